Background: an optimization exercise with open tools, aiming at small area. Do not read the settings as production practice.
At most, simulation tests tie the RTL to the original design; equivalence was not proved.
Runs are listed by start time; runs that overlapped did not see each other's results, and the first one shown may already differ from the original design.
The series may have gaps, and a smaller design here may also do less where the tests do not look.
For run 2, only the layout was checked, not whether the RTL still works.
The clock cells of runs 4 to 12 come from the design's own scripts or RTL, not from TritonCTS.
The clock port is modelled as an ideal driver, which makes a skipped or thinned clock tree look cheaper than it is; a real chip needs a root buffer or a tree.

## flow/design.v

```verilog
module key_debounce (
    input  wire clk,
    input  wire rst,
    input  wire key_in,
    output reg  key_pulse
);
    localparam [9:0] DB_END = 10'b1010110010;
    reg [1:0] key_state_sync;
    reg [9:0] counter;
    reg       key_state_q;
    reg       key_state_q_prev;
    always @(posedge clk or posedge rst) begin
        if (rst) begin
            key_state_sync   <= 2'b11;
            counter          <= 10'd0;
            key_state_q      <= 1'b1;
            key_state_q_prev <= 1'b1;
            key_pulse        <= 1'b0;
        end else begin
            key_state_sync <= {key_state_sync[0], key_in};
            if (key_state_sync[1] == key_state_q)
                counter <= 10'd0;
            else if (counter != DB_END)
                counter <= {counter[8:0], ~(counter[9] ^ counter[6])};
            else
                key_state_q <= key_state_sync[1];
            key_state_q_prev <= key_state_q;
            key_pulse <= key_state_q_prev & ~key_state_q;
        end
    end
endmodule
module clock_controller (
    input  wire       clk,
    input  wire       rst,
    input  wire       key_mode_pulse,
    input  wire       key_inc_pulse,
    input  wire       key_alarm_off_pulse,
    input  wire [3:0] sec0,
    input  wire [2:0] sec1,
    input  wire [3:0] min0,
    input  wire [2:0] min1,
    input  wire [3:0] hour0,
    input  wire [1:0] hour1,
    input  wire       sec_is_0,
    input  wire       sec_is_59,
    input  wire       min_is_0,
    output wire       time_count_en,
    output reg        load_h,
    output reg        load_m,
    output reg        sec_was_59,
    output wire       blank_h,
    output wire       blank_m,
    output wire       alarm_on_flag
);
    reg [2:0] state;          
    reg [2:0] display_mode;   
    reg [3:0] alarm_hour0;
    reg [1:0] alarm_hour1;
    reg [3:0] alarm_min0;
    reg [2:0] alarm_min1;
    reg       is_alarming;
    wire st_h = state[2], st_m = state[1], st_a = state[0];
    wire adj_h   = st_h & ~st_a;
    wire adj_m   = st_m & ~st_a;
    wire alarm_h = st_h &  st_a;
    wire alarm_m = st_m &  st_a;
    wire [2:0] next_state = {~st_h & ~st_a, st_h, (st_m & ~st_a) | (st_h & st_a)};
    wire match = (hour0 == alarm_hour0) && (hour1 == alarm_hour1) &&
                 (min0 == alarm_min0) && (min1 == alarm_min1) && sec_is_0;
    always @(posedge clk or posedge rst) begin
        if (rst) begin
            state        <= 3'b000;
            display_mode <= 3'b000;
            load_h       <= 1'b0;
            load_m       <= 1'b0;
            sec_was_59   <= 1'b0;
            alarm_hour0  <= 4'd6;
            alarm_hour1  <= 2'd0;
            alarm_min0   <= 4'd0;
            alarm_min1   <= 3'd0;
            is_alarming  <= 1'b0;
        end else begin
            if (key_mode_pulse) state <= next_state;
            display_mode <= state;
            load_h       <= key_inc_pulse & adj_h;
            load_m       <= key_inc_pulse & adj_m;
            sec_was_59   <= sec_is_59;
            if (key_inc_pulse & alarm_h) begin
                if (alarm_hour1 == 2'd2 && alarm_hour0 == 4'd3) begin
                    alarm_hour0 <= 4'd0; alarm_hour1 <= 2'd0;
                end else if (alarm_hour0 == 4'd9) begin
                    alarm_hour0 <= 4'd0; alarm_hour1 <= alarm_hour1 + 1'b1;
                end else
                    alarm_hour0 <= alarm_hour0 + 1'b1;
            end
            if (key_inc_pulse & alarm_m) begin
                if (alarm_min0 == 4'd9) begin
                    alarm_min0 <= 4'd0;
                    alarm_min1 <= (alarm_min1 == 3'd5) ? 3'd0 : alarm_min1 + 1'b1;
                end else
                    alarm_min0 <= alarm_min0 + 1'b1;
            end
            is_alarming <= ~key_alarm_off_pulse & ~key_mode_pulse & (is_alarming | match);
        end
    end
    assign blank_h = display_mode[2];
    assign blank_m = display_mode[1];
    assign time_count_en = display_mode[0] | ~(display_mode[2] | display_mode[1]);
    wire hourly_chime = time_count_en & min_is_0 & sec_is_0 & sec_was_59;
    assign alarm_on_flag = is_alarming | hourly_chime;
endmodule
module buzzer_controller (
    input  wire clk,
    input  wire rst,
    input  wire alarm_on,
    output reg  beep
);
    localparam [14:0] BZ_START = 15'b101001100000000;
    reg [14:0] counter;
    always @(posedge clk or posedge rst) begin
        if (rst) begin
            counter <= 15'd0;
            beep    <= 1'b0;
        end else if (!alarm_on) begin
            counter <= 15'd0;
            beep    <= 1'b0;
        end else if (counter == 15'd0) begin
            counter <= BZ_START;
            beep    <= ~beep;
        end else begin
            counter <= {counter[13:0], ~(counter[14] ^ counter[13])};
        end
    end
endmodule
module clk_divider (
    input  wire clk_in,
    input  wire rst,
    output wire clk_1hz_en,
    output wire scan_en,
    output wire blink
);
    reg [23:0] cyc;
    reg [4:0]  mod25;
    reg [6:0]  div25;
    wire wrap25 = mod25[4] & mod25[3];
    always @(posedge clk_in or posedge rst) begin
        if (rst) begin
            cyc   <= 24'd0;
            mod25 <= 5'd25;
            div25 <= 7'd124;
        end else begin
            cyc   <= cyc + 1'b1;
            mod25 <= wrap25 ? 5'd0 : mod25 + 1'b1;
            if (wrap25)
                div25 <= (&div25[6:2]) ? 7'd0 : div25 + 1'b1;
        end
    end
    assign clk_1hz_en = ~cyc[0] & (mod25 == 5'd24);
    assign scan_en    = (&cyc[3:0]) & (mod25 == 5'd23) & (div25 == 7'd124);
    assign blink      = cyc[23];
endmodule
module time_counter (
    input  wire       clk,
    input  wire       rst,
    input  wire       clk_1hz_en,
    input  wire       time_count_en,
    input  wire       load_h,
    input  wire       load_m,
    input  wire       sec_was_59,
    output reg  [3:0] sec0,
    output reg  [2:0] sec1,
    output reg  [3:0] min0,
    output reg  [2:0] min1,
    output reg  [3:0] hour0,
    output reg  [1:0] hour1,
    output wire       sec_is_0,
    output wire       sec_is_59,
    output wire       min_is_0
);
    assign sec_is_0  = (sec0 == 4'd0) & (sec1 == 3'd0);
    assign sec_is_59 = (sec0 == 4'd9) & (sec1 == 3'd5);
    assign min_is_0  = (min0 == 4'd0) & (min1 == 3'd0);
    wire   min_is_59 = (min0 == 4'd9) & (min1 == 3'd5);
    wire   wrapped   = sec_was_59 & sec_is_0;
    wire count   = time_count_en & clk_1hz_en;
    wire load    = load_h | load_m;
    wire sec_inc = ~load & count;
    wire min_inc = load_m | (sec_inc & sec_is_59);
    wire min_dec = load_h & wrapped;
    wire hour_inc = (load_h & ~(wrapped & min_is_0)) |
                    (sec_inc & sec_is_59 & min_is_59);
    always @(posedge clk or posedge rst) begin
        if (rst) begin
            sec0 <= 4'd0; sec1 <= 3'd0;
            min0 <= 4'd0; min1 <= 3'd0;
            hour0 <= 4'd0; hour1 <= 2'd0;
        end else begin
            if (load) begin
                sec0 <= 4'd0; sec1 <= 3'd0;
            end else if (sec_inc) begin
                if (sec0 == 4'd9) begin
                    sec0 <= 4'd0;
                    sec1 <= (sec1 == 3'd5) ? 3'd0 : sec1 + 1'b1;
                end else
                    sec0 <= sec0 + 1'b1;
            end
            if (min_inc) begin
                if (min0 == 4'd9) begin
                    min0 <= 4'd0;
                    min1 <= (min1 == 3'd5) ? 3'd0 : min1 + 1'b1;
                end else
                    min0 <= min0 + 1'b1;
            end else if (min_dec) begin
                if (min0 == 4'd0) begin
                    min0 <= 4'd9;
                    min1 <= (min1 == 3'd0) ? 3'd5 : min1 - 1'b1;
                end else
                    min0 <= min0 - 1'b1;
            end
            if (hour_inc) begin
                if (hour1 == 2'd2 && hour0 == 4'd3) begin
                    hour0 <= 4'd0; hour1 <= 2'd0;
                end else if (hour0 == 4'd9) begin
                    hour0 <= 4'd0; hour1 <= hour1 + 1'b1;
                end else
                    hour0 <= hour0 + 1'b1;
            end
        end
    end
endmodule
module display_scanner (
    input  wire       clk,
    input  wire       rst,
    input  wire       scan_en,
    input  wire       blink,
    input  wire       blank_h,
    input  wire       blank_m,
    input  wire [3:0] sec0,
    input  wire [2:0] sec1,
    input  wire [3:0] min0,
    input  wire [2:0] min1,
    input  wire [3:0] hour0,
    input  wire [1:0] hour1,
    output reg  [3:0] num_to_decode,
    output wire [5:0] digit_sel
);
    reg [2:0] pos;
    always @(posedge clk or posedge rst) begin
        if (rst)          pos <= 3'b000;
        else if (scan_en) pos <= {pos[1:0], ~pos[2]};
    end
    wire p0 = ~pos[2] & ~pos[0];
    wire p1 = ~pos[1] &  pos[0];
    wire p2 = ~pos[2] &  pos[1];
    wire p3 =  pos[2] &  pos[0];
    wire p4 =  pos[1] & ~pos[0];
    wire p5 =  pos[2] & ~pos[1];
    wire off_h = blink & blank_h;
    wire off_m = blink & blank_m;
    assign digit_sel = ~{p5 & ~off_h, p4 & ~off_h, p3 & ~off_m, p2 & ~off_m, p1, p0};
    always @(*) begin
        num_to_decode = ({4{p0}} & sec0) | ({4{p1}} & {1'b0, sec1}) |
                        ({4{p2}} & min0) | ({4{p3}} & {1'b0, min1}) |
                        ({4{p4}} & hour0) | ({4{p5}} & {2'b00, hour1});
    end
endmodule
module display_decoder (
    input  wire [3:0] num_in,
    output reg  [6:0] seg_out
);
    always @(*) begin
        case (num_in)
            4'd0: seg_out = 7'b0111111;
            4'd1: seg_out = 7'b0000110;
            4'd2: seg_out = 7'b1011011;
            4'd3: seg_out = 7'b1001111;
            4'd4: seg_out = 7'b1100110;
            4'd5: seg_out = 7'b1101101;
            4'd6: seg_out = 7'b1111101;
            4'd7: seg_out = 7'b0000111;
            4'd8: seg_out = 7'b1111111;
            4'd9: seg_out = 7'b1101111;
            default: seg_out = 7'b0000000;
        endcase
    end
endmodule
module DigitalClock (
    input   wire        clk,
    input   wire        rst,
    input   wire        key_mode,
    input   wire        key_inc,
    input   wire        key_alarm_off,
    output  wire        beep,
    output  wire [6:0]  seg_out,
    output  wire [5:0]  digit_sel
);
    wire key_mode_pulse, key_inc_pulse, key_alarm_off_pulse;
    wire clk_1hz_en, scan_en, blink;
    wire time_count_en, load_h, load_m, sec_was_59, blank_h, blank_m, alarm_on_flag;
    wire sec_is_0, sec_is_59, min_is_0;
    wire [3:0] sec0, min0, hour0;
    wire [2:0] sec1, min1;
    wire [1:0] hour1;
    wire [3:0] num_to_decode;
    key_debounce debounce_mode      (.clk(clk), .rst(rst), .key_in(key_mode),      .key_pulse(key_mode_pulse));
    key_debounce debounce_inc       (.clk(clk), .rst(rst), .key_in(key_inc),       .key_pulse(key_inc_pulse));
    key_debounce debounce_alarm_off (.clk(clk), .rst(rst), .key_in(key_alarm_off), .key_pulse(key_alarm_off_pulse));
    clk_divider u_clk_divider (
        .clk_in(clk), .rst(rst),
        .clk_1hz_en(clk_1hz_en), .scan_en(scan_en), .blink(blink)
    );
    clock_controller u_controller (
        .clk(clk), .rst(rst),
        .key_mode_pulse(key_mode_pulse), .key_inc_pulse(key_inc_pulse),
        .key_alarm_off_pulse(key_alarm_off_pulse),
        .sec0(sec0), .sec1(sec1), .min0(min0), .min1(min1), .hour0(hour0), .hour1(hour1),
        .sec_is_0(sec_is_0), .sec_is_59(sec_is_59), .min_is_0(min_is_0),
        .time_count_en(time_count_en), .load_h(load_h), .load_m(load_m),
        .sec_was_59(sec_was_59), .blank_h(blank_h), .blank_m(blank_m),
        .alarm_on_flag(alarm_on_flag)
    );
    buzzer_controller u_buzzer (.clk(clk), .rst(rst), .alarm_on(alarm_on_flag), .beep(beep));
    time_counter u_time_counter (
        .clk(clk), .rst(rst),
        .clk_1hz_en(clk_1hz_en), .time_count_en(time_count_en),
        .load_h(load_h), .load_m(load_m), .sec_was_59(sec_was_59),
        .sec0(sec0), .sec1(sec1), .min0(min0), .min1(min1), .hour0(hour0), .hour1(hour1),
        .sec_is_0(sec_is_0), .sec_is_59(sec_is_59), .min_is_0(min_is_0)
    );
    display_scanner u_display_scanner (
        .clk(clk), .rst(rst), .scan_en(scan_en), .blink(blink),
        .blank_h(blank_h), .blank_m(blank_m),
        .sec0(sec0), .sec1(sec1), .min0(min0), .min1(min1), .hour0(hour0), .hour1(hour1),
        .num_to_decode(num_to_decode), .digit_sel(digit_sel)
    );
    display_decoder u_display_decoder (.num_in(num_to_decode), .seg_out(seg_out));
endmodule
```

## flow/run.sh

```bash
#!/bin/bash
# synth_recipe.tcl (not shown) runs the flow's synth.tcl, then flattens the netlist and writes it again
# the make line also repeats each setting of config.mk as NAME=value (left out here)
make -C /OpenROAD-flow-scripts/flow DESIGN_CONFIG=/design/flow/config.mk WORK_HOME=/design/flow/orfs CLKGATE_MAP_FILE= SYNTH_SCRIPT=/design/flow/synth_recipe.tcl finish
```

## flow/config.mk

```make
export PLATFORM = sky130hd
export DESIGN_NAME = DigitalClock
export DESIGN_NICKNAME = DigitalClock
export VERILOG_FILES = /design/flow/design.v
export SDC_FILE = /design/flow/constraint.sdc
export NUM_CORES = 4
export LEC_CHECK = 0
export ABC_AREA = 1
export CAP_MARGIN = 20
export CORE_MARGIN = 2
export CORE_UTILIZATION = 40
export SLEW_MARGIN = 20
```

## flow/constraint.sdc

```tcl
create_clock -name core_clock -period 10.0 [get_ports {clk}]
set_input_delay 2.0000 -clock core_clock [delete_from_list [all_inputs] [get_ports {clk}]]
set_output_delay 2.0000 -clock core_clock [all_outputs]
set_load 0.01 [all_outputs]
```

==> qor.yml, run 1 <==
dp_cells: 1053
via_per_inst: 4.65
num_rows: 48
worst_setup_path_end_kind: "primary output"
path_delay_family: "buffers and inverters"
cts-hold-fix-buffers: 0
pre_cts_ws_ns: 5.85
wirelength_um: 12700
slowest_delay_ns: 0.52
crit_path_top_delay_cell: "clkdlybuf4s50_1"
post_cts_buffers: 0
drcViolationCount: 0
maxCapViolCount: 0
holdCritStartpoint: "debounce_alarm_off.key_state_sync[0]"
yosys_most_used_dff: "dfrtp_1"
cts_tree: "done"
grt_max_degree: 78
grt_pass1_wl_um: 22800
min_period_ns: 4.59
vias: 5050
antenna_cells: 0
wl_per_cell_um: 11.7
dieArea_mm2: 0.0188
hold_end: "debounce_alarm_off.key_state_sync[1]"
tightest_slew_ns: 0.826
track_usage_pct: 15.2
place.port_buffers: 18
clk_latency_ns: 0.42
setup_viol: 0
htree_levels: 4
synth_most_common_cell: "nand2_1"
cts-root-buf: "clkbuf_16"
crit_top_cell: "nand2_1"
fin_setup_tns_ns: 0
fin_ws_ns: 5.41
period_share_pct: 45.9
clock_sinks: 143
ys_seq_area_share_pct: 50.8
overflow: 0
min_path_type: "flip-flop to flip-flop"
status: "timing/DRC/antenna clean"
die_h_um: 137
hold_depth: 0
syn_area_mm2: 0.00710
grt_pass1_vias: 4966
cp.buffers_inverters: 3
slew_violations: 0
drive_gt1_share_pct: 13.7
crit_chain: "nor2_2 -> nand2_1 -> o21ai_0 -> nor2_1 -> nand4_1 -> inv_1 -> ha_1 -> inv_1 -> nand2_1 -> o21ai_0 -> nand2_1 -> nand2_1 -> clkdlybuf4s50_1"
synth_top_area_share_pct: 42.7
yosysUniqueCellTypes: 37
criticalPathCategory: "flip-flop to primary output"
rsz0062_at_grt: "false"
cts_max_path_buffers: 2
syn_to_final_growth_pct: 14.6
fp.dieW_um: 137
drt_iter0_markers: 236
required_ns: 8.00
cts.clk_slew.worst_paths_ns: 0.06
finalNonFillerCells: 1085
synthArstFlopShare_pct: 100
antenna_found_initial: 0
worstPathMaxFanout: 6
max_freq_ghz: 0.218
initial_utilization_pct: 41.0
regToRegSetupSlack_ns: 8.15
cts_resized: 0
finalHoldViolations: 0
place_hpwl_um: 9240
firstDrtPassIters: 5
ff2ff_path_depth: 10
regToRegEndpoint: "u_buzzer.counter[8]"
synth_area_leader_cell: "dfrtp_1"
ys_warn_count: 7
drtAntennaViolNets: 0
synthTopCellsByCount: "nand2_1 (146), inv_1 (122), dfrtp_1 (121), nor2_1 (80), nand3_1 (64)"
place.gp.congestion: 0.812
synth_area_per_cell_um2: 8.71
synthCells: 815
synth_seq_cells: 143
synth_area_leaders: "dfrtp_1 (43%), dfstp_2 (8.1%), nand2_1 (7.7%), inv_1 (6.5%), nand3_1 (4.5%)"
synthesis.nets: 838
r2r_start: "u_time_counter.sec0[0]"
relSlewSlack_pct: 44.9
core_area_mm2: 0.0173
ios: 19
place_area_mm2: 0.00753
finClkSkew_ns: 0.00836
cts_buffers: 17
final_area_mm2: 0.00813
worst_setup_path_start_kind: "flip-flop"
synth_edf_count: 0
cp.arrival_ns: 2.59
nets: 870
-- cell usage in the layout, fill, tap and decap left out, drive strengths merged, types with 19 or more instances in the layout --
master and count:
nand2 160, inv 135, dfrtp 121, nor2 103, nand3 69, o21ai 55, xnor2 22, dfstp 22
xor2 21, nor3 21, clkbuf 20, a21oi 19
-- logic make-up after synthesis --
family,share of synthesized area [%]
muxes,0.141
adders and majority gates,3.17
DFF,50.8
and+or+nand+nor,26.5
buffers and inverters,7.79
xor gates and xnor gates,5.31
AOI/OAI and AO/OA,6.31
-- metal layers --
layer	vias up	GRT usage (%)	part of all wire, %
met3	20	3.24	2.8
met4	0	6.13	2.0
li1	2645	-	-
met2	62	23.6	45
met1	2323	20.9	51
met5	-	0	0
-- state kept, by name, indices dropped and copies added, names as in the netlist, 4 cells and up --
| name | cells |
|---|---|
| u_clk_divider.cyc | 24 |
| u_buzzer.counter | 15 |
| debounce_alarm_off.counter | 10 |
| debounce_inc.counter | 10 |
| debounce_mode.counter | 10 |
| u_clk_divider.div25 | 7 |
| u_clk_divider.mod25 | 5 |
| u_controller.alarm_hour0 | 4 |
| u_controller.alarm_min0 | 4 |
| u_time_counter.hour0 | 4 |
| u_time_counter.min0 | 4 |
| u_time_counter.sec0 | 4 |
-- metrics by stage --
stage	util, %	hold WS [ns]
floorplan	-	0.345
global placement	43.5	0.346
detailed placement	43.5	0.347
CTS	47.0	0.356
global route	47.0	0.358
finish	47.0	0.355
-- area by class of cell --
type / count / area [µm²]
clock buffer: 20 / 447
clock inverter: 12 / 159
fill: 1676 / 9160
inverter: 135 / 513
multi-input combinational: 531 / 2940
sequential: 143 / 3610
tap: 225 / 282
timing repair buffer: 19 / 188
-- worst max-delay path by stage --
stage,from,endpoint,slack (ns),depth (start not counted)
detailed placement,u_display_scanner.pos[2],seg_out[0],5.85,13
CTS,u_display_scanner.pos[0],seg_out[0],5.39,13
finish,u_display_scanner.pos[2],seg_out[0],5.41,13
global route,u_display_scanner.pos[0],seg_out[0],5.10,13
floorplan,rst,debounce_alarm_off.counter[0],4.20,1
global placement,u_display_scanner.pos[0],seg_out[0],5.85,13
Power of run 1 is not shown: the default activity estimate is doubtful for this run.
==> inputs of run 2 (changes only) <==
--- a/flow/design.v
+++ b/flow/design.v
@@ -6,3 +6,3 @@
 );
-    localparam [9:0] DB_END = 10'b1010110010;
+    localparam [9:0] DB_START = 10'b0000011001;
     reg [1:0] key_state_sync;
@@ -11,18 +11,19 @@
     reg       key_state_q_prev;
+    wire differ  = key_state_sync[1] ^ key_state_q;
+    wire low_nz  = |counter[8:0];
+    wire at_end  = ~low_nz & ~counter[9];
     always @(posedge clk or posedge rst) begin
         if (rst) begin
-            key_state_sync   <= 2'b11;
-            counter          <= 10'd0;
-            key_state_q      <= 1'b1;
-            key_state_q_prev <= 1'b1;
-            key_pulse        <= 1'b0;
+            key_state_sync <= 2'b11;
+            counter        <= DB_START;
+            key_state_q    <= 1'b1;
+            key_pulse      <= 1'b0;
         end else begin
             key_state_sync <= {key_state_sync[0], key_in};
-            if (key_state_sync[1] == key_state_q)
-                counter <= 10'd0;
-            else if (counter != DB_END)
-                counter <= {counter[8:0], ~(counter[9] ^ counter[6])};
+            if (!differ)
+                counter <= DB_START;
             else
-                key_state_q <= key_state_sync[1];
-            key_state_q_prev <= key_state_q;
+                counter <= {counter[8:0], (counter[9] ^ counter[6]) & low_nz};
+            if (differ & at_end)
+                key_state_q <= ~key_state_q;
             key_pulse <= key_state_q_prev & ~key_state_q;
@@ -30,2 +31,4 @@
     end
+    always @(posedge clk)
+        key_state_q_prev <= key_state_q;
 endmodule
@@ -139,23 +142,27 @@
     output wire scan_en,
-    output wire blink
+    output reg  blink
 );
-    reg [23:0] cyc;
-    reg [4:0]  mod25;
-    reg [6:0]  div25;
-    wire wrap25 = mod25[4] & mod25[3];
+    reg [5:0]  mod50;
+    reg [9:0]  div50;
+    reg [22:0] lfsr;
+    wire wrap50  = mod50[5] & mod50[4] & mod50[0];
+    wire wrap1k  = (&div50[9:5]) & (&div50[2:0]);
+    wire low_zero = ~|lfsr[21:0];
     always @(posedge clk_in or posedge rst) begin
         if (rst) begin
-            cyc   <= 24'd0;
-            mod25 <= 5'd25;
-            div25 <= 7'd124;
+            mod50 <= 6'd51;
+            div50 <= 10'd999;
+            lfsr  <= 23'd0;
+            blink <= 1'b0;
         end else begin
-            cyc   <= cyc + 1'b1;
-            mod25 <= wrap25 ? 5'd0 : mod25 + 1'b1;
-            if (wrap25)
-                div25 <= (&div25[6:2]) ? 7'd0 : div25 + 1'b1;
+            mod50 <= wrap50 ? 6'd0 : mod50 + 1'b1;
+            if (wrap50)
+                div50 <= wrap1k ? 10'd0 : div50 + 1'b1;
+            lfsr <= {lfsr[21:0], lfsr[22] ^ lfsr[17] ^ low_zero};
+            if (low_zero & lfsr[22])
+                blink <= ~blink;
         end
     end
-    assign clk_1hz_en = ~cyc[0] & (mod25 == 5'd24);
-    assign scan_en    = (&cyc[3:0]) & (mod25 == 5'd23) & (div25 == 7'd124);
-    assign blink      = cyc[23];
+    assign clk_1hz_en = wrap50 & ~mod50[1];
+    assign scan_en    = wrap1k & (mod50 == 6'd48);
 endmodule
==> flow/flow/run.sh (new file) <==
#!/bin/bash
# Layout flow: the standard ORFS flow (standard.sh), with
#  - an area-oriented ABC script for the combinational logic (amap),
#  - no CTS dummy loads and small clock buffers,
#  - port buffers of the smallest buffer cell.
# Registers and the rest of the synthesis are as in the standard flow.
set -uo pipefail
W=$(pwd)
rm -rf "$W/scripts_local"
cp -r "$FLOW_HOME/scripts" "$W/scripts_local"
cp "$W/flow/abc_area.script" "$W/scripts_local/abc_area.script"
export SCRIPTS_DIR="$W/scripts_local"
export CTS_ARGS="-sink_clustering_enable -repair_clock_nets -dont_use_dummy_load -buf_list sky130_fd_sc_hd__clkbuf_4 -root_buf sky130_fd_sc_hd__clkbuf_8"
export BUFFER_PORTS_ARGS="-inputs -outputs -buffer_cell sky130_fd_sc_hd__buf_1"
bash standard.sh > standard.log 2>&1
==> flow/flow/abc_area.script (new file) <==
strash
dch -f
amap
topo
stime -c
==> flow/standard.sh (new file) <==
#!/bin/bash
# synth_recipe.tcl (not shown) runs the flow's synth.tcl, then flattens the netlist and writes it again
# the make line also repeats each setting of config.mk as NAME=value (left out here)
make -C /OpenROAD-flow-scripts/flow DESIGN_CONFIG=/design/flow/config.mk WORK_HOME=/design/flow/orfs CLKGATE_MAP_FILE= SYNTH_SCRIPT=/design/flow/synth_recipe.tcl "${@:-finish}"
removed: flow/run.sh
==> run 2 against run 1 <==
Against the previous run:
- critical path depth decreased by 3
- final area decreased by 19%
- area after synthesis decreased by 13%
- critical path type unchanged
- critical endpoint is now seg_out[3]
- highest routed layer unchanged
==> qor.yml, run 2 <==
synth_top_area_share_pct: 45.6  # +3.0 points
use_met2_pct: 22.1  # -1.5 points
reg.largest.list: "u_clk_divider.lfsr (23), u_buzzer.counter (15)"
ys_seq_area_share_pct: 60.3  # +9.5 points
cts-hold-fix-buffers: 0  # unchanged
max_freq_ghz: 0.215  # -1.2%
overflow: 0  # unchanged
initial_utilization_pct: 40.7  # -0.34 points
htree_levels: 4  # unchanged
drcViolationCount: 0  # unchanged
drt_iter0_markers: 292  # +24%
holdCritStartpoint: "u_clk_divider.lfsr[16]"
wl_per_cell_um: 13.5  # +15%
top_register: "u_clk_divider.lfsr"
setup_viol: 0  # unchanged
nets: 656  # -25%
syn_to_final_growth_pct: 7.25
finalHoldViolations: 0  # unchanged
finClkSkew_ns: 0.0391  # +0.0307 ns
grt_max_degree: 74  # -5.1%
whs_ns: 0.358  # +0.00314 ns
slew_violations: 0  # unchanged
grt_pass1_vias: 4230  # -15%
synth_seq_cells: 147  # +2.8%
cts_tree: "done"
worst_setup_path_start_kind: "flip-flop"
startpoint: "u_display_scanner.pos[2]"
grtUsageMet1_pct: 19.9  # -0.97 points
fin_setup_tns_ns: 0  # unchanged
track_usage_pct: 14.7  # -0.57 points
worstPathMaxFanout: 5  # -1
tightest_slew_ns: 0.873  # +0.0475 ns
largest_reg_flops: 23  # -4.2%
criticalPathCategory: "flip-flop to primary output"
vias: 4365  # -14%
via_per_inst: 5.32  # +14%
drtAntennaViolNets: 0  # unchanged
use_met3_pct: 4.26  # +1.0 points
rsz0062_at_grt: "false"
cts_max_path_buffers: 2  # unchanged
layout_commonest_cell: "dfrtp_1"
multi_input_area_mm2: 0.00212  # -28%
syn_area_mm2: 0.00614  # -13%
crit_end: "seg_out[3]"
die_h_um: 128  # -6.8%
antenna_found_initial: 0  # unchanged
core_area_mm2: 0.0151  # -13%
seq_area_mm2: 0.00370  # +2.7%
maxCapViolCount: 0  # unchanged
synth_edf_count: 0  # unchanged
cts_buffers: 17  # unchanged
yosysUniqueCellTypes: 39  # +5.4%
regToRegSetupSlack_ns: 6.32  # -1.83 ns
place_hpwl_um: 7850  # -15%
synth_area_leaders: "dfrtp_1 (46%), dfstp_2 (14%), clkinv_1 (5.1%), nor2_1 (4.8%), ha_1 (3.5%)"
synthCells: 597  # -27%
post_cts_buffers: 0  # unchanged
ys_warn_count: 7  # unchanged
cts-root-buf: "clkbuf_8"
grt_pass1_wl_um: 19200  # -15%
nFillCells: 1441  # -14%
wirelength_um: 11100  # -13%
place.port_buffers: 18  # unchanged
num_rows: 45  # -6.3%
place.gp.congestion: 0.876  # +7.9%
ios: 19  # unchanged
clk_latency_ns: 0.41  # about the same
relSlewSlack_pct: 41.8  # -3.2 points
synthTopCellsByCount: "dfrtp_1 (112), clkinv_1 (84), nor2_1 (79), nor2b_1 (34), dfstp_2 (32)"
yosys_most_used_dff: "dfrtp_1"
antenna_cells: 0  # unchanged
min_path_type: "flip-flop to flip-flop"
min_period_ns: 4.65  # +0.0562 ns
ff2ff_path_depth: 10  # unchanged
dieArea_mm2: 0.0164  # -13%
synthArstFlopShare_pct: 98.0  # -2.0 points
final_cell_mix: "dfrtp_1 (112), clkinv_1 (83), nor2_1 (79), nor2b_1 (34), dfstp_2 (32)"
r2r_start: "u_clk_divider.mod50[0]"
fp.dieW_um: 128  # -6.8%
cts_resized: 0  # unchanged
drive_gt1_share_pct: 8.07  # -5.7 points
status: "timing/DRC/antenna clean"
worst_setup_path_end_kind: "primary output"
top_usage_layer: "met2"
synthesis.nets: 619  # -26%
regToRegEndpoint: "u_time_counter.hour1[0]"
synth_area_per_cell_um2: 10.3  # +18%
synth_area_leader_cell: "dfrtp_1"
cp.arrival_ns: 2.65  # +0.06 ns
clock_sinks: 147  # +2.8%
synth_most_common_cell: "dfrtp_1"
cts.clk_slew.worst_paths_ns: 0.11  # +0.05 ns
period_share_pct: 46.5  # +0.56 points
firstDrtPassIters: 4  # -1
required_ns: 8.00  # about the same
[run 2: cell types whose count changed after synthesis, moves of 16 or more]
| cell | before | now |
|---|---|---|
| nor2b_1 | 0 | 34 |
| o22ai_1 | 6 | 30 |
| xnor2_1 | 22 | 0 |
| nand3_1 | 64 | 10 |
| xor2_1 | 21 | 0 |
| nand2_1 | 146 | 30 |
| nor4_1 | 3 | 19 |
| inv_1 | 122 | 0 |
| o21ai_0 | 49 | 31 |
| clkinv_1 | 1 | 84 |
[run 2: area by class of cell]
class	instances	share of cell area, %
Inverter	84	4.86
Timing Repair Buffer	19	1.14
Tap cell	188	3.57
Clock buffer	17	2.03
Sequential cell	147	56.2
Multi-Input combinational cell	365	32.2
[run 2: kinds of logic (layout without fill, tap and decap cells)]
family / Yosys count / in the layout / share of synthesized area [%]
buf+inv: 85 / 120 / 5.20
fa+ha+maj: 17 / 17 / 3.46
flops: 147 / 147 / 60.3
simple gates: 214 / 214 / 16.9
compound gates: 134 / 134 / 14.1
[run 2: metrics by stage]
| stage | setup WS [ns] | cell area (µm²) | std cells | util [%] |
|---|---|---|---|---|
| 2_1_floorplan | 5.49 | 6140 | 597 | - |
| 3_3_place_gp | 5.94 | 6450 | 803 | 42.8 |
| 3_5_place_dp | 5.80 | 6450 | 803 | 42.8 |
| 4_1_cts | 5.35 | 6590 | 820 | 43.6 |
| 5_1_grt | 5.03 | 6590 | 820 | 43.6 |
| 6_report | 5.35 | 6590 | 820 | 43.6 |
[run 2: worst min-delay path by stage]
stage | cells past startpoint | slack (ns) | end
3_3_place_gp | 0 | 0.35 | debounce_alarm_off.key_state_sync[1]
2_1_floorplan | 0 | 0.35 | debounce_alarm_off.key_state_sync[1]
3_5_place_dp | 0 | 0.35 | debounce_inc.key_state_sync[1]
6_report | 0 | 0.36 | u_clk_divider.lfsr[17]
5_1_grt | 0 | 0.37 | u_clk_divider.lfsr[17]
4_1_cts | 0 | 0.35 | u_clk_divider.lfsr[17]
[run 2: critical path: stages, from the launching register on]
cell and delay (ns):
dfrtp_1 0.38, clkinv_1 0.13, nand2_1 0.16, o22ai_1 0.11
a221oi_1 0.26, o221ai_1 0.30, ha_1 0.35, nor2b_1 0.17
nor2_1 0.06, o21ai_0 0.15, buf_1 0.18
[run 2: routing by layer]
metal	wire length [µm]	part of all wire, %
met5	0	0
met4	208	1.9
met3	472	4.3
met2	4900	44
met1	5480	50
Power of run 2 is not shown: the default activity estimate is doubtful for this run.
==> inputs of run 3 (changes only) <==
--- a/flow/design.v
+++ b/flow/design.v
@@ -17,3 +17,2 @@
             key_state_sync <= 2'b11;
-            counter        <= DB_START;
             key_state_q    <= 1'b1;
@@ -22,6 +21,2 @@
             key_state_sync <= {key_state_sync[0], key_in};
-            if (!differ)
-                counter <= DB_START;
-            else
-                counter <= {counter[8:0], (counter[9] ^ counter[6]) & low_nz};
             if (differ & at_end)
@@ -31,4 +26,9 @@
     end
-    always @(posedge clk)
+    always @(posedge clk) begin
+        if (!differ)
+            counter <= DB_START;
+        else
+            counter <= {counter[8:0], (counter[9] ^ counter[6]) & low_nz};
         key_state_q_prev <= key_state_q;
+    end
 endmodule
@@ -47,8 +47,7 @@
     input  wire       sec_is_0,
-    input  wire       sec_is_59,
     input  wire       min_is_0,
+    input  wire       sec_wrapped,
     output wire       time_count_en,
-    output reg        load_h,
-    output reg        load_m,
-    output reg        sec_was_59,
+    output wire       load_h,
+    output wire       load_m,
     output wire       blank_h,
@@ -64,2 +63,3 @@
     reg       is_alarming;
+    reg       load_adj;       
     wire st_h = state[2], st_m = state[1], st_a = state[0];
@@ -76,5 +76,3 @@
             display_mode <= 3'b000;
-            load_h       <= 1'b0;
-            load_m       <= 1'b0;
-            sec_was_59   <= 1'b0;
+            load_adj     <= 1'b0;
             alarm_hour0  <= 4'd6;
@@ -87,5 +85,3 @@
             display_mode <= state;
-            load_h       <= key_inc_pulse & adj_h;
-            load_m       <= key_inc_pulse & adj_m;
-            sec_was_59   <= sec_is_59;
+            load_adj     <= key_inc_pulse & (adj_h | adj_m);
             if (key_inc_pulse & alarm_h) begin
@@ -111,3 +107,5 @@
     assign time_count_en = display_mode[0] | ~(display_mode[2] | display_mode[1]);
-    wire hourly_chime = time_count_en & min_is_0 & sec_is_0 & sec_was_59;
+    assign load_h = load_adj & display_mode[2];
+    assign load_m = load_adj & display_mode[1];
+    wire hourly_chime = time_count_en & min_is_0 & sec_wrapped;
     assign alarm_on_flag = is_alarming | hourly_chime;
@@ -122,15 +120,16 @@
     reg [14:0] counter;
+    wire at_end = (counter == 15'd0);
     always @(posedge clk or posedge rst) begin
-        if (rst) begin
-            counter <= 15'd0;
-            beep    <= 1'b0;
-        end else if (!alarm_on) begin
+        if (rst)
+            beep <= 1'b0;
+        else
+            beep <= alarm_on & (beep ^ at_end);
+    end
+    always @(posedge clk) begin
+        if (!alarm_on)
             counter <= 15'd0;
-            beep    <= 1'b0;
-        end else if (counter == 15'd0) begin
+        else if (at_end)
             counter <= BZ_START;
-            beep    <= ~beep;
-        end else begin
+        else
             counter <= {counter[13:0], ~(counter[14] ^ counter[13])};
-        end
     end
@@ -147,4 +146,4 @@
     reg [22:0] lfsr;
-    wire wrap50  = mod50[5] & mod50[4] & mod50[0];
-    wire wrap1k  = (&div50[9:5]) & (&div50[2:0]);
+    wire wrap50   = mod50[5] & mod50[4] & mod50[0];
+    wire wrap1k   = (&div50[9:5]) & (&div50[2:0]);
     wire low_zero = ~|lfsr[21:0];
@@ -153,3 +152,3 @@
             mod50 <= 6'd51;
-            div50 <= 10'd999;
+            div50 <= 10'd0;
             lfsr  <= 23'd0;
@@ -166,3 +165,3 @@
     assign clk_1hz_en = wrap50 & ~mod50[1];
-    assign scan_en    = wrap1k & (mod50 == 6'd48);
+    assign scan_en    = (div50 == 10'd0) & (mod50 == 6'd48);
 endmodule
@@ -175,3 +174,2 @@
     input  wire       load_m,
-    input  wire       sec_was_59,
     output reg  [3:0] sec0,
@@ -183,16 +181,15 @@
     output wire       sec_is_0,
-    output wire       sec_is_59,
-    output wire       min_is_0
+    output wire       min_is_0,
+    output reg        sec_wrapped       
 );
     assign sec_is_0  = (sec0 == 4'd0) & (sec1 == 3'd0);
-    assign sec_is_59 = (sec0 == 4'd9) & (sec1 == 3'd5);
+    wire   sec_is_59 = (sec0 == 4'd9) & (sec1 == 3'd5);
     assign min_is_0  = (min0 == 4'd0) & (min1 == 3'd0);
     wire   min_is_59 = (min0 == 4'd9) & (min1 == 3'd5);
-    wire   wrapped   = sec_was_59 & sec_is_0;
-    wire count   = time_count_en & clk_1hz_en;
-    wire load    = load_h | load_m;
-    wire sec_inc = ~load & count;
-    wire min_inc = load_m | (sec_inc & sec_is_59);
-    wire min_dec = load_h & wrapped;
-    wire hour_inc = (load_h & ~(wrapped & min_is_0)) |
+    wire count    = time_count_en & clk_1hz_en;
+    wire load     = load_h | load_m;
+    wire sec_inc  = ~load & count;
+    wire min_inc  = load_m | (sec_inc & sec_is_59);
+    wire min_dec  = load_h & sec_wrapped;
+    wire hour_inc = (load_h & ~(sec_wrapped & min_is_0)) |
                     (sec_inc & sec_is_59 & min_is_59);
@@ -203,3 +200,5 @@
             hour0 <= 4'd0; hour1 <= 2'd0;
+            sec_wrapped <= 1'b0;
         end else begin
+            sec_wrapped <= sec_is_59 & (load | count);
             if (load) begin
@@ -305,4 +304,4 @@
     wire clk_1hz_en, scan_en, blink;
-    wire time_count_en, load_h, load_m, sec_was_59, blank_h, blank_m, alarm_on_flag;
-    wire sec_is_0, sec_is_59, min_is_0;
+    wire time_count_en, load_h, load_m, sec_wrapped, blank_h, blank_m, alarm_on_flag;
+    wire sec_is_0, min_is_0;
     wire [3:0] sec0, min0, hour0;
@@ -323,5 +322,5 @@
         .sec0(sec0), .sec1(sec1), .min0(min0), .min1(min1), .hour0(hour0), .hour1(hour1),
-        .sec_is_0(sec_is_0), .sec_is_59(sec_is_59), .min_is_0(min_is_0),
+        .sec_is_0(sec_is_0), .min_is_0(min_is_0), .sec_wrapped(sec_wrapped),
         .time_count_en(time_count_en), .load_h(load_h), .load_m(load_m),
-        .sec_was_59(sec_was_59), .blank_h(blank_h), .blank_m(blank_m),
+        .blank_h(blank_h), .blank_m(blank_m),
         .alarm_on_flag(alarm_on_flag)
@@ -332,5 +331,5 @@
         .clk_1hz_en(clk_1hz_en), .time_count_en(time_count_en),
-        .load_h(load_h), .load_m(load_m), .sec_was_59(sec_was_59),
+        .load_h(load_h), .load_m(load_m),
         .sec0(sec0), .sec1(sec1), .min0(min0), .min1(min1), .hour0(hour0), .hour1(hour1),
-        .sec_is_0(sec_is_0), .sec_is_59(sec_is_59), .min_is_0(min_is_0)
+        .sec_is_0(sec_is_0), .min_is_0(min_is_0), .sec_wrapped(sec_wrapped)
     );
==> flow/flow/run.sh (replaced) <==
#!/bin/bash
# Layout flow: the standard ORFS flow (standard.sh) with these changes:
#  - synthesis maps the combinational logic with an area-oriented ABC script
#    (abc_area.script: deepsyn, then amap) and leaves adders to ABC
#    instead of mapping them to half/full-adder cells; registers are
#    synthesized exactly as in the standard flow;
#  - CTS uses small clock buffers and no dummy loads (cts_args.txt);
#  - the port buffers are the smallest buffer cell.
# Each tool's output is in standard.log and in orfs/logs.
set -uo pipefail
W=$(pwd)
rm -rf "$W/scripts_local"
cp -r "$FLOW_HOME/scripts" "$W/scripts_local"
cp "$W/flow/abc_area.script" "$W/scripts_local/abc_area.script"
export SCRIPTS_DIR="$W/scripts_local"
export ADDER_MAP_FILE=
export CTS_ARGS="$(cat "$W/flow/cts_args.txt")"
export BUFFER_PORTS_ARGS="-inputs -outputs -buffer_cell sky130_fd_sc_hd__buf_1"
bash standard.sh > standard.log 2>&1
==> flow/flow/abc_area.script (replaced) <==
strash
&get -n
&deepsyn -T 20
&put
dch -f
amap
topo
stime -c
==> flow/flow/cts_args.txt (new file) <==
-sink_clustering_enable -repair_clock_nets -dont_use_dummy_load -buf_list sky130_fd_sc_hd__clkbuf_8 -root_buf sky130_fd_sc_hd__clkbuf_8
==> run 3 against run 2 <==
Against the previous run:
- synthesized cell count shrank 3.4%
- routed wire length shrank 3.0%
- worst setup slack got worse by 0.72 ns
==> qor.yml, run 3 <==
status: "timing/DRC/antenna clean"
layout_commonest_cell: "nor2_1"
grt_max_degree: 81  # +9.5%
synth_most_common_cell: "nor2_1"
top_register: "u_clk_divider.lfsr"
use_met2_pct: 24.8  # +2.7 points
cts_resized: 0  # unchanged
rsz0062_at_grt: "false"
top_usage_layer: "met2"
synth_top_family_by_area: "simple AND/OR/NAND/NOR gates"
hold_end: "debounce_inc.key_state_sync[1]"
synth_area_leaders: "dfrtp_1 (37%), dfxtp_1 (17%), nor2_1 (7.2%), dfstp_2 (7.1%), clkinv_1 (6.2%)"
synthCells: 577  # -3.4%
final_area_mm2: 0.00609  # -7.6%
yosys.area_share.simple_pct: 19.1  # +2.2 points
worst_setup_path_end_kind: "primary output"
cts_max_path_buffers: 2  # unchanged
synthTopCellsByCount: "nor2_1 (107), clkinv_1 (91), dfrtp_1 (83), dfxtp_1 (48), nand2_1 (34)"
grt_pass1_wl_um: 18400  # -4.6%
synth-adder-area-share_pct: 0  # -3.5 points
reg.largest.list: "u_clk_divider.lfsr (23), u_buzzer.counter (15)"
ys_seq_area_share_pct: 61.9  # +1.6 points
cts-root-buf: "clkbuf_8"
min_period_ns: 5.38  # +0.724 ns
synth_mux_area_share_pct: 0  # unchanged
cp.arrival_ns: 3.38  # +0.73 ns
slew_violations: 0  # unchanged
synth_area_per_cell_um2: 9.61  # -6.6%
finalHoldViolations: 0  # unchanged
syn_to_final_growth_pct: 9.75
synth_area_leader_cell: "dfrtp_1"
clock_sinks: 146  # -0.68%
syn_area_mm2: 0.00555  # -9.7%
track_usage_pct: 15.9  # +1.2 points
regToRegEndpoint: "u_time_counter.hour1[1]"
relSlewSlack_pct: 39.0  # -2.8 points
worst_setup_path_start_kind: "flip-flop"
pre_cts_ws_ns: 5.13  # -0.663 ns
wirelength_um: 10700  # -3.0%
holdCritStartpoint: "debounce_inc.key_state_sync[0]"
cts.clk_slew.worst_paths_ns: 0.06  # -0.05 ns
synthArstFlopShare_pct: 67.1  # -31 points
grt_pass1_vias: 3928  # -7.1%
r2r_start: "u_clk_divider.mod50[0]"
hold_depth: 0  # unchanged
wl_per_cell_um: 13.5  # +0.32%
place_hpwl_um: 7720  # -1.6%
yosysUniqueCellTypes: 32  # -18%
use_met3_pct: 4.63  # +0.38 points
antenna_found_initial: 0  # unchanged
drive_gt1_share_pct: 5.55  # -2.5 points
fin_setup_tns_ns: 0  # unchanged
firstDrtPassIters: 6  # +2
finClkSkew_ns: 0.0282  # -0.0109 ns
synth_compound_area_share_pct: 12.8  # -1.3 points
synth_edf_count: 0  # unchanged
worstPathMaxFanout: 5  # unchanged
yosys_most_used_dff: "dfrtp_1"
synth_top_area_share_pct: 37.5  # -8.2 points
dieArea_mm2: 0.0148  # -9.4%
nFillCells: 1340  # -7.0%
min_path_type: "flip-flop to flip-flop"
required_ns: 8.00  # about the same
largest_reg_flops: 23  # unchanged
ios: 19  # unchanged
fp.dieW_um: 122  # -4.8%
maxCapViolCount: 0  # unchanged
period_share_pct: 53.8  # +7.2 points
via_per_inst: 5.20  # -2.4%
overflow: 0  # unchanged
drcViolationCount: 0  # unchanged
place.gp.congestion: 0.881  # +0.61%
ys_warn_count: 7  # unchanged
cts-hold-fix-buffers: 0  # unchanged
fin_ws_ns: 4.62  # -0.724 ns
die_h_um: 122  # -4.8%
antenna_cells: 0  # unchanged
drt_iter0_markers: 333  # +14%
synth_seq_cells: 146  # -0.68%
post_cts_buffers: 0  # unchanged
synthesis.nets: 582  # -6.0%
nets: 620  # -5.5%
htree_levels: 4  # unchanged
core_area_mm2: 0.0137  # -9.1%
regToRegSetupSlack_ns: 6.25  # -0.07 ns
place.port_buffers: 18  # unchanged
tightest_slew_ns: 0.892  # +0.0186 ns
drtAntennaViolNets: 0  # unchanged
place_area_mm2: 0.00585  # -9.4%
max_freq_ghz: 0.186  # -13%
setup_viol: 0  # unchanged
synth_xor_xnor_area_share_pct: 0  # unchanged
grtUsageMet1_pct: 20.6  # +0.67 points
ff2ff_path_depth: 16  # +6
initial_utilization_pct: 40.4  # -0.28 points
clk_latency_ns: 0.44  # +0.03 ns
num_rows: 43  # -4.4%
vias: 4121  # -5.6%
criticalPathCategory: "flip-flop to primary output"
cts_buffers: 17  # unchanged
final_cell_mix: "nor2_1 (107), clkinv_1 (90), dfrtp_1 (83), dfxtp_1 (48), nand2_1 (34)"
cts_tree: "done"
## run 3: changes by cell type after synthesis, moves of 5 or more
cell	before	now
ha_1	17	0
or4_1	0	5
nor2_1	79	107
o21a_1	2	8
nor2b_1	34	18
clkinv_1	84	91
dfstp_2	32	15
o22ai_1	30	17
dfrtp_1	112	83
o21ai_0	31	25
dfxtp_1	3	48
## run 3: per-stage QoR
stage | util (%) | instances | hold slack (ns)
floorplan | - | 577 | 0.345
detailed placement | 42.6 | 776 | 0.347
finish | 44.4 | 793 | 0.356
CTS | 44.3 | 793 | 0.357
global placement | 42.6 | 776 | 0.346
global route | 44.4 | 793 | 0.365
## run 3: worst max-delay path by stage
stage                       endpoint  slack, ns                     start  depth (start not counted)
after detailed placement  seg_out[3]       5.13  u_display_scanner.pos[0]                         11
after global placement    seg_out[3]       5.42  u_display_scanner.pos[2]                         11
after global routing      seg_out[3]       4.25  u_display_scanner.pos[2]                         11
after CTS                 seg_out[3]       4.63  u_display_scanner.pos[0]                         11
final                     seg_out[3]       4.62  u_display_scanner.pos[2]                         11
after floorplan           seg_out[3]       5.47  u_display_scanner.pos[2]                         10
## run 3: cell families after synthesis
kind of cell / Yosys count
flip-flops: 146
AO/OA/AOI/OAI: 110
buffers and inverters: 91
AND/OR/NAND/NOR: 230
## run 3: cell type report
type | instances | area, µm² | share of cell area (%)
multi-input cells | 340 | 1770 | 29.1
inverters | 91 | 344 | 5.65
repair buffers | 19 | 78.8 | 1.30
clock buffers | 17 | 234 | 3.84
flip-flops and latches | 146 | 3430 | 56.4
well taps | 180 | 225 | 3.70
## run 3: layer usage
layer  routed length [µm]  up-vias
li1                     -     2033
met3                  555       23
met5                    0        -
met1                 5010     1958
met2                 4920      107
met4                  241        0
## run 3: worst max-delay path, stage by stage (launching register included)
cell       delay, ns
dfrtp_1         0.37
clkinv_1        0.13
nand2_1         0.20
o22ai_1         0.10
a2111oi_0       0.78
clkinv_1        0.22
nor2_1          0.25
o22ai_1         0.15
o21ai_0         0.32
clkinv_1        0.15
nor2_1          0.12
buf_1           0.16
Power of run 3 is not shown: the default activity estimate is doubtful for this run.
==> inputs of run 4 (changes only) <==
--- a/flow/design.v
+++ b/flow/design.v
@@ -40,8 +40,2 @@
     input  wire       key_alarm_off_pulse,
-    input  wire [3:0] sec0,
-    input  wire [2:0] sec1,
-    input  wire [3:0] min0,
-    input  wire [2:0] min1,
-    input  wire [3:0] hour0,
-    input  wire [1:0] hour1,
     input  wire       sec_is_0,
@@ -49,2 +43,5 @@
     input  wire       sec_wrapped,
+    input  wire       min_inc,
+    input  wire       min_dec,
+    input  wire       hour_inc,
     output wire       time_count_en,
@@ -58,6 +55,4 @@
     reg [2:0] display_mode;   
-    reg [3:0] alarm_hour0;
-    reg [1:0] alarm_hour1;
-    reg [3:0] alarm_min0;
-    reg [2:0] alarm_min1;
+    reg [4:0] alarm_dh;
+    reg [5:0] alarm_dm;
     reg       is_alarming;
@@ -70,4 +65,7 @@
     wire [2:0] next_state = {~st_h & ~st_a, st_h, (st_m & ~st_a) | (st_h & st_a)};
-    wire match = (hour0 == alarm_hour0) && (hour1 == alarm_hour1) &&
-                 (min0 == alarm_min0) && (min1 == alarm_min1) && sec_is_0;
+    wire match = (alarm_dh == 5'd0) && (alarm_dm == 6'd0) && sec_is_0;
+    wire dm_up = (key_inc_pulse & alarm_m) | min_dec;
+    wire dm_dn = min_inc;
+    wire dh_up = key_inc_pulse & alarm_h;
+    wire dh_dn = hour_inc;
     always @(posedge clk or posedge rst) begin
@@ -77,6 +75,4 @@
             load_adj     <= 1'b0;
-            alarm_hour0  <= 4'd6;
-            alarm_hour1  <= 2'd0;
-            alarm_min0   <= 4'd0;
-            alarm_min1   <= 3'd0;
+            alarm_dh     <= 5'd6;
+            alarm_dm     <= 6'd0;
             is_alarming  <= 1'b0;
@@ -86,17 +82,10 @@
             load_adj     <= key_inc_pulse & (adj_h | adj_m);
-            if (key_inc_pulse & alarm_h) begin
-                if (alarm_hour1 == 2'd2 && alarm_hour0 == 4'd3) begin
-                    alarm_hour0 <= 4'd0; alarm_hour1 <= 2'd0;
-                end else if (alarm_hour0 == 4'd9) begin
-                    alarm_hour0 <= 4'd0; alarm_hour1 <= alarm_hour1 + 1'b1;
-                end else
-                    alarm_hour0 <= alarm_hour0 + 1'b1;
-            end
-            if (key_inc_pulse & alarm_m) begin
-                if (alarm_min0 == 4'd9) begin
-                    alarm_min0 <= 4'd0;
-                    alarm_min1 <= (alarm_min1 == 3'd5) ? 3'd0 : alarm_min1 + 1'b1;
-                end else
-                    alarm_min0 <= alarm_min0 + 1'b1;
-            end
+            if (dh_up & ~dh_dn)
+                alarm_dh <= (alarm_dh == 5'd23) ? 5'd0 : alarm_dh + 1'b1;
+            else if (dh_dn & ~dh_up)
+                alarm_dh <= (alarm_dh == 5'd0) ? 5'd23 : alarm_dh - 1'b1;
+            if (dm_up & ~dm_dn)
+                alarm_dm <= (alarm_dm == 6'd59) ? 6'd0 : alarm_dm + 1'b1;
+            else if (dm_dn & ~dm_up)
+                alarm_dm <= (alarm_dm == 6'd0) ? 6'd59 : alarm_dm - 1'b1;
             is_alarming <= ~key_alarm_off_pulse & ~key_mode_pulse & (is_alarming | match);
@@ -182,3 +171,6 @@
     output wire       min_is_0,
-    output reg        sec_wrapped       
+    output reg        sec_wrapped,      
+    output wire       min_inc,          
+    output wire       min_dec,          
+    output wire       hour_inc          
 );
@@ -191,5 +183,5 @@
     wire sec_inc  = ~load & count;
-    wire min_inc  = load_m | (sec_inc & sec_is_59);
-    wire min_dec  = load_h & sec_wrapped;
-    wire hour_inc = (load_h & ~(sec_wrapped & min_is_0)) |
+    assign min_inc  = load_m | (sec_inc & sec_is_59);
+    assign min_dec  = load_h & sec_wrapped;
+    assign hour_inc = (load_h & ~(sec_wrapped & min_is_0)) |
                     (sec_inc & sec_is_59 & min_is_59);
@@ -305,3 +297,3 @@
     wire time_count_en, load_h, load_m, sec_wrapped, blank_h, blank_m, alarm_on_flag;
-    wire sec_is_0, min_is_0;
+    wire sec_is_0, min_is_0, min_inc, min_dec, hour_inc;
     wire [3:0] sec0, min0, hour0;
@@ -321,4 +313,4 @@
         .key_alarm_off_pulse(key_alarm_off_pulse),
-        .sec0(sec0), .sec1(sec1), .min0(min0), .min1(min1), .hour0(hour0), .hour1(hour1),
         .sec_is_0(sec_is_0), .min_is_0(min_is_0), .sec_wrapped(sec_wrapped),
+        .min_inc(min_inc), .min_dec(min_dec), .hour_inc(hour_inc),
         .time_count_en(time_count_en), .load_h(load_h), .load_m(load_m),
@@ -333,3 +325,4 @@
         .sec0(sec0), .sec1(sec1), .min0(min0), .min1(min1), .hour0(hour0), .hour1(hour1),
-        .sec_is_0(sec_is_0), .min_is_0(min_is_0), .sec_wrapped(sec_wrapped)
+        .sec_is_0(sec_is_0), .min_is_0(min_is_0), .sec_wrapped(sec_wrapped),
+        .min_inc(min_inc), .min_dec(min_dec), .hour_inc(hour_inc)
     );
==> flow/flow/run.sh (replaced) <==
#!/bin/bash
# Layout flow: the standard ORFS flow (standard.sh) with these changes:
#  - synthesis maps the combinational logic with an area-oriented ABC script
#    (abc_area.script: deepsyn, then amap) and leaves adders to ABC instead
#    of mapping them to half/full-adder cells; registers are synthesized
#    exactly as in the standard flow;
#  - the clock tree is built by manual_cts.tcl (a root buffer and leaf
#    buffers that each drive a compact group of flip-flops) instead of
#    TritonCTS; the rest of the CTS step (legalization, repair) is unchanged;
#  - the port buffers are the smallest buffer cell.
# Each tool's output is in standard.log and in orfs/logs.
set -uo pipefail
W=$(pwd)
rm -rf "$W/scripts_local"
cp -r "$FLOW_HOME/scripts" "$W/scripts_local"
cp "$W/flow/abc_area.script" "$W/scripts_local/abc_area.script"
cp "$W/flow/manual_cts.tcl" "$W/scripts_local/manual_cts.tcl"
sed -i 's|^log_cmd clock_tree_synthesis {\*}\$cts_args|source $::env(SCRIPTS_DIR)/manual_cts.tcl|' "$W/scripts_local/cts.tcl"
grep -q manual_cts.tcl "$W/scripts_local/cts.tcl" || { echo "cts.tcl patch failed"; exit 1; }
export SCRIPTS_DIR="$W/scripts_local"
export ADDER_MAP_FILE=
export MCTS_MAX_SINKS=12
export MCTS_LEAF_CELL=sky130_fd_sc_hd__clkbuf_8
export MCTS_ROOT_CELL=sky130_fd_sc_hd__clkbuf_8
export BUFFER_PORTS_ARGS="-inputs -outputs -buffer_cell sky130_fd_sc_hd__buf_1"
bash standard.sh > standard.log 2>&1
==> flow/flow/manual_cts.tcl (new file) <==
# Manual clock tree: the clock port drives one root buffer, which drives
# leaf buffers; each leaf drives a compact group of at most MCTS_MAX_SINKS
# flip-flop clock pins, formed by recursive median bisection of their
# placement. All buffers are placed at their group's centroid and legalized
# later by the flow's detailed placement.
set mcts_max_sinks [expr {[info exists ::env(MCTS_MAX_SINKS)] ? $::env(MCTS_MAX_SINKS) : 12}]
set mcts_leaf_cell [expr {[info exists ::env(MCTS_LEAF_CELL)] ? $::env(MCTS_LEAF_CELL) : "sky130_fd_sc_hd__clkbuf_8"}]
set mcts_root_cell [expr {[info exists ::env(MCTS_ROOT_CELL)] ? $::env(MCTS_ROOT_CELL) : "sky130_fd_sc_hd__clkbuf_8"}]

set mcts_block [ord::get_db_block]
set mcts_db [ord::get_db]
set mcts_clk_name [get_full_name [lindex [get_property [lindex [all_clocks] 0] sources] 0]]
set mcts_clk_net [[$mcts_block findBTerm $mcts_clk_name] getNet]
set mcts_leaf_master [$mcts_db findMaster $mcts_leaf_cell]
set mcts_root_master [$mcts_db findMaster $mcts_root_cell]

set mcts_sinks {}
foreach it [$mcts_clk_net getITerms] {
  set bb [[$it getInst] getBBox]
  lappend mcts_sinks [list $it [expr {([$bb xMin] + [$bb xMax]) / 2}] [expr {([$bb yMin] + [$bb yMax]) / 2}]]
}

proc mcts_split { sinks maxn } {
  if { [llength $sinks] <= $maxn } { return [list $sinks] }
  set xs [lsort -integer [lmap s $sinks {lindex $s 1}]]
  set ys [lsort -integer [lmap s $sinks {lindex $s 2}]]
  set dx [expr {[lindex $xs end] - [lindex $xs 0]}]
  set dy [expr {[lindex $ys end] - [lindex $ys 0]}]
  set key [expr {$dx >= $dy ? 1 : 2}]
  set sorted [lsort -integer -index $key $sinks]
  # split into two parts whose sizes are multiples of maxn where possible
  set n [llength $sorted]
  set groups [expr {($n + $maxn - 1) / $maxn}]
  set left [expr {(($groups / 2) * $n) / $groups}]
  return [concat [mcts_split [lrange $sorted 0 [expr {$left - 1}]] $maxn] \
                 [mcts_split [lrange $sorted $left end] $maxn]]
}

set mcts_groups [mcts_split $mcts_sinks $mcts_max_sinks]
puts "manual CTS: [llength $mcts_sinks] sinks in [llength $mcts_groups] groups"

set mcts_root_net [odb::dbNet_create $mcts_block "clknet_root"]
$mcts_root_net setSigType CLOCK
set mcts_cx 0
set mcts_cy 0
set i 0
foreach g $mcts_groups {
  set sx 0; set sy 0
  foreach s $g { incr sx [lindex $s 1]; incr sy [lindex $s 2] }
  set cx [expr {$sx / [llength $g]}]
  set cy [expr {$sy / [llength $g]}]
  incr mcts_cx $cx; incr mcts_cy $cy
  set buf [odb::dbInst_create $mcts_block $mcts_leaf_master "clkbuf_leaf_$i"]
  $buf setLocation $cx $cy
  $buf setPlacementStatus PLACED
  set net [odb::dbNet_create $mcts_block "clknet_leaf_$i"]
  $net setSigType CLOCK
  foreach s $g {
    set it [lindex $s 0]
    $it disconnect
    $it connect $net
  }
  [$buf findITerm X] connect $net
  [$buf findITerm A] connect $mcts_root_net
  incr i
}
set root [odb::dbInst_create $mcts_block $mcts_root_master "clkbuf_root"]
$root setLocation [expr {$mcts_cx / $i}] [expr {$mcts_cy / $i}]
$root setPlacementStatus PLACED
[$root findITerm A] connect $mcts_clk_net
[$root findITerm X] connect $mcts_root_net
$mcts_clk_net setSigType CLOCK
set_propagated_clock [all_clocks]
removed: flow/flow/cts_args.txt
==> run 4 against run 3 <==
Against the previous run:
- area after synthesis is 1.4% lower
- sequential share of layout area is 0.45 points higher
- routed wire length is 9.9% lower
- synthesized cell count is 0.17% lower
- clock skew is 0.017 ns lower
==> qor.yml, run 4 <==
die_h_um: 121  # -0.67%
crit_top_cell: "nor2_1"
worstPathMaxFanout: 5  # unchanged
drcViolationCount: 0  # unchanged
crit_path_top_delay_cell: "dfrtp_1"
layout_commonest_cell: "nor2_1"
finalHoldViolations: 0  # unchanged
crit_chain: "clkinv_1 -> nand2_1 -> o22ai_1 -> a221oi_1 -> o221ai_1 -> nor2_1 -> nor2_1 -> a21o_1 -> o21ai_0 -> clkinv_1 -> nor2_1 -> buf_1"
wirelength_um: 9660  # -9.9%
synth_most_common_cell: "nor2_1"
yosys_most_used_dff: "dfrtp_1"
place_hpwl_um: 6920  # -10%
wl_per_cell_um: 12.3  # -8.9%
multi_input_area_mm2: 0.00177  # -0.21%
num_rows: 42  # -2.3%
core_area_mm2: 0.0133  # -3.1%
criticalPathCategory: "flip-flop to primary output"
syn_area_mm2: 0.00547  # -1.4%
nets: 615  # -0.81%
slowest_delay_ns: 0.38  # -0.40 ns
final_cell_mix: "nor2_1 (113), clkinv_1 (84), dfrtp_1 (81), dfxtp_1 (48), nand2_1 (31)"
regToRegSetupSlack_ns: 5.97  # -0.28 ns
track_usage_pct: 13.8  # -2.0 points
largest_reg_flops: 23  # unchanged
drtAntennaViolNets: 0  # unchanged
overflow: 0  # unchanged
min_path_type: "flip-flop to flip-flop"
synth_area_leader_cell: "dfrtp_1"
maxCapViolCount: 0  # unchanged
worst_setup_path_end_kind: "primary output"
antenna_found_initial: 0  # unchanged
cts-hold-fix-buffers: 0  # unchanged
max_freq_ghz: 0.209  # +12%
place.port_buffers: 18  # unchanged
drt_iter0_markers: 225  # -32%
fin_setup_tns_ns: 0  # unchanged
seq_area_mm2: 0.00338  # -1.5%
drive_gt1_share_pct: 4.93  # -0.61 points
clk_latency_ns: 0.42  # -0.02 ns
ys_warn_count: 7  # unchanged
syn_to_final_growth_pct: 8.79
post_cts_buffers: 0  # unchanged
via_per_inst: 5.04  # -3.0%
period_share_pct: 47.9  # -5.9 points
place.gp.congestion: 0.889  # +0.87%
ys_seq_area_share_pct: 61.8  # about the same
synth_area_leaders: "dfrtp_1 (37%), dfxtp_1 (18%), nor2_1 (7.8%), dfstp_2 (7.2%), clkinv_1 (5.8%)"
required_ns: 8.00  # about the same
synthArstFlopShare_pct: 66.7  # -0.46 points
fp.dieW_um: 121  # -0.67%
synthesis.nets: 581  # -0.17%
slew_violations: 0  # unchanged
ios: 19  # unchanged
rsz0062_at_grt: "false"
tightest_slew_ns: 0.780  # -0.112 ns
min_period_ns: 4.79  # -0.588 ns
synthTopCellsByCount: "nor2_1 (113), clkinv_1 (85), dfrtp_1 (81), dfxtp_1 (48), nand2_1 (31)"
grt_pass1_wl_um: 17200  # -6.1%
reg.largest.list: "u_clk_divider.lfsr (23), u_buzzer.counter (15)"
vias: 3951  # -4.1%
synth_edf_count: 0  # unchanged
cp.arrival_ns: 2.79  # -0.59 ns
top_register: "u_clk_divider.lfsr"
relSlewSlack_pct: 48.0  # +9.0 points
setup_viol: 0  # unchanged
synth_top_area_share_pct: 37.1  # -0.39 points
dieArea_mm2: 0.0146  # -1.3%
cts_resized: 0  # unchanged
synthCells: 576  # -0.17%
finClkSkew_ns: 0.0114  # -0.0168 ns
synth_area_per_cell_um2: 9.49  # -1.2%
path_delay_family: "compound AO/OA/AOI/OAI gates"
firstDrtPassIters: 4  # -2
initial_utilization_pct: 41.1  # +0.72 points
cp.buffers_inverters: 3  # -1
synth_seq_cells: 144  # -1.4%
cts.clk_slew.worst_paths_ns: 0.08  # +0.02 ns
nFillCells: 1257  # -6.2%
grt_max_degree: 89  # +9.9%
antenna_cells: 0  # unchanged
status: "timing/DRC/antenna clean"
worst_setup_path_start_kind: "flip-flop"
yosysUniqueCellTypes: 36  # +13%
grt_pass1_vias: 3767  # -4.1%
run 4: cell count changes after synthesis, moves of 4 or more:
cell,change
nor2_1,+6
o21a_1,-6
a221oi_1,-4
a211oi_1,+4
clkinv_1,-6
run 4: cell type report:
class	count	share of cell area, %
Timing Repair Buffer	19	1.32
Buffer	13	3.01
Inverter	85	5.40
Multi-Input combinational cell	347	29.7
Sequential cell	144	56.8
Tap cell	176	3.70
run 4: worst paths after layout:
| kind | startpoint | endpoint | depth (start not counted) |
|---|---|---|---|
| max | u_display_scanner.pos[2] | seg_out[3] | 12 |
| min | debounce_alarm_off.key_state_sync[0] | debounce_alarm_off.key_state_sync[1] | 0 |
| max reg2reg | u_clk_divider.mod50[0] | u_time_counter.hour0[3] | 17 |
| min reg2reg | debounce_alarm_off.key_state_sync[0] | debounce_alarm_off.key_state_sync[1] | 0 |
| max in group asynchronous | rst | u_clk_divider.lfsr[7] | 3 |
| min in group asynchronous | rst | u_clk_divider.div50[8] | 2 |
run 4: routing by layer:
metal | vias to the layer above | wire length [µm] | GRT usage, %
li1 | 2009 | - | -
met1 | 1861 | 4690 | 19.6
met2 | 61 | 4390 | 22.7
met3 | 20 | 339 | 1.50
met4 | 0 | 249 | 3.49
met5 | - | 0 | 0
run 4: worst reg2reg max path: cells and delay by family, from the launching register on:
family	cells	cell delay, ns
DFF	1	0.54
AOI/OAI and AO/OA	3	0.47
buffers and inverters	5	0.70
and+or+nand+nor	9	2.20
run 4: logic make-up (layout without fill, tap and decap cells):
| kind of cell | after synthesis | after routing | synth area share [%] |
|---|---|---|---|
| simple gates | 244 | 244 | 20.8 |
| flops | 144 | 144 | 61.8 |
| compound gates | 103 | 103 | 11.6 |
| buf+inv | 85 | 117 | 5.83 |
run 4: metrics by stage:
stage	area (µm²)	setup slack (ns)	hold slack [ns]	cells	util [%]
6_report	5950	5.21	0.358	784	44.7
5_1_grt	5950	4.86	0.369	784	44.7
4_1_cts	5950	5.22	0.364	784	44.7
3_5_place_dp	5770	5.72	0.348	771	43.4
3_3_place_gp	5770	5.88	0.346	771	43.4
2_1_floorplan	5470	5.78	0.345	576	-
Power of run 4 is not shown: the default activity estimate is doubtful for this run.
==> inputs of run 5 (changes only) <==
--- a/flow/flow/run.sh
+++ b/flow/flow/run.sh
@@ -21,4 +21,4 @@
 export ADDER_MAP_FILE=
-export MCTS_MAX_SINKS=12
-export MCTS_LEAF_CELL=sky130_fd_sc_hd__clkbuf_8
+export MCTS_MAX_SINKS=10
+export MCTS_LEAF_CELL=sky130_fd_sc_hd__clkbuf_4
 export MCTS_ROOT_CELL=sky130_fd_sc_hd__clkbuf_8
==> run 5 against run 4 <==
Against the previous run:
- still clean on timing, DRC and antenna
- via count up 0.18%
- synthesized cell count unchanged
- worst setup slack better by 0.0021 ns
- clock skew up 0.012 ns
- utilization down 0.40 points
- register-to-register slack about the same
- hold slack better by 0.0020 ns
- final cell count up 0.38%
- critical endpoint unchanged
==> qor.yml, run 5 <==
status: "timing/DRC/antenna clean"
setup_viol: 0  # unchanged
wl_per_cell_um: 12.4  # +0.83%
synthTopCellsByCount: "nor2_1 (113), clkinv_1 (85), dfrtp_1 (81), dfxtp_1 (48), nand2_1 (31)"
slew_violations: 0  # unchanged
ys_warn_count: 7  # unchanged
drt_iter0_markers: 282  # +25%
place_hpwl_um: 6920  # unchanged
worstPathMaxFanout: 5  # unchanged
rsz0062_at_grt: "false"
wirelength_um: 9780  # +1.2%
worst_setup_path_end_kind: "primary output"
finClkSkew_ns: 0.0234  # +0.0120 ns
tightest_slew_ns: 0.782  # +0.00168 ns
maxCapViolCount: 0  # unchanged
antenna_cells: 0  # unchanged
post_cts_buffers: 0  # unchanged
ys_seq_area_share_pct: 61.8  # unchanged
cts.clk_slew.worst_paths_ns: 0.09  # about the same
synth_top_family_by_area: "simple AND/OR/NAND/NOR gates"
min_path_type: "flip-flop to flip-flop"
yosys_most_used_dff: "dfrtp_1"
ios: 19  # unchanged
period_share_pct: 47.9  # about the same
clk_latency_ns: 0.44  # +0.02 ns
criticalPathCategory: "flip-flop to primary output"
layout_commonest_cell: "nor2_1"
top_register: "u_clk_divider.lfsr"
grt_max_degree: 89  # unchanged
track_usage_pct: 14.0  # +0.16 points
synthCells: 576  # unchanged
reg.largest.list: "u_clk_divider.lfsr (23), u_buzzer.counter (15)"
vias: 3958  # +0.18%
synth_mux_area_share_pct: 0  # unchanged
nFillCells: 1268  # +0.88%
synth_area_per_cell_um2: 9.49  # unchanged
synth_edf_count: 0  # unchanged
required_ns: 8.00  # about the same
synthArstFlopShare_pct: 66.7  # unchanged
drive_gt1_share_pct: 5.40  # +0.47 points
synth-adder-area-share_pct: 0  # unchanged
yosysUniqueCellTypes: 36  # unchanged
place.port_buffers: 18  # unchanged
syn_area_mm2: 0.00547  # unchanged
multi_input_area_mm2: 0.00177  # unchanged
synth_seq_cells: 144  # unchanged
final_cell_mix: "nor2_1 (113), clkinv_1 (84), dfrtp_1 (81), dfxtp_1 (48), nand2_1 (31)"
initial_utilization_pct: 41.1  # unchanged
synth_area_leaders: "dfrtp_1 (37%), dfxtp_1 (18%), nor2_1 (7.8%), dfstp_2 (7.2%), clkinv_1 (5.8%)"
worst_setup_path_start_kind: "flip-flop"
firstDrtPassIters: 4  # unchanged
overflow: 0  # unchanged
syn_to_final_growth_pct: 7.82
via_per_inst: 5.03  # -0.20%
grt_pass1_vias: 3785  # +0.48%
place.gp.congestion: 0.889  # unchanged
synth_most_common_cell: "nor2_1"
fin_setup_tns_ns: 0  # unchanged
fp.dieW_um: 121  # unchanged
core_area_mm2: 0.0133  # unchanged
yosys.area_share.simple_pct: 20.8  # unchanged
synth_xor_xnor_area_share_pct: 0  # unchanged
synth_compound_area_share_pct: 11.6  # unchanged
largest_reg_flops: 23  # unchanged
dieArea_mm2: 0.0146  # unchanged
relSlewSlack_pct: 47.9  # -0.11 points
finalHoldViolations: 0  # unchanged
cts-hold-fix-buffers: 0  # unchanged
drcViolationCount: 0  # unchanged
num_rows: 42  # unchanged
synth_area_leader_cell: "dfrtp_1"
cp.arrival_ns: 2.79  # about the same
die_h_um: 121  # unchanged
nets: 618  # +0.49%
synthesis.nets: 581  # unchanged
seq_area_mm2: 0.00338  # unchanged
drtAntennaViolNets: 0  # unchanged
grt_pass1_wl_um: 17400  # +0.92%
cts_resized: 0  # unchanged
antenna_found_initial: 0  # unchanged
min_period_ns: 4.79  # -0.00214 ns
synth_top_area_share_pct: 37.1  # unchanged
max_freq_ghz: 0.209  # about the same
-- run 5: cell types whose count changed in the layout (fill, tap and decap cells not counted) --
cell      previous run  this run
clkbuf_8            13         1
clkbuf_4             0        15
-- run 5: logic make-up (layout without fill, tap and decap cells) --
kind of cell	after synthesis	in the layout
and+or+nand+nor	244	244
DFF	144	144
AOI/OAI and AO/OA	103	103
buffers and inverters	85	120
-- run 5: worst max-delay path: stages, from the launching register on --
cell      delay (ns)
dfrtp_1         0.38
clkinv_1        0.14
nand2_1         0.16
o22ai_1         0.09
a221oi_1        0.22
o221ai_1        0.21
nor2_1          0.22
nor2_1          0.09
a21o_1          0.18
o21ai_0         0.25
clkinv_1        0.14
nor2_1          0.12
buf_1           0.17
-- run 5: path summary, 6_finish.rpt --
kind                                                     start                        endpoint  slack [ns]  cells after the start
worst min register to register  debounce_inc.key_state_sync[0]  debounce_inc.key_state_sync[1]        0.36                      0
worst max register to register          u_clk_divider.mod50[0]         u_time_counter.hour0[3]        5.97                     17
worst min-delay path            debounce_inc.key_state_sync[0]  debounce_inc.key_state_sync[1]        0.36                      0
worst max-delay path                  u_display_scanner.pos[2]                      seg_out[3]        5.21                     12
min in group asynchronous                                  rst          u_clk_divider.div50[8]        1.44                      2
max in group asynchronous                                  rst          u_clk_divider.div50[2]        7.59                      3
-- run 5: metrics by stage --
stage	cells	area [µm²]	worst slack [ns]	util (%)	hold slack, ns
floorplan	576	5470	5.78	-	0.345
global placement	771	5770	5.88	43.4	0.346
detailed placement	771	5770	5.72	43.4	0.348
CTS	787	5890	5.21	44.3	0.361
global route	787	5900	4.83	44.4	0.363
finish	787	5900	5.21	44.4	0.360
-- run 5: layer usage --
layer / vias up / wire, µm / track usage (%)
li1: 2020 / - / -
met1: 1845 / 4720 / 20.0
met2: 71 / 4360 / 22.5
met3: 22 / 438 / 2.07
met4: 0 / 266 / 3.34
met5: - / 0 / 0
-- run 5: layout make-up --
class                   instances  share of cell area (%)
repair buffers                 19                    1.34
flip-flops and latches        144                    57.4
inverters                      85                    5.45
multi-input cells             347                    30.0
plain buffers                  16                    2.14
well taps                     176                    3.73
Power of run 5 is not shown: the default activity estimate is doubtful for this run.
==> inputs of run 6 (changes only) <==
--- a/flow/design.v
+++ b/flow/design.v
@@ -53,4 +53,4 @@
 );
-    reg [2:0] state;          
     reg [2:0] display_mode;   
+    reg       mode_pulse_q;   
     reg [4:0] alarm_dh;
@@ -59,2 +59,5 @@
     reg       load_adj;       
+    wire dm_h = display_mode[2], dm_m = display_mode[1], dm_a = display_mode[0];
+    wire [2:0] dm_next = {~dm_h & ~dm_a, dm_h, (dm_m & ~dm_a) | (dm_h & dm_a)};
+    wire [2:0] state = mode_pulse_q ? dm_next : display_mode;
     wire st_h = state[2], st_m = state[1], st_a = state[0];
@@ -64,12 +67,11 @@
     wire alarm_m = st_m &  st_a;
-    wire [2:0] next_state = {~st_h & ~st_a, st_h, (st_m & ~st_a) | (st_h & st_a)};
     wire match = (alarm_dh == 5'd0) && (alarm_dm == 6'd0) && sec_is_0;
-    wire dm_up = (key_inc_pulse & alarm_m) | min_dec;
-    wire dm_dn = min_inc;
-    wire dh_up = key_inc_pulse & alarm_h;
-    wire dh_dn = hour_inc;
+    wire am_up = (key_inc_pulse & alarm_m) | min_dec;
+    wire am_dn = min_inc;
+    wire ah_up = key_inc_pulse & alarm_h;
+    wire ah_dn = hour_inc;
     always @(posedge clk or posedge rst) begin
         if (rst) begin
-            state        <= 3'b000;
             display_mode <= 3'b000;
+            mode_pulse_q <= 1'b0;
             load_adj     <= 1'b0;
@@ -79,12 +81,12 @@
         end else begin
-            if (key_mode_pulse) state <= next_state;
             display_mode <= state;
+            mode_pulse_q <= key_mode_pulse;
             load_adj     <= key_inc_pulse & (adj_h | adj_m);
-            if (dh_up & ~dh_dn)
+            if (ah_up & ~ah_dn)
                 alarm_dh <= (alarm_dh == 5'd23) ? 5'd0 : alarm_dh + 1'b1;
-            else if (dh_dn & ~dh_up)
+            else if (ah_dn & ~ah_up)
                 alarm_dh <= (alarm_dh == 5'd0) ? 5'd23 : alarm_dh - 1'b1;
-            if (dm_up & ~dm_dn)
+            if (am_up & ~am_dn)
                 alarm_dm <= (alarm_dm == 6'd59) ? 6'd0 : alarm_dm + 1'b1;
-            else if (dm_dn & ~dm_up)
+            else if (am_dn & ~am_up)
                 alarm_dm <= (alarm_dm == 6'd0) ? 6'd59 : alarm_dm - 1'b1;
--- a/flow/flow/run.sh
+++ b/flow/flow/run.sh
@@ -3,3 +3,3 @@
 #  - synthesis maps the combinational logic with an area-oriented ABC script
-#    (abc_area.script: deepsyn, then amap) and leaves adders to ABC instead
+#    (abc_area.script: deepsyn, then &nf with relaxed delay) and leaves adders to ABC instead
 #    of mapping them to half/full-adder cells; registers are synthesized
@@ -21,4 +21,4 @@
 export ADDER_MAP_FILE=
-export MCTS_MAX_SINKS=10
-export MCTS_LEAF_CELL=sky130_fd_sc_hd__clkbuf_4
+export MCTS_MAX_SINKS=16
+export MCTS_LEAF_CELL=sky130_fd_sc_hd__clkbuf_8
 export MCTS_ROOT_CELL=sky130_fd_sc_hd__clkbuf_8
==> flow/flow/abc_area.script (replaced) <==
strash
&get -n
&deepsyn -T 20
&dch -f
&nf -R 1000
&put
topo
stime -c
--- a/flow/config.mk
+++ b/flow/config.mk
@@ -10,3 +10,3 @@
 export CORE_MARGIN = 2
-export CORE_UTILIZATION = 40
+export CORE_UTILIZATION = 60
 export SLEW_MARGIN = 20
==> run 6 against run 5 <==
Against the previous run:
- sequential share of layout area up 1.2 points
- via count down 12%
- final area down 3.6%
- global-route usage up 4.5 points
- maximum frequency down 1.8%
- clock skew down 0.014 ns
- worst setup slack worse by 0.090 ns
- area after synthesis down 2.5%
- synthesized cell count down 16%
- critical path depth unchanged
- final cell count down 21%
- utilization up 21 points
- largest cell class unchanged
==> qor.yml, run 6 <==
cts.clk_slew.worst_paths_ns: 0.09  # about the same
synth_most_common_cell: "dfrtp_1"
ys_seq_area_share_pct: 62.5  # +0.63 points
vias: 3467  # -12%
synth_seq_cells: 142  # -1.4%
drcViolationCount: 0  # unchanged
relSlewSlack_pct: 50.9  # +3.0 points
reg.largest.list: "u_clk_divider.lfsr (23), u_buzzer.counter (15)"
maxCapViolCount: 0  # unchanged
synthCells: 485  # -16%
seq_area_mm2: 0.00333  # -1.5%
cts-hold-fix-buffers: 0  # unchanged
synth_area_leaders: "dfrtp_1 (37%), dfxtp_1 (18%), dfstp_2 (7.4%), and2_0 (4.1%), nor2_1 (3.3%)"
place_hpwl_um: 6020  # -13%
antenna_found_initial: 0  # unchanged
core_area_mm2: 0.00868  # -35%
place.port_buffers: 18  # unchanged
crit_path_top_delay_cell: "dfrtp_1"
synth_xor_xnor_area_share_pct: 4.93  # +4.9 points
nFillCells: 690  # -46%
worst_setup_path_end_kind: "primary output"
num_rows: 34  # -19%
grt_max_degree: 85  # -4.5%
ios: 19  # unchanged
synthArstFlopShare_pct: 66.2  # -0.47 points
worst_setup_path_start_kind: "flip-flop"
pre_cts_ws_ns: 5.59  # -0.133 ns
drt_iter0_markers: 124  # -56%
antenna_cells: 0  # unchanged
synthesis.nets: 490  # -16%
final_cell_mix: "dfrtp_1 (79), dfxtp_1 (48), nor2_1 (47), nand2_1 (38), and2_0 (35)"
synth_edf_count: 0  # unchanged
synth_compound_area_share_pct: 8.52  # -3.1 points
post_cts_buffers: 0  # unchanged
place.gp.congestion: 0.918  # +3.2%
cp.arrival_ns: 2.88  # +0.09 ns
top_register: "u_clk_divider.lfsr"
clk_latency_ns: 0.40  # -0.04 ns
yosys_most_used_dff: "dfrtp_1"
rsz0062_at_grt: "false"
multi_input_area_mm2: 0.00196  # +11%
min_period_ns: 4.88  # +0.0901 ns
cts_resized: 0  # unchanged
grt_pass1_vias: 3427  # -9.5%
largest_reg_flops: 23  # unchanged
die_h_um: 98.3  # -19%
cp.buffers_inverters: 1  # -2
finClkSkew_ns: 0.00980  # -0.0136 ns
fin_ws_ns: 5.12  # -0.0901 ns
syn_to_final_growth_pct: 6.61
layout_commonest_cell: "dfrtp_1"
ys_warn_count: 7  # unchanged
synth_top_family_by_area: "simple AND/OR/NAND/NOR gates"
min_path_type: "flip-flop to flip-flop"
synth_mux_area_share_pct: 1.45  # +1.5 points
wirelength_um: 8560  # -12%
syn_area_mm2: 0.00533  # -2.5%
setup_viol: 0  # unchanged
status: "timing/DRC/antenna clean"
fp.dieW_um: 98.3  # -19%
path_delay_family: "simple AND/OR/NAND/NOR gates"
wl_per_cell_um: 13.8  # +11%
dieArea_mm2: 0.00966  # -34%
firstDrtPassIters: 4  # unchanged
track_usage_pct: 18.5  # +4.5 points
finalHoldViolations: 0  # unchanged
max_freq_ghz: 0.205  # -1.8%
yosysUniqueCellTypes: 44  # +22%
worstPathMaxFanout: 9  # +4
slew_violations: 0  # unchanged
synth_area_per_cell_um2: 11.0  # +16%
criticalPathCategory: "flip-flop to primary output"
yosys.area_share.simple_pct: 21.9  # +1.1 points
grt_pass1_wl_um: 15500  # -11%
via_per_inst: 5.57  # +11%
fin_setup_tns_ns: 0  # unchanged
tightest_slew_ns: 0.737  # -0.0448 ns
slowest_delay_ns: 0.48  # +0.10 ns
period_share_pct: 48.8  # +0.90 points
drive_gt1_share_pct: 5.25  # -0.15 points
synth-adder-area-share_pct: 0  # unchanged
synth_top_area_share_pct: 37.1  # about the same
initial_utilization_pct: 61.5  # +20 points
drtAntennaViolNets: 0  # unchanged
required_ns: 8.00  # about the same
synthTopCellsByCount: "dfrtp_1 (79), dfxtp_1 (48), nor2_1 (47), nand2_1 (38), and2_0 (35)"
synth_area_leader_cell: "dfrtp_1"
crit_chain: "nor2b_1 -> a222oi_1 -> nand3_1 -> nand2_1 -> nor2_1 -> a21oi_1 -> o21ai_0 -> nand2_1 -> and2_0 -> or3_1 -> o21ai_0 -> buf_1"
whs_ns: 0.358  # -0.00245 ns
nets: 521  # -16%
overflow: 0  # unchanged
## run 6: cell count changes in the layout (fill, tap and decap cells not counted), sizes merged, moves of 14 or more
| cell | change |
|---|---|
| and2 | +34 |
| clkinv | -73 |
| nor2 | -66 |
| o21ai | -19 |
| o22ai | -14 |
| xnor2 | +14 |
| xor2 | +16 |
## run 6: cells by family after synthesis
group                     after synthesis
muxes                                   7
buffers and inverters                  11
and+or+nand+nor                       223
AOI/OAI and AO/OA                      72
xor gates and xnor gates               30
DFF                                   142
## run 6: cell type report
| cell class | instances | share of cell area (%) |
|---|---|---|
| plain buffers | 10 | 2.42 |
| inverters | 11 | 0.748 |
| multi-input cells | 332 | 34.5 |
| flip-flops and latches | 142 | 58.6 |
| well taps | 108 | 2.38 |
| repair buffers | 19 | 1.39 |
## run 6: per-layer routing
layer  up-vias  part of all wire, %  GRT usage [%]
met1      1649                   49           27.2
met5         -                    0              0
li1       1741                    -              -
met2        64                   45           30.9
met3        13                  4.0           1.72
met4         0                  1.7           3.06
## run 6: through the flow
stage | area [µm²] | util [%] | cells
after floorplan | 5330 | - | 485
after global placement | 5550 | 63.9 | 612
after detailed placement | 5550 | 63.9 | 612
after CTS | 5680 | 65.5 | 622
after global routing | 5690 | 65.5 | 622
final | 5690 | 65.5 | 622
## run 6: worst paths after layout
check                      cells past startpoint                              end  slack [ns]                            start
setup / recovery                              12                       seg_out[0]        5.12         u_display_scanner.pos[2]
hold / removal                                 0  debounce_mode.key_state_sync[1]        0.36  debounce_mode.key_state_sync[0]
setup reg to reg                              11          u_time_counter.hour1[1]        6.63           u_clk_divider.mod50[0]
hold reg to reg                                0  debounce_mode.key_state_sync[1]        0.36  debounce_mode.key_state_sync[0]
max in group asynchronous                      3           u_time_counter.sec0[1]        7.58                              rst
min in group asynchronous                      2           u_clk_divider.mod50[3]        1.47                              rst
Power of run 6 is not shown: the default activity estimate is doubtful for this run.
==> inputs of run 7 (changes only) <==
--- a/flow/config.mk
+++ b/flow/config.mk
@@ -10,3 +10,3 @@
 export CORE_MARGIN = 2
-export CORE_UTILIZATION = 60
+export CORE_UTILIZATION = 40
 export SLEW_MARGIN = 20
==> run 7 against run 6 <==
Against the previous run:
- utilization is 22 points lower
- hold slack better by 0.0011 ns
- first-iteration DRC count is 58% higher
- die area is 48% higher
- final area is 1.5% higher
- final cell count is 11% higher
- area after synthesis stayed put
- critical path type unchanged
- highest routed layer unchanged
- clock skew is 0.0016 ns lower
==> qor.yml, run 7 <==
synth_area_per_cell_um2: 11.0  # unchanged
synth-adder-area-share_pct: 0  # unchanged
synth_top_area_share_pct: 37.1  # unchanged
synth_area_leader_cell: "dfrtp_1"
via_per_inst: 5.02  # -10%
largest_reg_flops: 23  # unchanged
final_util_pct: 43.9  # -22 points
whs_ns: 0.359  # +0.00111 ns
grt_max_degree: 82  # -3.5%
yosys.area_share.simple_pct: 21.9  # unchanged
firstDrtPassIters: 6  # +2
core_area_mm2: 0.0131  # +51%
synthArstFlopShare_pct: 66.2  # unchanged
nFillCells: 1254  # +82%
die_h_um: 119  # +22%
synth_mux_area_share_pct: 1.45  # unchanged
synth_edf_count: 0  # unchanged
fin_setup_tns_ns: 0  # unchanged
maxCapViolCount: 0  # unchanged
synth_xor_xnor_area_share_pct: 4.93  # unchanged
yosysUniqueCellTypes: 44  # unchanged
path_delay_family: "simple AND/OR/NAND/NOR gates"
slew_violations: 0  # unchanged
antenna_found_initial: 0  # unchanged
reg.largest.list: "u_clk_divider.lfsr (23), u_buzzer.counter (15)"
place.gp.congestion: 0.858  # -6.5%
wl_per_cell_um: 12.7  # -7.5%
tightest_slew_ns: 0.725  # -0.0119 ns
clk_latency_ns: 0.40  # about the same
syn_area_mm2: 0.00533  # unchanged
initial_utilization_pct: 40.6  # -21 points
min_path_type: "flip-flop to flip-flop"
final_cell_mix: "dfrtp_1 (79), dfxtp_1 (48), nor2_1 (47), nand2_1 (38), and2_0 (35)"
crit_chain: "nor2b_1 -> a222oi_1 -> nand3_1 -> nand2_1 -> nor2_1 -> a21oi_1 -> o21ai_0 -> nand2_1 -> and2_0 -> or3_1 -> nor2_1 -> buf_1"
nets: 521  # unchanged
place.port_buffers: 18  # unchanged
syn_to_final_growth_pct: 8.23
worst_setup_path_start_kind: "flip-flop"
synthesis.nets: 490  # unchanged
finClkSkew_ns: 0.00815  # -0.00165 ns
place_area_mm2: 0.00563  # +1.6%
yosys_most_used_dff: "dfrtp_1"
criticalPathCategory: "flip-flop to primary output"
cts-hold-fix-buffers: 0  # unchanged
setup_viol: 0  # unchanged
top_register: "u_clk_divider.lfsr"
worstPathMaxFanout: 9  # unchanged
grt_pass1_wl_um: 15800  # +2.1%
ios: 19  # unchanged
vias: 3461  # -0.17%
cp.arrival_ns: 2.91  # +0.03 ns
synthCells: 485  # unchanged
synth_area_leaders: "dfrtp_1 (37%), dfxtp_1 (18%), dfstp_2 (7.4%), and2_0 (4.1%), nor2_1 (3.3%)"
post_cts_buffers: 0  # unchanged
crit_path_top_delay_cell: "dfrtp_1"
rsz0062_at_grt: "false"
synthTopCellsByCount: "dfrtp_1 (79), dfxtp_1 (48), nor2_1 (47), nand2_1 (38), and2_0 (35)"
cts.clk_slew.worst_paths_ns: 0.10  # about the same
worst_setup_path_end_kind: "primary output"
dieArea_mm2: 0.0143  # +48%
antenna_cells: 0  # unchanged
cp.buffers_inverters: 1  # unchanged
final_area_mm2: 0.00577  # +1.5%
grt_pass1_vias: 3382  # -1.3%
slowest_delay_ns: 0.48  # about the same
overflow: 0  # unchanged
ys_warn_count: 7  # unchanged
drt_iter0_markers: 196  # +58%
drcViolationCount: 0  # unchanged
synth_compound_area_share_pct: 8.52  # unchanged
status: "timing/DRC/antenna clean"
period_share_pct: 49.1  # +0.37 points
required_ns: 8.00  # about the same
drive_gt1_share_pct: 5.25  # unchanged
place_hpwl_um: 6100  # +1.4%
ys_seq_area_share_pct: 62.5  # unchanged
drtAntennaViolNets: 0  # unchanged
fp.dieW_um: 119  # +22%
track_usage_pct: 12.8  # -5.7 points
relSlewSlack_pct: 51.5  # +0.61 points
num_rows: 42  # +24%
finalHoldViolations: 0  # unchanged
layout_commonest_cell: "dfrtp_1"
wirelength_um: 8780  # +2.6%
min_period_ns: 4.91  # +0.0367 ns
synth_seq_cells: 142  # unchanged
synth_most_common_cell: "dfrtp_1"
cts_resized: 0  # unchanged
synth_top_family_by_area: "simple AND/OR/NAND/NOR gates"
max_freq_ghz: 0.204  # -0.75%
## run 7: cell counts after synthesis
Identical to the previous run, type by type.
## run 7: final timing paths
kind | from | end | slack, ns | depth (start not counted)
setup reg to reg | u_clk_divider.mod50[0] | u_time_counter.hour1[1] | 6.75 | 11
hold reg to reg | debounce_inc.key_state_sync[0] | debounce_inc.key_state_sync[1] | 0.36 | 0
hold / removal | debounce_inc.key_state_sync[0] | debounce_inc.key_state_sync[1] | 0.36 | 0
min in group asynchronous | rst | u_clk_divider.div50[9] | 1.49 | 2
setup / recovery | u_display_scanner.pos[0] | seg_out[4] | 5.09 | 12
max in group asynchronous | rst | u_controller.alarm_dh[3] | 7.57 | 3
## run 7: cells by family after synthesis
| logic type | Yosys count |
|---|---|
| and+or+nand+nor | 223 |
| DFF | 142 |
| AOI/OAI and AO/OA | 72 |
| xor gates and xnor gates | 30 |
| buffers and inverters | 11 |
| muxes | 7 |
## run 7: area by class of cell
class	count	area, µm²	share of cell area [%]
Sequential cell	142	3330	57.7
Timing Repair Buffer	19	78.8	1.37
Buffer	10	138	2.38
Inverter	11	43.8	0.759
Multi-Input combinational cell	332	1960	34.0
Tap cell	176	220	3.81
## run 7: worst register-to-register path: stages (launching register included)
cell and delay (ns):
dfstp_2 0.57, and3_1 0.36, nor3b_1 0.53, nand2_1 0.15
nor4_1 0.28, a31oi_1 0.16, nor2b_1 0.44, a21oi_1 0.14
and2_0 0.21, nand2_1 0.10, xor2_1 0.15, a31oi_1 0.05
## run 7: routing by layer
layer,share of wire [%],global-route usage [%],vias to the layer above
met5,0,0,-
met4,1.7,2.21,0
met2,45,20.3,59
met1,50,19.1,1645
met3,3.9,1.48,12
li1,-,-,1745
## run 7: stage by stage
step | setup slack (ns) | cells
4_1_cts | 5.08 | 690
3_5_place_dp | 5.55 | 680
6_report | 5.09 | 690
5_1_grt | 4.76 | 690
2_1_floorplan | 5.78 | 485
3_3_place_gp | 5.73 | 680
Power of run 7 is not shown: the default activity estimate is doubtful for this run.
==> inputs of run 8 (changes only) <==
--- a/flow/design.v
+++ b/flow/design.v
@@ -7,4 +7,6 @@
     localparam [9:0] DB_START = 10'b0000011001;
+    localparam [9:0] DB_POL   = 10'b1010101010;
     reg [1:0] key_state_sync;
-    reg [9:0] counter;
+    reg [9:0] counter_q;
+    wire [9:0] counter = counter_q ^ DB_POL;
     reg       key_state_q;
@@ -28,5 +30,5 @@
         if (!differ)
-            counter <= DB_START;
+            counter_q <= DB_START ^ DB_POL;
         else
-            counter <= {counter[8:0], (counter[9] ^ counter[6]) & low_nz};
+            counter_q <= {counter[8:0], (counter[9] ^ counter[6]) & low_nz} ^ DB_POL;
         key_state_q_prev <= key_state_q;
@@ -110,3 +112,5 @@
     localparam [14:0] BZ_START = 15'b101001100000000;
-    reg [14:0] counter;
+    localparam [14:0] BZ_POL   = 15'b101010101010101;
+    reg  [14:0] counter_q;
+    wire [14:0] counter = counter_q ^ BZ_POL;
     wire at_end = (counter == 15'd0);
@@ -120,7 +124,7 @@
         if (!alarm_on)
-            counter <= 15'd0;
+            counter_q <= BZ_POL;
         else if (at_end)
-            counter <= BZ_START;
+            counter_q <= BZ_START ^ BZ_POL;
         else
-            counter <= {counter[13:0], ~(counter[14] ^ counter[13])};
+            counter_q <= {counter[13:0], ~(counter[14] ^ counter[13])} ^ BZ_POL;
     end
==> run 8 against run 7 <==
Against the previous run:
- hold slack got worse by 0.0030 ns
- highest routed layer unchanged
- largest cell class unchanged
- final area is 0.56% lower
- register-to-register slack lost 0.08 ns
- die area decreased by 0.50%
- global-route usage increased by 0.053 points
- routed wire length grew 4.3%
==> qor.yml, run 8 <==
final_area_mm2: 0.00574  # -0.56%
drtAntennaViolNets: 0  # unchanged
setup_viol: 0  # unchanged
maxCapViolCount: 0  # unchanged
synthCells: 505  # +4.1%
synthesis.nets: 510  # +4.1%
max_freq_ghz: 0.214  # +5.0%
grt_pass1_vias: 3440  # +1.7%
whs_ns: 0.356  # -0.00305 ns
crit_chain: "nor2_1 -> a222oi_1 -> nand2_1 -> or2_0 -> xnor2_1 -> a21oi_1 -> clkinv_1 -> buf_1"
synthArstFlopShare_pct: 66.2  # unchanged
min_period_ns: 4.68  # -0.234 ns
core_area_mm2: 0.0131  # -0.40%
place.gp.congestion: 0.833  # -2.8%
initial_utilization_pct: 40.6  # -0.047 points
track_usage_pct: 12.8  # +0.053 points
syn_to_final_growth_pct: 8.18  # about the same
yosysUniqueCellTypes: 40  # -9.1%
finalHoldViolations: 0  # unchanged
slowest_delay_ns: 0.51  # +0.03 ns
top_register: "u_clk_divider.lfsr"
period_share_pct: 46.8  # -2.3 points
fp.dieW_um: 119  # -0.25%
post_cts_buffers: 0  # unchanged
cts.clk_slew.worst_paths_ns: 0.10  # about the same
drcViolationCount: 0  # unchanged
overflow: 0  # unchanged
grt_max_degree: 74  # -9.8%
cts_resized: 0  # unchanged
antenna_cells: 0  # unchanged
nets: 541  # +3.8%
synth_edf_count: 0  # unchanged
wirelength_um: 9160  # +4.3%
synth_area_leaders: "dfrtp_1 (37%), dfxtp_1 (18%), dfstp_2 (7.4%), nor2_1 (4.7%), nand2_1 (4.5%)"
antenna_found_initial: 0  # unchanged
drive_gt1_share_pct: 5.06  # -0.20 points
fin_setup_tns_ns: 0  # unchanged
synth_area_leader_cell: "dfrtp_1"
reg.largest.list: "u_clk_divider.lfsr (23), u_buzzer.counter_q (15)"
ios: 19  # unchanged
place_area_mm2: 0.00560  # -0.51%
crit_path_top_delay_cell: "dfrtp_1"
relSlewSlack_pct: 40.4  # -11 points
tightest_slew_ns: 0.894  # +0.169 ns
cp.buffers_inverters: 2  # +1
place_hpwl_um: 6470  # +6.0%
synth_top_area_share_pct: 37.3  # +0.19 points
synthTopCellsByCount: "dfrtp_1 (79), nor2_1 (67), nand2_1 (64), dfxtp_1 (48), a21oi_1 (38)"
grt_pass1_wl_um: 15800  # -0.35%
path_delay_family: "compound AO/OA/AOI/OAI gates"
criticalPathCategory: "flip-flop to primary output"
synth_most_common_cell: "dfrtp_1"
worstPathMaxFanout: 9  # unchanged
drt_iter0_markers: 211  # +7.7%
slew_violations: 0  # unchanged
min_path_type: "flip-flop to flip-flop"
finClkSkew_ns: 0.0118  # +0.00367 ns
die_h_um: 119  # -0.25%
synth_area_per_cell_um2: 10.5  # -4.5%
ys_warn_count: 7  # unchanged
via_per_inst: 5.06  # +0.97%
dieArea_mm2: 0.0142  # -0.50%
layout_commonest_cell: "dfrtp_1"
cts-hold-fix-buffers: 0  # unchanged
num_rows: 42  # unchanged
synth_seq_cells: 142  # unchanged
final_cell_mix: "dfrtp_1 (79), nor2_1 (67), nand2_1 (64), dfxtp_1 (48), a21oi_1 (38)"
vias: 3596  # +3.9%
syn_area_mm2: 0.00531  # -0.52%
required_ns: 8.00  # about the same
cp.arrival_ns: 2.68  # -0.23 ns
wl_per_cell_um: 12.9  # +1.4%
worst_setup_path_end_kind: "primary output"
firstDrtPassIters: 6  # unchanged
place.port_buffers: 18  # unchanged
worst_setup_path_start_kind: "flip-flop"
largest_reg_flops: 23  # unchanged
ys_seq_area_share_pct: 62.8  # +0.32 points
rsz0062_at_grt: "false"
status: "timing/DRC/antenna clean"
yosys_most_used_dff: "dfrtp_1"
clk_latency_ns: 0.39  # about the same
run 8: cell types whose count changed in the layout (fill, tap and decap cells not counted), sizes merged, moves of 5 or more:
| cell | before | now |
|---|---|---|
| and2 | 35 | 9 |
| nand2 | 38 | 64 |
| nor2 | 47 | 67 |
| o21ai | 7 | 19 |
| nand2b | 11 | 2 |
| a21oi | 30 | 38 |
| o21a | 7 | 1 |
| nor3 | 18 | 13 |
run 8: area by class of cell:
class | count | area, µm²
inverters | 14 | 53.8
repair buffers | 19 | 75.1
plain buffers | 10 | 138
well taps | 176 | 220
flip-flops and latches | 142 | 3330
multi-input cells | 349 | 1920
fillers | 1229 | 7340
run 8: worst paths after layout:
kind	to	start	depth (start not counted)	slack [ns]
setup / recovery	seg_out[0]	u_display_scanner.pos[2]	8	5.32
hold reg to reg	debounce_alarm_off.key_state_sync[1]	debounce_alarm_off.key_state_sync[0]	0	0.36
min in group asynchronous	u_clk_divider.div50[1]	rst	2	1.56
setup reg to reg	u_time_counter.min1[2]	u_clk_divider.mod50[0]	10	6.67
hold / removal	debounce_alarm_off.key_state_sync[1]	debounce_alarm_off.key_state_sync[0]	0	0.36
max in group asynchronous	u_clk_divider.lfsr[18]	rst	3	7.23
run 8: metrics by stage:
stage	std cells	utilization [%]	setup slack, ns
after floorplan	505	-	6.20
after global placement	700	42.8	6.00
after detailed placement	700	42.8	5.79
after CTS	710	43.9	5.33
after global routing	710	43.9	5.09
final	710	43.9	5.32
run 8: cell families after synthesis:
family                 Yosys count  share of synthesized area [%]
flip-flops                     142                           62.8
multiplexers                     7                           1.44
AND/OR/NAND/NOR                224                           19.9
XOR/XNOR                        32                           5.28
buffers and inverters           14                          0.990
AO/OA/AOI/OAI                   86                           9.60
run 8: per-layer routing:
layer	GRT usage, %	share of wire (%)	vias up
met2	21.8	46	48
met3	1.01	2.5	13
met5	0	0	-
met4	2.31	2.2	0
met1	18.3	49	1731
li1	-	-	1804
Power of run 8 is not shown: the default activity estimate is doubtful for this run.
==> inputs of run 9 (changes only) <==
--- a/flow/flow/run.sh
+++ b/flow/flow/run.sh
@@ -23,3 +23,3 @@
 export MCTS_LEAF_CELL=sky130_fd_sc_hd__clkbuf_8
-export MCTS_ROOT_CELL=sky130_fd_sc_hd__clkbuf_8
+export MCTS_ROOT_CELL=sky130_fd_sc_hd__clkbuf_4
 export BUFFER_PORTS_ARGS="-inputs -outputs -buffer_cell sky130_fd_sc_hd__buf_1"
==> run 9 against run 8 <==
Against the previous run:
- utilization down 0.11 points
- register-to-register slack got worse by 0.15 ns
- critical path type unchanged
- final cell count is 0.28% higher
- critical path depth grew 2
- flip-flop and latch count unchanged
- via count decreased by 0.89%
- sequential share of layout area shrank 0.088 points
- final area up 0.15%
- worst setup slack improved by 0.020 ns
- critical endpoint unchanged
==> qor.yml, run 9 <==
status: "timing/DRC/antenna clean"
ys_seq_area_share_pct: 62.7  # -0.13 points
track_usage_pct: 13.1  # +0.31 points
wl_per_cell_um: 12.9  # about the same
clk_latency_ns: 0.50  # +0.11 ns
ys_warn_count: 7  # unchanged
worst_setup_path_start_kind: "flip-flop"
place_hpwl_um: 6460  # -0.13%
whs_ns: 0.359  # +0.00266 ns
fin_ws_ns: 5.34  # +0.0195 ns
cts-hold-fix-buffers: 0  # unchanged
synth_most_common_cell: "dfrtp_1"
grt_pass1_wl_um: 16200  # +2.9%
place.gp.congestion: 0.861  # +3.3%
drcViolationCount: 0  # unchanged
drtAntennaViolNets: 0  # unchanged
vias: 3564  # -0.89%
period_share_pct: 46.6  # -0.20 points
syn_area_mm2: 0.00532  # +0.21%
maxCapViolCount: 0  # unchanged
dieArea_mm2: 0.0142  # +0.21%
yosysUniqueCellTypes: 42  # +5.0%
worstPathMaxFanout: 8  # -1
tightest_slew_ns: 0.816  # -0.0786 ns
ios: 19  # unchanged
cp.arrival_ns: 2.66  # -0.02 ns
worst_setup_path_end_kind: "primary output"
die_h_um: 119  # +0.10%
rsz0062_at_grt: "false"
reg.largest.list: "u_clk_divider.lfsr (23), u_buzzer.counter_q (15)"
grt_pass1_vias: 3519  # +2.3%
grt_max_degree: 86  # +16%
final_cell_mix: "dfrtp_1 (79), nand2_1 (77), nor2_1 (72), dfxtp_1 (48)"
required_ns: 8.00  # about the same
layout_commonest_cell: "dfrtp_1"
nets: 543  # +0.37%
synthArstFlopShare_pct: 66.2  # unchanged
yosys_most_used_dff: "dfrtp_1"
overflow: 0  # unchanged
min_path_type: "flip-flop to flip-flop"
finalHoldViolations: 0  # unchanged
cts_resized: 0  # unchanged
synth_area_per_cell_um2: 10.5  # -0.18%
fp.dieW_um: 119  # +0.10%
synthCells: 507  # +0.40%
final_util_pct: 43.8  # -0.11 points
drive_gt1_share_pct: 5.04  # -0.019 points
cts.clk_slew.worst_paths_ns: 0.10  # about the same
criticalPathCategory: "flip-flop to primary output"
finClkSkew_ns: 0.0111  # -0.000694 ns
synth_area_leaders: "dfrtp_1 (37%), dfxtp_1 (18%), dfstp_2 (7.4%), nand2_1 (5.4%), nor2_1 (5.1%)"
firstDrtPassIters: 4  # -2
synth_area_leader_cell: "dfrtp_1"
synth_top_area_share_pct: 37.2  # -0.079 points
antenna_cells: 0  # unchanged
num_rows: 42  # unchanged
place.port_buffers: 18  # unchanged
setup_viol: 0  # unchanged
relSlewSlack_pct: 45.2  # +4.8 points
via_per_inst: 5.01  # -1.2%
post_cts_buffers: 0  # unchanged
syn_to_final_growth_pct: 8.12  # about the same
synth_edf_count: 0  # unchanged
slew_violations: 0  # unchanged
fin_setup_tns_ns: 0  # unchanged
synthTopCellsByCount: "dfrtp_1 (79), nand2_1 (77), nor2_1 (72), dfxtp_1 (48)"
largest_reg_flops: 23  # unchanged
drt_iter0_markers: 229  # +8.5%
nFillCells: 1293  # +5.2%
initial_utilization_pct: 40.5  # -0.076 points
core_area_mm2: 0.0131  # +0.40%
pre_cts_ws_ns: 5.90  # +0.110 ns
synth_seq_cells: 142  # unchanged
synthesis.nets: 512  # +0.39%
wirelength_um: 9200  # +0.37%
top_register: "u_clk_divider.lfsr"
min_period_ns: 4.66  # -0.0195 ns
max_freq_ghz: 0.215  # +0.42%
antenna_found_initial: 1  # +1
## run 9: path summary, 6_finish.rpt
| kind | from | end | slack, ns | cells past startpoint |
|---|---|---|---|---|
| setup / recovery | u_display_scanner.pos[0] | seg_out[0] | 5.34 | 10 |
| hold / removal | debounce_inc.key_state_sync[0] | debounce_inc.key_state_sync[1] | 0.36 | 0 |
| min in group asynchronous | rst | debounce_inc.key_state_sync[0] | 1.58 | 2 |
| setup reg to reg | u_clk_divider.mod50[0] | u_controller.alarm_dm[5] | 6.52 | 15 |
| max in group asynchronous | rst | u_clk_divider.lfsr[3] | 7.66 | 3 |
| hold reg to reg | debounce_inc.key_state_sync[0] | debounce_inc.key_state_sync[1] | 0.36 | 0 |
## run 9: logic make-up (layout without fill, tap and decap cells)
family | count (synthesis) | after routing | share of synthesized area, %
AOI/OAI and AO/OA | 60 | 60 | 7.04
xor gates and xnor gates | 35 | 35 | 5.76
buffers and inverters | 12 | 41 | 0.847
DFF | 142 | 142 | 62.7
muxes | 6 | 6 | 1.25
and+or+nand+nor | 252 | 252 | 22.4
## run 9: through the flow
step           instances  cell area [µm²]
6_report             712             5750
5_1_grt              712             5750
4_1_cts              712             5750
3_5_place_dp         702             5610
3_3_place_gp         702             5610
2_1_floorplan        507             5320
## run 9: area by class of cell
| class | count | area, µm² | area share (%) |
|---|---|---|---|
| tap | 176 | 220 | 3.83 |
| multi-input combinational | 353 | 1940 | 33.8 |
| sequential | 142 | 3330 | 58.0 |
| buffer | 10 | 131 | 2.29 |
| timing repair buffer | 19 | 78.8 | 1.37 |
| inverter | 12 | 46.3 | 0.805 |
## run 9: worst max-delay path: stages, from the launching register on
cell and delay [ns]:
dfrtp_1 0.47, clkinv_1 0.09, nor2_1 0.08, a222oi_1 0.34, nand2_1 0.14, or2_0 0.30, xnor2_1 0.25, nor2_1 0.08
nor2_1 0.20, clkinv_1 0.09, buf_1 0.13
## run 9: routing by layer
layer | wire [µm] | GRT usage [%]
met1 | 4620 | 19.1
met2 | 4160 | 21.7
met3 | 209 | 1.39
met4 | 189 | 2.28
met5 | 13 | 0
Power of run 9 is not shown: the default activity estimate is doubtful for this run.
==> inputs of run 10 (changes only) <==
--- a/flow/flow/run.sh
+++ b/flow/flow/run.sh
@@ -3,3 +3,3 @@
 #  - synthesis maps the combinational logic with an area-oriented ABC script
-#    (abc_area.script: deepsyn, then &nf with relaxed delay) and leaves adders to ABC instead
+#    (abc_area.script: 120 s of deepsyn, then &nf with relaxed delay) and leaves adders to ABC instead
 #    of mapping them to half/full-adder cells; registers are synthesized
@@ -23,3 +23,3 @@
 export MCTS_LEAF_CELL=sky130_fd_sc_hd__clkbuf_8
-export MCTS_ROOT_CELL=sky130_fd_sc_hd__clkbuf_4
+export MCTS_ROOT_CELL=sky130_fd_sc_hd__clkbuf_8
 export BUFFER_PORTS_ARGS="-inputs -outputs -buffer_cell sky130_fd_sc_hd__buf_1"
==> flow/flow/abc_area.script (replaced) <==
strash
&get -n
&deepsyn -T 120
&dch -f
&nf -R 1000
&put
topo
stime -c
==> run 10 against run 9 <==
Against the previous run:
- die area fell by 1.6%
- utilization rose by 0.92 points
- routed wire length fell by 2.9%
- area after synthesis fell by 1.7%
- via count fell by 1.9%
- flip-flop and latch count did not move
- first-iteration DRC count rose by 7.0%
- final area fell by 1.5%
- register-to-register slack got worse by 0.74 ns
- synthesized cell count fell by 4.5%
- critical path depth rose by 1
- critical endpoint is now seg_out[1]
==> qor.yml, run 10 <==
status: "timing/DRC/antenna clean"
slowest_delay_ns: 0.49  # +0.02 ns
worst_setup_path_end_kind: "primary output"
place_hpwl_um: 6320  # -2.2%
top_register: "u_clk_divider.lfsr"
min_period_ns: 4.63  # -0.0286 ns
yosys_most_used_dff: "dfrtp_1"
crit_path_top_delay_cell: "dfrtp_1"
drt_iter0_markers: 245  # +7.0%
grtUsageMet1_pct: 19.6  # +0.53 points
dp_cells: 675  # -3.8%
criticalPathCategory: "flip-flop to primary output"
pre_cts_ws_ns: 5.79  # -0.114 ns
setup_viol: 0  # unchanged
fp.dieW_um: 118  # -0.81%
die_h_um: 118  # -0.81%
synthArstFlopShare_pct: 66.2  # unchanged
path_delay_family: "simple AND/OR/NAND/NOR gates"
finalNonFillerCells: 685  # -3.8%
num_rows: 41  # -2.4%
ys_seq_area_share_pct: 63.7  # +1.1 points
use_met3_pct: 1.45  # +0.059 points
syn_to_final_growth_pct: 8.28
drtAntennaViolNets: 0  # unchanged
required_ns: 8.00  # about the same
max_freq_ghz: 0.216  # +0.62%
synth_area_per_cell_um2: 10.8  # +3.0%
cts-hold-fix-buffers: 0  # unchanged
cts.clk_slew.worst_paths_ns: 0.10  # about the same
crit_top_cell: "nor2_1"
yosys.area_share.simple_pct: 19.2  # -3.3 points
syn_area_mm2: 0.00523  # -1.7%
cp.buffers_inverters: 2  # -1
vias: 3498  # -1.9%
post_cts_buffers: 0  # unchanged
drive_gt1_share_pct: 5.26  # +0.23 points
synthCells: 484  # -4.5%
min_path_type: "flip-flop to flip-flop"
worstSetupPathDepth: 11  # +1
ios: 19  # unchanged
synthTopCellsByCount: "dfrtp_1 (79), nor2_1 (64), nand2_1 (54), dfxtp_1 (48), a21oi_1 (27)"
synth_top_family_by_area: "simple AND/OR/NAND/NOR gates"
synth_most_common_cell: "dfrtp_1"
worst_setup_path_start_kind: "flip-flop"
use_met2_pct: 20.8  # -0.96 points
grt_pass1_vias: 3302  # -6.2%
wirelength_um: 8930  # -2.9%
antenna_found_initial: 0  # -1
synth_compound_area_share_pct: 9.45  # +2.4 points
synth_mux_area_share_pct: 1.24  # -0.0027 points
hold_depth: 0  # unchanged
rsz0062_at_grt: "false"
synthesis.nets: 489  # -4.5%
final_util_pct: 44.7  # +0.92 points
drcViolationCount: 0  # unchanged
nFillCells: 1192  # -7.8%
via_per_inst: 5.11  # +2.0%
synth-adder-area-share_pct: 0  # unchanged
tightest_slew_ns: 0.834  # +0.0184 ns
overflow: 0  # unchanged
cts_resized: 0  # unchanged
synth_xor_xnor_area_share_pct: 5.70  # -0.070 points
ys_warn_count: 7  # unchanged
grt_pass1_wl_um: 15900  # -2.2%
dieArea_mm2: 0.0140  # -1.6%
finClkSkew_ns: 0.0110  # -0.0000823 ns
cp.arrival_ns: 2.63  # -0.03 ns
track_usage_pct: 13.0  # -0.14 points
firstDrtPassIters: 4  # unchanged
finalHoldViolations: 0  # unchanged
largest_reg_flops: 23  # unchanged
ff2ff_path_depth: 18  # +3
seq_area_mm2: 0.00333  # unchanged
layout_commonest_cell: "dfrtp_1"
synth_top_area_share_pct: 37.8  # +0.63 points
fin_setup_tns_ns: 0  # unchanged
grt_max_degree: 86  # unchanged
period_share_pct: 46.3  # -0.29 points
relSlewSlack_pct: 44.1  # -1.1 points
worstPathMaxFanout: 8  # unchanged
synth_area_leader_cell: "dfrtp_1"
wl_per_cell_um: 13.0  # +0.91%
fin_ws_ns: 5.37  # +0.0286 ns
synth_seq_cells: 142  # unchanged
place.gp.congestion: 0.848  # -1.5%
nets: 520  # -4.2%
top_usage_layer: "met2"
place.port_buffers: 18  # unchanged
antenna_cells: 0  # unchanged
slew_violations: 0  # unchanged
clk_latency_ns: 0.39  # -0.11 ns
reg.largest.list: "u_clk_divider.lfsr (23), u_buzzer.counter_q (15)"
core_area_mm2: 0.0127  # -3.6%
final_cell_mix: "dfrtp_1 (79), nor2_1 (64), nand2_1 (54), dfxtp_1 (48), a21oi_1 (27)"
synth_edf_count: 0  # unchanged
multi_input_area_mm2: 0.00186  # -4.2%
yosysUniqueCellTypes: 42  # unchanged
crit_chain: "clkinv_1 -> nor2_1 -> a32oi_1 -> nand3_1 -> nand3_1 -> nor2_1 -> nor2_1 -> o21ai_0 -> a31oi_1 -> a21boi_0 -> buf_1"
synth_area_leaders: "dfrtp_1 (38%), dfxtp_1 (18%), dfstp_2 (7.5%), nor2_1 (4.6%), nand2_1 (3.9%)"
initial_utilization_pct: 41.3  # +0.79 points
maxCapViolCount: 0  # unchanged
## run 10: cell count changes after synthesis, sizes merged, moves of 3 or more
cell    delta
a21oi      +7
a31oi      +7
and2       -3
and3       -3
nand2     -23
nor2       -8
nor4       +3
o21ai      +5
o21bai     -4
o22ai      +3
or2        -3
or3        -3
## run 10: metrics by stage
step	hold WS, ns	instance area, µm²
floorplan	0.345	5230
global placement	0.347	5520
detailed placement	0.347	5520
CTS	0.360	5660
global route	0.369	5660
finish	0.359	5660
## run 10: cell families after synthesis
family / after synthesis
compound gates: 81
xor+xnor: 34
buf+inv: 10
mux: 6
simple gates: 211
flops: 142
## run 10: final timing paths
| path | startpoint | to | slack [ns] |
|---|---|---|---|
| min reg2reg | debounce_inc.key_state_sync[0] | debounce_inc.key_state_sync[1] | 0.36 |
| min | debounce_inc.key_state_sync[0] | debounce_inc.key_state_sync[1] | 0.36 |
| max in group asynchronous | rst | debounce_mode.key_pulse | 7.56 |
| max | u_display_scanner.pos[0] | seg_out[1] | 5.37 |
| min in group asynchronous | rst | u_controller.alarm_dm[2] | 1.48 |
| max reg2reg | u_clk_divider.mod50[0] | u_time_counter.hour1[1] | 5.78 |
## run 10: worst register-to-register path, cell delays in order (launching register included)
cell and delay (ns):
dfstp_2 0.59, nand3_1 0.18, nor3_1 0.32, and2_0 0.29, nor2_1 0.09, nor2_1 0.14
nor2_1 0.07, nor2_1 0.25, nand2_1 0.16, nor3_1 0.28, nand3_1 0.17, nor2_1 0.15
a31oi_1 0.31, nor2b_1 0.46, a21oi_1 0.14, and2_0 0.21, nand2_1 0.09, xor2_1 0.14
a31oi_1 0.05
## run 10: final cells by class
cell class | count | share of cell area, %
sequential | 142 | 58.9
multi-input combinational | 332 | 32.8
tap | 172 | 3.80
buffer | 10 | 2.43
timing repair buffer | 19 | 1.39
inverter | 10 | 0.685
## run 10: metal layers
layer	wire, µm	up-vias
met4	115	0
met3	433	11
met5	0	-
met2	3870	66
met1	4510	1671
li1	-	1750
Power of run 10 is not shown: the default activity estimate is doubtful for this run.
==> inputs of run 11 (changes only) <==
--- a/flow/design.v
+++ b/flow/design.v
@@ -61,10 +61,10 @@
     reg       load_adj;       
-    wire dm_h = display_mode[2], dm_m = display_mode[1], dm_a = display_mode[0];
-    wire [2:0] dm_next = {~dm_h & ~dm_a, dm_h, (dm_m & ~dm_a) | (dm_h & dm_a)};
+    wire dm_h = display_mode[2], dm_m = display_mode[1], dm_c = display_mode[0];
+    wire [2:0] dm_next = {~dm_h & ~(dm_m & dm_c), dm_h, dm_m | (dm_h & dm_c)};
     wire [2:0] state = mode_pulse_q ? dm_next : display_mode;
-    wire st_h = state[2], st_m = state[1], st_a = state[0];
-    wire adj_h   = st_h & ~st_a;
-    wire adj_m   = st_m & ~st_a;
-    wire alarm_h = st_h &  st_a;
-    wire alarm_m = st_m &  st_a;
+    wire st_h = state[2], st_m = state[1], st_c = state[0];
+    wire adj_h   = st_h & ~st_c;
+    wire adj_m   = st_m & ~st_c;
+    wire alarm_h = st_h &  st_c;
+    wire alarm_m = st_m &  st_c;
     wire match = (alarm_dh == 5'd0) && (alarm_dm == 6'd0) && sec_is_0;
@@ -76,3 +76,3 @@
         if (rst) begin
-            display_mode <= 3'b000;
+            display_mode <= 3'b001;
             mode_pulse_q <= 1'b0;
@@ -99,3 +99,3 @@
     assign blank_m = display_mode[1];
-    assign time_count_en = display_mode[0] | ~(display_mode[2] | display_mode[1]);
+    assign time_count_en = dm_c;
     assign load_h = load_adj & display_mode[2];
@@ -188,3 +188,3 @@
     wire load     = load_h | load_m;
-    wire sec_inc  = ~load & count;
+    wire sec_inc  = count;
     assign min_inc  = load_m | (sec_inc & sec_is_59);
==> run 11 against run 10 <==
Against the previous run:
- still clean on timing, DRC and antenna
- routed wire length up 0.54%
- area after synthesis increased by 0.50%
- clock skew is 0.0019 ns lower
- global-route usage grew 0.066 points
- final cell count grew 0.88%
- flip-flop and latch count is the same
- utilization barely moved
- register-to-register slack better by 0.49 ns
- critical path depth fell by 3
- critical path type unchanged
==> qor.yml, run 11 <==
yosysUniqueCellTypes: 41  # -2.4%
path_delay_family: "compound AO/OA/AOI/OAI gates"
ys_seq_area_share_pct: 63.4  # -0.29 points
required_ns: 8.00  # about the same
cts_resized: 0  # unchanged
drive_gt1_share_pct: 5.39  # +0.13 points
hold_depth: 0  # unchanged
reg.largest.list: "u_clk_divider.lfsr (23), u_buzzer.counter_q (15)"
dieArea_mm2: 0.0141  # +0.49%
synth_most_common_cell: "dfrtp_1"
syn_area_mm2: 0.00526  # +0.50%
grt_pass1_vias: 3458  # +4.7%
track_usage_pct: 13.1  # +0.066 points
drtAntennaViolNets: 0  # unchanged
fp.dieW_um: 119  # +0.25%
via_per_inst: 5.12  # +0.32%
syn_to_final_growth_pct: 8.17
slew_violations: 0  # unchanged
crit_path_top_delay_cell: "dfrtp_1"
synthCells: 490  # +1.2%
wl_per_cell_um: 13.0  # -0.34%
clk_latency_ns: 0.40  # about the same
synth_seq_cells: 142  # unchanged
setup_viol: 0  # unchanged
min_period_ns: 4.46  # -0.171 ns
antenna_cells: 0  # unchanged
holdCritStartpoint: "debounce_mode.key_state_sync[0]"
maxCapViolCount: 0  # unchanged
cts-hold-fix-buffers: 0  # unchanged
grt_max_degree: 59  # -31%
top_register: "u_clk_divider.lfsr"
nFillCells: 1239  # +3.9%
worst_setup_path_start_kind: "flip-flop"
cp.buffers_inverters: 2  # unchanged
criticalPathCategory: "flip-flop to primary output"
synth_edf_count: 0  # unchanged
overflow: 0  # unchanged
finClkSkew_ns: 0.00915  # -0.00189 ns
worst_setup_path_end_kind: "primary output"
ios: 19  # unchanged
yosys_most_used_dff: "dfrtp_1"
min_path_type: "flip-flop to flip-flop"
status: "timing/DRC/antenna clean"
ys_warn_count: 7  # unchanged
final_cell_mix: "dfrtp_1 (78), nand2_1 (68), nor2_1 (63), dfxtp_1 (48), xnor2_1 (21)"
finalHoldViolations: 0  # unchanged
synthesis.nets: 495  # +1.2%
cp.arrival_ns: 2.46  # -0.17 ns
synthArstFlopShare_pct: 66.2  # unchanged
place.gp.congestion: 0.846  # -0.19%
place_hpwl_um: 6380  # +0.99%
slowest_delay_ns: 0.48  # about the same
largest_reg_flops: 23  # unchanged
worstPathMaxFanout: 9  # +1
core_area_mm2: 0.0127  # +0.40%
post_cts_buffers: 0  # unchanged
max_freq_ghz: 0.224  # +3.8%
period_share_pct: 44.6  # -1.7 points
cts.clk_slew.worst_paths_ns: 0.10  # about the same
fin_setup_tns_ns: 0  # unchanged
tightest_slew_ns: 0.878  # +0.0444 ns
num_rows: 41  # unchanged
ff2ff_path_depth: 12  # -6
drt_iter0_markers: 260  # +6.1%
rsz0062_at_grt: "false"
drcViolationCount: 0  # unchanged
regToRegSetupSlack_ns: 6.27  # +0.49 ns
synthTopCellsByCount: "dfrtp_1 (78), nand2_1 (68), nor2_1 (63), dfxtp_1 (48), xnor2_1 (21)"
antenna_found_initial: 0  # unchanged
synth_top_area_share_pct: 37.1  # -0.67 points
synth_area_per_cell_um2: 10.7  # -0.73%
crit_chain: "nor2b_1 -> a222oi_1 -> and3_1 -> nand2_1 -> xnor2_1 -> a21oi_1 -> clkinv_1 -> buf_1"
nets: 526  # +1.2%
place.port_buffers: 18  # unchanged
relSlewSlack_pct: 40.6  # -3.5 points
die_h_um: 119  # +0.25%
layout_commonest_cell: "dfrtp_1"
synth_area_leaders: "dfrtp_1 (37%), dfxtp_1 (18%), dfstp_2 (8.0%), nand2_1 (4.9%), nor2_1 (4.5%)"
r2r_start: "u_clk_divider.mod50[0]"
hold_end: "debounce_mode.key_state_sync[1]"
regToRegEndpoint: "u_time_counter.min1[0]"
synth_area_leader_cell: "dfrtp_1"
grt_pass1_wl_um: 16100  # +1.2%
vias: 3540  # +1.2%
firstDrtPassIters: 5  # +1
wirelength_um: 8980  # +0.54%
initial_utilization_pct: 41.3  # about the same
==> run 11: layout make-up <==
cell class	instances	area, µm²	area share, %
inverters	14	53.8	0.947
repair buffers	19	75.1	1.32
flip-flops and latches	142	3330	58.6
well taps	172	215	3.79
plain buffers	10	138	2.42
multi-input cells	334	1870	32.9
==> run 11: cells by family (layout without fill, tap and decap cells) <==
| family | count (synthesis) | count (layout) | synth area share (%) |
|---|---|---|---|
| AOI/OAI and AO/OA | 73 | 73 | 8.76 |
| xor gates and xnor gates | 35 | 35 | 5.83 |
| buffers and inverters | 14 | 43 | 1.00 |
| DFF | 142 | 142 | 63.4 |
| muxes | 6 | 6 | 1.29 |
| and+or+nand+nor | 220 | 220 | 19.7 |
==> run 11: worst reg2reg max path, delay by kind of cell, from the launching register on <==
kind,cells,cell delay [ns]
AOI/OAI and AO/OA,3,0.87
xor gates and xnor gates,1,0.18
buffers and inverters,2,0.34
DFF,1,0.59
and+or+nand+nor,6,1.70
==> run 11: through the flow <==
step	util, %	instances	hold WS (ns)	area [µm²]	setup WS, ns
after floorplan	-	490	0.345	5260	6.27
after global placement	43.6	681	0.346	5550	6.14
after detailed placement	43.6	681	0.347	5550	5.99
after CTS	44.7	691	0.361	5680	5.53
after global routing	44.7	691	0.365	5680	5.32
final	44.7	691	0.360	5680	5.54
==> run 11: how the worst max path moves through the flow <==
stage                     depth (start not counted)                      from         end  slack, ns
after detailed placement                          8  u_display_scanner.pos[0]  seg_out[0]       5.99
after floorplan                                   7  u_display_scanner.pos[0]  seg_out[2]       6.27
after CTS                                         8  u_display_scanner.pos[0]  seg_out[0]       5.53
after global placement                            8  u_display_scanner.pos[0]  seg_out[0]       6.14
final                                             8  u_display_scanner.pos[0]  seg_out[0]       5.54
after global routing                              8  u_display_scanner.pos[0]  seg_out[0]       5.32
==> run 11: routing by layer <==
metal,routed length [µm],part of all wire [%],track usage (%),vias to the layer above
met4,197,2.2,2.46,0
met3,377,4.2,1.59,14
met1,4320,48,18.9,1705
met5,0,0,0,-
met2,4080,45,21.3,64
li1,-,-,-,1757
Power of run 11 is not shown: the default activity estimate is doubtful for this run.
==> inputs of run 12 (changes only) <==
--- a/flow/design.v
+++ b/flow/design.v
@@ -61,10 +61,10 @@
     reg       load_adj;       
-    wire dm_h = display_mode[2], dm_m = display_mode[1], dm_c = display_mode[0];
-    wire [2:0] dm_next = {~dm_h & ~(dm_m & dm_c), dm_h, dm_m | (dm_h & dm_c)};
+    wire dm_h = display_mode[2], dm_m = display_mode[1], dm_a = display_mode[0];
+    wire [2:0] dm_next = {~dm_h & ~dm_a, dm_h, (dm_m & ~dm_a) | (dm_h & dm_a)};
     wire [2:0] state = mode_pulse_q ? dm_next : display_mode;
-    wire st_h = state[2], st_m = state[1], st_c = state[0];
-    wire adj_h   = st_h & ~st_c;
-    wire adj_m   = st_m & ~st_c;
-    wire alarm_h = st_h &  st_c;
-    wire alarm_m = st_m &  st_c;
+    wire st_h = state[2], st_m = state[1], st_a = state[0];
+    wire adj_h   = st_h & ~st_a;
+    wire adj_m   = st_m & ~st_a;
+    wire alarm_h = st_h &  st_a;
+    wire alarm_m = st_m &  st_a;
     wire match = (alarm_dh == 5'd0) && (alarm_dm == 6'd0) && sec_is_0;
@@ -76,3 +76,3 @@
         if (rst) begin
-            display_mode <= 3'b001;
+            display_mode <= 3'b000;
             mode_pulse_q <= 1'b0;
@@ -99,3 +99,3 @@
     assign blank_m = display_mode[1];
-    assign time_count_en = dm_c;
+    assign time_count_en = display_mode[0] | ~(display_mode[2] | display_mode[1]);
     assign load_h = load_adj & display_mode[2];
@@ -188,3 +188,3 @@
     wire load     = load_h | load_m;
-    wire sec_inc  = count;
+    wire sec_inc  = ~load & count;
     assign min_inc  = load_m | (sec_inc & sec_is_59);
--- a/flow/flow/run.sh
+++ b/flow/flow/run.sh
@@ -21,3 +21,3 @@
 export ADDER_MAP_FILE=
-export MCTS_MAX_SINKS=16
+export MCTS_MAX_SINKS=18
 export MCTS_LEAF_CELL=sky130_fd_sc_hd__clkbuf_8
==> run 12 against run 11 <==
Against the previous run:
- utilization shrank 0.11 points
- critical path depth grew 3
- synthesized cell count shrank 1.2%
- via count shrank 0.79%
- global-route usage is essentially flat
- register-to-register slack lost 0.50 ns
- clock skew is essentially flat
- sequential share of layout area grew 0.35 points
- die area shrank 0.49%
- first-iteration DRC count grew 5.0%
==> qor.yml, run 12 <==
cts.clk_slew.worst_paths_ns: 0.10  # about the same
grt_pass1_vias: 3307  # -4.4%
ys_warn_count: 7  # unchanged
place.gp.congestion: 0.848  # +0.19%
core_area_mm2: 0.0127  # -0.40%
synth_area_per_cell_um2: 10.8  # +0.73%
rsz0062_at_grt: "false"
antenna_found_initial: 0  # unchanged
synthCells: 484  # -1.2%
top_register: "u_clk_divider.lfsr"
yosys_most_used_dff: "dfrtp_1"
place.port_buffers: 18  # unchanged
drt_iter0_markers: 273  # +5.0%
track_usage_pct: 13.1  # about the same
worst_setup_path_end_kind: "primary output"
fin_setup_tns_ns: 0  # unchanged
yosysUniqueCellTypes: 42  # +2.4%
reg.largest.list: "u_clk_divider.lfsr (23), u_buzzer.counter_q (15)"
drive_gt1_share_pct: 5.08  # -0.32 points
worstPathMaxFanout: 8  # -1
holdCritStartpoint: "debounce_inc.key_state_sync[0]"
die_h_um: 118  # -0.24%
relSlewSlack_pct: 45.6  # +5.0 points
via_per_inst: 5.13  # +0.22%
antenna_cells: 0  # unchanged
synthArstFlopShare_pct: 66.2  # unchanged
criticalPathCategory: "flip-flop to primary output"
period_share_pct: 46.2  # +1.6 points
fp.dieW_um: 118  # -0.24%
syn_to_final_growth_pct: 8.02
synthesis.nets: 489  # -1.2%
dieArea_mm2: 0.0140  # -0.49%
r2r_start: "u_clk_divider.mod50[0]"
startpoint: "u_display_scanner.pos[0]"
wl_per_cell_um: 13.1  # +1.0%
final_cell_mix: "dfrtp_1 (79), nor2_1 (64), nand2_1 (54), dfxtp_1 (48), a21oi_1 (27)"
vias: 3512  # -0.79%
cp.arrival_ns: 2.62  # +0.16 ns
finalHoldViolations: 0  # unchanged
synth_area_leaders: "dfrtp_1 (38%), dfxtp_1 (18%), dfstp_2 (7.5%), nor2_1 (4.6%), nand2_1 (3.9%)"
syn_area_mm2: 0.00523  # -0.50%
max_freq_ghz: 0.216  # -3.6%
hold_depth: 0  # unchanged
min_path_type: "flip-flop to flip-flop"
synthTopCellsByCount: "dfrtp_1 (79), nor2_1 (64), nand2_1 (54), dfxtp_1 (48), a21oi_1 (27)"
nFillCells: 1192  # -3.8%
regToRegEndpoint: "u_time_counter.hour1[1]"
grt_max_degree: 86  # +46%
cts-hold-fix-buffers: 0  # unchanged
num_rows: 41  # unchanged
maxCapViolCount: 0  # unchanged
firstDrtPassIters: 5  # unchanged
drtAntennaViolNets: 0  # unchanged
regToRegSetupSlack_ns: 5.77  # -0.50 ns
post_cts_buffers: 0  # unchanged
ff2ff_path_depth: 18  # +6
setup_viol: 0  # unchanged
wirelength_um: 8980  # unchanged
finClkSkew_ns: 0.00963  # +0.000480 ns
drcViolationCount: 0  # unchanged
tightest_slew_ns: 0.812  # -0.0668 ns
hold_end: "debounce_inc.key_state_sync[1]"
synth_seq_cells: 142  # unchanged
synth_most_common_cell: "dfrtp_1"
synth_top_area_share_pct: 37.8  # +0.67 points
place_hpwl_um: 6320  # -0.98%
overflow: 0  # unchanged
min_period_ns: 4.62  # +0.165 ns
layout_commonest_cell: "dfrtp_1"
ios: 19  # unchanged
worst_setup_path_start_kind: "flip-flop"
initial_utilization_pct: 41.3  # about the same
slew_violations: 0  # unchanged
largest_reg_flops: 23  # unchanged
required_ns: 8.00  # about the same
clk_latency_ns: 0.38  # -0.02 ns
synth_edf_count: 0  # unchanged
grt_pass1_wl_um: 15900  # -0.73%
cts_resized: 0  # unchanged
ys_seq_area_share_pct: 63.7  # +0.29 points
nets: 519  # -1.3%
status: "timing/DRC/antenna clean"
synth_area_leader_cell: "dfrtp_1"
[run 12: layout make-up]
class,count,area (µm²),share of cell area [%]
plain buffers,9,124,2.19
inverters,10,38.8,0.687
multi-input cells,332,1860,32.9
flip-flops and latches,142,3330,59.0
well taps,172,215,3.81
repair buffers,19,78.8,1.40
[run 12: per-stage QoR]
stage,hold slack [ns],area [µm²],setup WS [ns],util (%),cells
6_report,0.360,5650,5.38,44.6,684
3_3_place_gp,0.347,5520,5.85,43.6,675
2_1_floorplan,0.345,5230,6.03,-,484
5_1_grt,0.370,5650,4.98,44.6,684
4_1_cts,0.361,5640,5.37,44.5,684
3_5_place_dp,0.347,5520,5.79,43.6,675
[run 12: cells by family after synthesis]
kind of cell,Yosys count,synth area share (%)
multiplexers,6,1.24
XOR/XNOR,34,5.70
AND/OR/NAND/NOR,211,19.2
AO/OA/AOI/OAI,81,9.45
buffers and inverters,10,0.718
flip-flops,142,63.7
[run 12: worst max-delay path by stage]
| stage | slack (ns) | to | depth (start not counted) |
|---|---|---|---|
| 6_report | 5.38 | seg_out[1] | 11 |
| 5_1_grt | 4.98 | seg_out[1] | 11 |
| 4_1_cts | 5.37 | seg_out[1] | 11 |
| 3_5_place_dp | 5.79 | u_time_counter.hour1[1] | 18 |
| 3_3_place_gp | 5.85 | seg_out[1] | 11 |
| 2_1_floorplan | 6.03 | seg_out[1] | 8 |
[run 12: per-layer routing]
layer	vias up	global-route usage, %	share of wire [%]	routed length (µm)
li1	1750	-	-	-
met1	1679	19.7	51	4540
met3	17	1.25	4.3	388
met5	-	0	0	0
met2	66	20.8	43	3880
met4	0	1.88	1.9	173
[run 12: worst max-delay path, stage by stage (launching register included)]
cell and delay [ns]:
dfrtp_1 0.48, clkinv_1 0.11, nor2_1 0.31, a32oi_1 0.10, nand3_1 0.19, nand3_1 0.12
nor2_1 0.14, nor2_1 0.06, o21ai_0 0.27, a31oi_1 0.10, a21boi_0 0.18, buf_1 0.17
Power of run 12 is not shown: the default activity estimate is doubtful for this run.

-- static timing again, ports no longer ideal --
The flow's constraints put no driver on any port. The routed layouts listed below were extracted and timed again, unchanged, in two steps. Step 1 assumes that a clkbuf_16 drives the clock port and a buf_2 every other input. Step 2, shift: input delay + t, output delay - t, t = (earliest + latest rising clock arrival at the registers) / 2. This alone moves slack from input paths to output paths. Slacks: ideal ports / drivers / drivers and shift; pairs: ideal ports / drivers.
run	t, ns	setup slack, ns	latest minus earliest clock arrival (ns)	slew at the worst register clock pin (ns)	worst slew at a driven data input, ns
run 1	0.457	5.405 / 5.365 / 5.821	0.009 / 0.009	0.06 / 0.06	0.03
run 2	0.428	5.349 / 5.316 / 5.744	0.046 / 0.045	0.11 / 0.11	0.03
run 3	0.464	4.625 / 4.589 / 5.053	0.029 / 0.029	0.09 / 0.09	0.03
run 4	0.441	5.213 / 5.182 / 5.623	0.012 / 0.012	0.08 / 0.08	0.03
run 5	0.460	5.215 / 5.184 / 5.643	0.025 / 0.025	0.12 / 0.12	0.03
run 6	0.418	5.125 / 5.095 / 5.513	0.013 / 0.014	0.10 / 0.10	0.03
run 7	0.416	5.088 / 5.059 / 5.476	0.015 / 0.015	0.10 / 0.10	0.03
run 8	0.417	5.322 / 5.287 / 5.704	0.013 / 0.012	0.10 / 0.10	0.03
run 9	0.523	5.341 / 5.310 / 5.833	0.014 / 0.014	0.10 / 0.10	0.03
run 10	0.415	5.370 / 5.339 / 5.755	0.012 / 0.013	0.10 / 0.10	0.03
run 11	0.424	5.540 / 5.509 / 5.933	0.014 / 0.014	0.10 / 0.10	0.03
run 12	0.408	5.376 / 5.344 / 5.753	0.010 / 0.009	0.11 / 0.11	0.03
After both steps setup and hold are still met in every run listed.
